From an optimization exercise on the open Yosys and OpenROAD flow, aimed at small area; shortcuts taken in it are not production practice.
RTL that was checked went through simulation tests only; none was proved equivalent to the original.
The runs stand in the order in which they began. Some may have run side by side, so a run need not build on the results above it, and the first need not be the original design.
The series may have gaps, and a smaller design here may also do less where the tests do not look.
Only the layout flow was run in run 2; the RTL was not checked for function there.
In runs 10, 11, 13 and 14 the design's own scripts or RTL, not TritonCTS, make the clock network.
The clock port is modelled as an ideal driver, which makes a skipped or thinned clock tree look cheaper than it is; a real chip needs a root buffer or a tree.
Power figures rest on the tool's default switching activity, not on a simulated workload.

## flow/design.v

```verilog
module snake(hex3_d,hex2_d,hex1_d,hex0_d,p,sw,button,clk,rst,step);
input step;
output [6:0]hex0_d;
output [6:0]hex1_d;
output [6:0]hex2_d;
output [6:0]hex3_d;
input rst;
reg [2:0]hex_d[11:0];
reg  [6:0]record[30:0];    
reg [3:0]x;
reg [2:0]y;
reg [3:0]regp;
integer length;   
localparam integer initheadx=7;
localparam integer initheady=0;
integer headx;
integer heady;
integer tempheadx;
integer tempheady;
reg [1:0]tempdirection;
reg [1:0]direction;
reg blockdirection;
output [3:0]p;
input clk;
input [3:0]sw;
input [2:0]button;
reg error;
reg delete;
integer i;
integer j;
assign p[3]=!regp[3];
assign p[2]=!regp[2];
assign p[1]=!regp[1];
assign p[0]=!regp[0];
always@(posedge clk)
begin
if(rst==1'b0)
begin
	regp=4'b0000;
	delete=1'b1;
	error=1'b0;
	tempdirection=2'b11;
	direction=2'b11;
	blockdirection=1'b0;
	for (i = 0; i < 12; i = i + 1)
	begin
		hex_d[i]=3'b111;
	end
	for (i = 0; i < 31; i = i + 1)
	begin
		record[i]=7'b1111111;
	end
	headx=initheadx;
	heady=initheady;
	x=headx;
	y=heady;
	length=0;
	record[length]={x,y};
	hex_d[initheadx][initheady]=1'b0;
end
else if(step)
begin
	delete=1'b1;
	if(sw[0])
		regp[0]=1'b1;
	if(sw[1])
		regp[1]=1'b1;
	if(sw[2])
		regp[2]=1'b1;
	if(sw[3])
		regp[3]=1'b1;
	delete=1'b1;
	tempheadx=headx;
	tempheady=heady;
	if(button[2]==1'b1)
	begin
		if(button[1]==1'b0&&button[0]==1'b1)
		begin
			direction=2'b11;
		end
		else if(button[1]==1'b1&&button[0]==1'b0)
		begin
			direction=2'b01;
		end
		else
		begin
			direction=2'b00;
		end
	end
	else
	begin
		direction=2'b10;
	end
	tempdirection=direction;
	if(error==1'b0)
	begin
		if(headx==0&&heady==0&&direction==2'b01&&regp[3]==1'b1)
		begin
			regp[3]=1'b0;
			delete=1'b0;
		end
		if(headx==0&&heady==0&&direction==2'b11&&regp[0]==1'b1)
		begin
			regp[0]=1'b0;
			delete=1'b0;
		end
		if(headx==3&&heady==0&&direction==2'b01&&regp[2]==1'b1)
		begin
			regp[2]=1'b0;
			delete=1'b0;
		end
		if(headx==3&&heady==0&&direction==2'b11&&regp[3]==1'b1)
		begin
			regp[3]=1'b0;
			delete=1'b0;
		end
		if(headx==6&&heady==0&&direction==2'b01&&regp[1]==1'b1)
		begin
			regp[1]=1'b0;
			delete=1'b0;
		end
		if(headx==6&&heady==0&&direction==2'b11&&regp[2]==1'b1)
		begin
			regp[2]=1'b0;
			delete=1'b0;
		end
		if(headx==9&&heady==0&&direction==2'b11&&regp[1]==1'b1)
		begin
			regp[1]=1'b0;
			delete=1'b0;
		end
		if(headx==9&&heady==0&&direction==2'b01&&regp[0]==1'b1)
		begin
			regp[0]=1'b0;
			delete=1'b0;
		end
	end
	if(error==1'b0)
	begin
	if(headx==initheadx&&heady==initheady)
		tempdirection=direction;
	case(direction)
	2'b00:
	begin
		if(heady==0)
		begin
			if(blockdirection==1'b0)
			begin
				heady=heady+1;
			end
			else if(blockdirection==1'b1)
			begin
				heady=heady+2;
			end
			if(headx==2||headx==5||headx==8||headx==11)
			begin
				headx=headx-2;
			end
			blockdirection=1'b0;
		end
		else
		begin
			headx=headx+1;
		end
		blockdirection=1'b0;
	end
	2'b01:
	begin
		if(heady!=0)
		begin
			if(blockdirection==1'b1)
			begin			
				if(heady==2)
					headx=headx+3;
				heady=0;
			end
			else if(blockdirection==1'b0)
			begin			
				headx=headx+1;
				blockdirection=1'b1;
				if(heady==2)
					headx=headx+3;
				heady=0;
			end
		end
		else
		begin
			headx=headx+3;
		end
		blockdirection=1'b1;
	end
	2'b10:
	begin
		if(heady==0)
		begin
			if(blockdirection==1'b0)
			begin
				heady=heady+1;
				headx=headx-1;
			end
			else if(blockdirection==1'b1)
			begin
				heady=heady+2;
				headx=headx-1;
			end
		end
		else
		begin
			headx=headx-1;
		end
		blockdirection=1'b1;
	end
	2'b11:
	begin
		if(heady!=0)
		begin
			if(blockdirection==1'b1)
			begin			
				if(heady==1)
					headx=headx-3;
				heady=0;
			end
			else if(blockdirection==1'b0)
			begin			
				headx=headx+1;
				blockdirection=1'b0;
				if(heady==1)
					headx=headx-3;
				heady=0;
			end
		end
		else
		begin
			headx=headx-3;
		end
		blockdirection=1'b0;
	end
	endcase
	if(tempheadx==10&&headx==11&&direction==2'b00)
	begin
		headx=9;
	end
	else if(tempheadx==7&&headx==8&&direction==2'b00)
	begin
		headx=6;
	end
	else if(tempheadx==4&&headx==5&&direction==2'b00)
	begin
		headx=3;
	end
	else if(tempheadx==1&&headx==2&&direction==2'b00)
	begin
		headx=0;
	end
	else if(tempheadx==0&&headx==-1)
	begin
		headx=1;
	end
	else if(tempheadx==3&&headx==2)
	begin
		headx=4;
	end
	else if(tempheadx==6&&headx==5)
	begin
		headx=7;
	end
	else if(tempheadx==9&&headx==8)
	begin
		headx=10;
	end
	else if(headx==-1)
	begin
		headx=11;
	end
	else if(headx==-2)
	begin
		headx=10;
	end
	else if(headx==-3)
	begin
		headx=9;
	end
	else if(headx==14)
	begin
		headx=2;
	end
	else if(headx==13)
	begin
		headx=1;
	end
	else if(headx==12)
	begin
		headx=0;
	end
	if(error==1'b0)
	begin
		if(delete==1'b1)
		begin
			y={record[0][2],record[0][1],record[0][0]};
			x={record[0][6],record[0][5],record[0][4],record[0][3]};
			hex_d[x][y]=1'b1;	
			for(i=0;i<30;i=i+1)
			begin
				record[i]=record[i+1];
			end
			length=length-1;
		end
	end
	if(hex_d[headx][heady]==1'b0)
		error=1'b1;
	if(error==1'b0)
	begin
		hex_d[headx][heady]=1'b0;
		length=length+1;
		x=headx;
		y=heady;
		record[length]={x,y};
	end
	end
	else if(error==1'b1)
	begin
		hex_d[0][0]=1'b0;
		hex_d[0][1]=1'b0;
		hex_d[0][2]=1'b1;
		hex_d[1][0]=1'b0;
		hex_d[1][1]=1'b0;
		hex_d[1][2]=1'b1;
		hex_d[2][0]=1'b0;
		hex_d[3][0]=1'b1;
		hex_d[3][1]=1'b0;
		hex_d[3][2]=1'b0;
		hex_d[4][0]=1'b0;
		hex_d[4][1]=1'b0;
		hex_d[4][2]=1'b0;
		hex_d[5][0]=1'b0;
		hex_d[6][0]=1'b1;
		hex_d[6][1]=1'b0;
		hex_d[6][2]=1'b0;
		hex_d[7][0]=1'b0;
		hex_d[7][1]=1'b0;
		hex_d[7][2]=1'b0;
		hex_d[8][0]=1'b0;
		hex_d[9][0]=1'b0;
		hex_d[9][1]=1'b1;
		hex_d[9][2]=1'b1;
		hex_d[10][0]=1'b1;
		hex_d[10][1]=1'b1;
		hex_d[10][2]=1'b1;
		hex_d[11][0]=1'b1;
	end
end
end
assign hex0_d[0]=hex_d[2][0];
assign hex0_d[1]=hex_d[1][2];
assign hex0_d[2]=hex_d[0][2];
assign hex0_d[3]=hex_d[0][0];
assign hex0_d[4]=hex_d[0][1];
assign hex0_d[5]=hex_d[1][1];
assign hex0_d[6]=hex_d[1][0];
assign hex1_d[0]=hex_d[5][0];
assign hex1_d[1]=hex_d[4][2];
assign hex1_d[2]=hex_d[3][2];
assign hex1_d[3]=hex_d[3][0];
assign hex1_d[4]=hex_d[3][1];
assign hex1_d[5]=hex_d[4][1];
assign hex1_d[6]=hex_d[4][0];
assign hex2_d[0]=hex_d[8][0];
assign hex2_d[1]=hex_d[7][2];
assign hex2_d[2]=hex_d[6][2];
assign hex2_d[3]=hex_d[6][0];
assign hex2_d[4]=hex_d[6][1];
assign hex2_d[5]=hex_d[7][1];
assign hex2_d[6]=hex_d[7][0];
assign hex3_d[0]=hex_d[11][0];
assign hex3_d[1]=hex_d[10][2];
assign hex3_d[2]=hex_d[9][2];
assign hex3_d[3]=hex_d[9][0];
assign hex3_d[4]=hex_d[9][1];
assign hex3_d[5]=hex_d[10][1];
assign hex3_d[6]=hex_d[10][0];
endmodule 
```

## flow/run.sh

```bash
#!/bin/bash
# synth_recipe.tcl (not shown) runs the flow's synth.tcl, then flattens the netlist and writes it again
# the make line also repeats each setting of config.mk as NAME=value (left out here)
make -C /OpenROAD-flow-scripts/flow DESIGN_CONFIG=/design/flow/config.mk WORK_HOME=/design/flow/orfs CLKGATE_MAP_FILE= SYNTH_SCRIPT=/design/flow/synth_recipe.tcl finish
```

## flow/config.mk

```make
export PLATFORM = sky130hd
export DESIGN_NAME = snake
export DESIGN_NICKNAME = snake
export VERILOG_FILES = /design/flow/design.v
export SDC_FILE = /design/flow/constraint.sdc
export NUM_CORES = 4
export LEC_CHECK = 0
export CAP_MARGIN = 20
export CORE_MARGIN = 2
export CORE_UTILIZATION = 40
export SLEW_MARGIN = 20
```

## flow/constraint.sdc

```tcl
create_clock -name core_clock -period 15.0 [get_ports {clk}]
set_input_delay 3.0000 -clock core_clock [delete_from_list [all_inputs] [get_ports {clk}]]
set_output_delay 3.0000 -clock core_clock [all_outputs]
set_load 0.01 [all_outputs]
```

==> flow_metrics.tcl, run 1 <==
set metrics [dict create \
    drt-initial-drc-count 4382 \
    post_cts_buffers 0 \
    worstSkewPairLatency_ns 0.58 \
    end_kind "register" \
    routed-wl-met3_um 12500 \
    multiInputGateArea_mm2 0.0189 \
    seqCellArea_mm2 0.00657 \
    die_w_um 264 \
    peakVddDrop_v 0.000140 \
    maxCapViolations 0 \
    stdcell_area_mm2 0.0292 \
    worst_pin_slew_ns 1.20 \
    routed_via_density 6.70 \
    post_cts_resized 0 \
    relSlewSlack 0.195 \
    h-tree-depth 2 \
    finalCriticalPeriod_ns 11.32 \
    ys_seq_area_frac 0.243 \
    nets 3676 \
    grt_first_pass_wirelength_um 174000 \
    netlist_area_mm2 0.0270 \
    grt_antenna_before_repair 3 \
    drive_gt1_frac 0.0868 \
    core_region_area_mm2 0.0670 \
    die_h_um 264 \
    cts_hold_buf 0 \
    cts_sinks 328 \
    min_delay_path_depth 2 \
    cts-root-buf "clkbuf_16" \
    finalCritPeriodShare 0.754 \
    synth-edff-count 0 \
    setup_viol 0 \
    rsz0062_at_grt "no" \
    skew_ns 0.0380 \
    wl_per_cell_um 25.4 \
    wl_met2_um 48800 \
    grt_start_max_net_pins 200 \
    grt_pass1_vias 27574 \
    track_usage 0.316 \
    clockBufferDepth 3 \
    clk_pin_slew_ns 0.06 \
    yosys-top-cells-area "dfxtp_1, a21oi_1, nand2_1, clkbuf_1, mux2i_1" \
    vias 30394 \
    yosys.area.top_type "dfxtp_1" \
    syn_nets 3850 \
    syn_avg_cell_area_um2 7.10 \
    cts_tree "built" \
    die_area_mm2 0.0697 \
    dr.pass1.iters 9 \
    synth-main-ff-cell "dfxtp_1" \
    required_ns 15.44 \
    fillers 6966 \
    port_buffers 41 \
    p_per_area_mw_per_mm2 172 \
    r2r_cells 21 \
    criticalPathCategory "primary input to register" \
    hold_viol_final 0 \
    cp.arrival_ns 11.76 \
    initial_core_util 0.403 \
    critPathLaunchType "primary input" \
    io_pins 42 \
    synth_warnings 3 \
    ys_ff_latch 328 \
    grt_overflow 0 \
    syn_inst 3810 \
    gp_congestion 1.05 \
    status "complete, no violations" \
    detail-route-antenna-nets 0 \
    fp-row-count 95 \
    fin_hold_ws_ns 0.443 \
    cts-buffers-inserted 39 \
    place_hpwl_um 76900 \
    p_leak_nw 11.3 \
    dpl-instance-area_mm2 0.0280 \
    synth_top_area_share 0.243 \
    power_mw 5.02 \
    hold_path.class "register to register" \
    drc 0 \
    fmax_mhz 88.4 \
    area_growth_pct 8.10 \
    met1Wirelength_um 46100 \
    yosysUniqueCellTypes 103 \
    drv_slew 0 \
    tns_ns 0 \
    postSynth.asyncResetShare 0 \
    cp_max_fo 29 \
    routed.top_layer "met5" \
    finalWirelength_um 115000 \
]
-- where the power goes --
group | internal [mW] | total [mW] | switching (mW)
clock | 0.543 | 0.958 | 0.416
combinational | 0.869 | 2.85 | 1.98
sequential | 1.05 | 1.21 | 0.167
-- cell usage after synthesis (12+ instances only) --
cell / n
a211oi_1: 26
a21o_1: 25
a21oi_1: 431
a221o_1: 12
a22oi_1: 29
a31o_2: 13
a31oi_1: 56
a32oi_1: 15
and2_1: 58
and3_1: 44
and4_1: 20
buf_1: 27
buf_2: 52
clkbuf_1: 262
dfxtp_1: 328
ha_1: 30
inv_1: 70
mux2_2: 42
mux2i_1: 96
nand2_1: 521
nand2b_1: 33
nand3_1: 138
nand4_1: 87
nor2_1: 249
nor2b_1: 17
nor3_1: 120
nor4_1: 74
o2111ai_1: 20
o211ai_1: 97
o21a_1: 19
o21ai_0: 164
o21ai_1: 32
o22ai_1: 22
o31a_1: 14
o31ai_1: 57
or2_2: 15
or3_1: 49
or4_1: 29
xnor2_1: 79
xor2_1: 39
-- logic make-up after synthesis --
group                      Yosys count  synth area share
AOI/OAI and AO/OA                 1205             0.289
xor gates and xnor gates           118            0.0382
adders and majority gates           30            0.0139
buffers and inverters              430            0.0649
DFF                                328             0.243
muxes                              144            0.0557
and+or+nand+nor                   1555             0.295
-- area by class of cell --
cell class                      count  area share
Antenna cell                        1   0.0000856
Tap cell                          873      0.0374
Timing Repair Buffer              140      0.0397
Clock buffer                       56      0.0386
Clock inverter                     11     0.00372
Inverter                           75     0.00989
Sequential cell                   328       0.225
Multi-Input combinational cell   3052       0.646
-- path summary, 6_finish.rpt --
check           startpoint             to  slack, ns
min reg2reg  record[30][2]  record[30][2]       0.44
min          record[30][2]  record[30][2]       0.44
max reg2reg       headx[1]  record[19][2]       4.55
max              button[1]  record[19][2]       3.68
-- through the flow --
stage	util	worst slack, ns	std cells
6_report	0.436	3.68	4536
5_1_grt	0.436	3.39	4535
4_1_cts	0.436	3.97	4535
3_5_place_dp	0.417	3.41	4468
3_3_place_gp	0.417	3.61	4468
2_1_floorplan	-	6.63	3810
-- registers in the layout, indices dropped and copies added (netlist names) --
| signal | cells |
|---|---|
| record | 217 |
| hex_d | 36 |
| headx | 32 |
| heady | 32 |
| length | 5 |
| regp | 4 |
| blockdirection | 1 |
| error | 1 |
-- cells in the final DEF, fill, tap and decap left out, drive strengths merged, types with 87 or more instances in the layout --
master	n
nand2	521
a21oi	432
dfxtp	328
nor2	250
o21ai	196
nand3	144
nor3	126
buf	100
nand4	99
o211ai	98
mux2i	96
nor4	87
-- layer usage --
layer	vias to the layer above	global-route usage
met2	1860	0.473
met3	509	0.0790
met5	-	0
li1	13792	-
met1	14229	0.412
met4	4	0.183
-- worst max-delay path: stages --
cell	delay [ns]
clkdlybuf4s50_1	0.45
inv_1	0.04
ha_1	0.26
nor2b_1	0.21
inv_1	0.10
ha_2	0.40
inv_1	0.65
buf_4	0.38
o221ai_1	0.15
a31oi_1	0.30
a32oi_1	0.19
or4b_1	0.66
or4_4	0.58
nor4b_1	0.72
a21o_1	0.14
buf_4	0.32
mux2_4	0.33
o32a_1	0.29
o211a_1	0.15
o211ai_4	0.81
buf_4	0.44
nand4_1	0.65
a31oi_1	0.38
o21ai_1	0.10
==> inputs of run 2 (changes only) <==
==> flow/design.v (replaced) <==
module snake(hex3_d,hex2_d,hex1_d,hex0_d,p,sw,button,clk,rst,step);
input clk, rst, step;
input [3:0] sw;
input [2:0] button;
output [6:0] hex0_d, hex1_d, hex2_d, hex3_d;
output [3:0] p;
reg [1:0] hd, td;       
reg [2:0] hs, ts;       
reg blk, err, len0;
reg [3:0] regp;
reg [83:0] cd;          
function [4:0] mv;
input [2:0] s; input b; input [1:0] d;
begin
  case ({s, b, d})
  6'b000000: mv = 5'b00011;
  6'b000001: mv = 5'b01000;
  6'b000010: mv = 5'b00100;
  6'b000011: mv = 5'b11000;
  6'b000100: mv = 5'b00101;
  6'b000101: mv = 5'b01000;
  6'b000110: mv = 5'b00110;
  6'b000111: mv = 5'b11000;
  6'b001000: mv = 5'b00100;
  6'b001001: mv = 5'b01001;
  6'b001010: mv = 5'b00011;
  6'b001011: mv = 5'b11001;
  6'b001100: mv = 5'b00110;
  6'b001101: mv = 5'b01001;
  6'b001110: mv = 5'b00101;
  6'b001111: mv = 5'b11001;
  6'b010000: mv = 5'b00011;
  6'b010001: mv = 5'b01010;
  6'b010010: mv = 5'b00100;
  6'b010011: mv = 5'b11010;
  6'b010100: mv = 5'b00101;
  6'b010101: mv = 5'b01010;
  6'b010110: mv = 5'b00110;
  6'b010111: mv = 5'b11010;
  6'b011000: mv = 5'b00100;
  6'b011001: mv = 5'b00001;
  6'b011010: mv = 5'b00100;
  6'b011011: mv = 5'b11001;
  6'b011100: mv = 5'b00100;
  6'b011101: mv = 5'b00000;
  6'b011110: mv = 5'b00100;
  6'b011111: mv = 5'b11000;
  6'b100000: mv = 5'b00011;
  6'b100001: mv = 5'b00010;
  6'b100010: mv = 5'b00011;
  6'b100011: mv = 5'b11010;
  6'b100100: mv = 5'b00011;
  6'b100101: mv = 5'b00001;
  6'b100110: mv = 5'b00011;
  6'b100111: mv = 5'b11001;
  6'b101000: mv = 5'b00110;
  6'b101001: mv = 5'b01001;
  6'b101010: mv = 5'b00110;
  6'b101011: mv = 5'b00001;
  6'b101100: mv = 5'b00110;
  6'b101101: mv = 5'b01000;
  6'b101110: mv = 5'b00110;
  6'b101111: mv = 5'b00000;
  6'b110000: mv = 5'b00101;
  6'b110001: mv = 5'b01010;
  6'b110010: mv = 5'b00101;
  6'b110011: mv = 5'b00010;
  6'b110100: mv = 5'b00101;
  6'b110101: mv = 5'b01001;
  6'b110110: mv = 5'b00101;
  6'b110111: mv = 5'b00001;
  default: mv = 5'b00000;
  endcase
end
endfunction
function [2:0] enc;
input [2:0] s; input b; input [1:0] d;
begin
  case ({s, b, d})
  6'b000000: enc = 3'd1;
  6'b000001: enc = 3'd5;
  6'b000010: enc = 3'd3;
  6'b000011: enc = 3'd6;
  6'b000100: enc = 3'd2;
  6'b000101: enc = 3'd5;
  6'b000110: enc = 3'd4;
  6'b000111: enc = 3'd6;
  6'b001000: enc = 3'd3;
  6'b001001: enc = 3'd5;
  6'b001010: enc = 3'd1;
  6'b001011: enc = 3'd6;
  6'b001100: enc = 3'd4;
  6'b001101: enc = 3'd5;
  6'b001110: enc = 3'd2;
  6'b001111: enc = 3'd6;
  6'b010000: enc = 3'd1;
  6'b010001: enc = 3'd5;
  6'b010010: enc = 3'd3;
  6'b010011: enc = 3'd6;
  6'b010100: enc = 3'd2;
  6'b010101: enc = 3'd5;
  6'b010110: enc = 3'd4;
  6'b010111: enc = 3'd6;
  6'b011000: enc = 3'd3;
  6'b011001: enc = 3'd2;
  6'b011010: enc = 3'd3;
  6'b011011: enc = 3'd5;
  6'b011100: enc = 3'd3;
  6'b011101: enc = 3'd1;
  6'b011110: enc = 3'd3;
  6'b011111: enc = 3'd4;
  6'b100000: enc = 3'd1;
  6'b100001: enc = 3'd3;
  6'b100010: enc = 3'd1;
  6'b100011: enc = 3'd5;
  6'b100100: enc = 3'd1;
  6'b100101: enc = 3'd2;
  6'b100110: enc = 3'd1;
  6'b100111: enc = 3'd4;
  6'b101000: enc = 3'd3;
  6'b101001: enc = 3'd5;
  6'b101010: enc = 3'd3;
  6'b101011: enc = 3'd2;
  6'b101100: enc = 3'd3;
  6'b101101: enc = 3'd4;
  6'b101110: enc = 3'd3;
  6'b101111: enc = 3'd1;
  6'b110000: enc = 3'd1;
  6'b110001: enc = 3'd5;
  6'b110010: enc = 3'd1;
  6'b110011: enc = 3'd3;
  6'b110100: enc = 3'd1;
  6'b110101: enc = 3'd4;
  6'b110110: enc = 3'd1;
  6'b110111: enc = 3'd2;
  default: enc = 3'd1;
  endcase
end
endfunction
function [4:0] tmv;
input [2:0] s; input [2:0] c;
begin
  case ({s, c})
  6'b000001: tmv = 5'b00011;
  6'b000010: tmv = 5'b00101;
  6'b000011: tmv = 5'b00100;
  6'b000100: tmv = 5'b00110;
  6'b000101: tmv = 5'b01000;
  6'b000110: tmv = 5'b11000;
  6'b001001: tmv = 5'b00011;
  6'b001010: tmv = 5'b00101;
  6'b001011: tmv = 5'b00100;
  6'b001100: tmv = 5'b00110;
  6'b001101: tmv = 5'b01001;
  6'b001110: tmv = 5'b11001;
  6'b010001: tmv = 5'b00011;
  6'b010010: tmv = 5'b00101;
  6'b010011: tmv = 5'b00100;
  6'b010100: tmv = 5'b00110;
  6'b010101: tmv = 5'b01010;
  6'b010110: tmv = 5'b11010;
  6'b011001: tmv = 5'b00000;
  6'b011010: tmv = 5'b00001;
  6'b011011: tmv = 5'b00100;
  6'b011100: tmv = 5'b11000;
  6'b011101: tmv = 5'b11001;
  6'b100001: tmv = 5'b00011;
  6'b100010: tmv = 5'b00001;
  6'b100011: tmv = 5'b00010;
  6'b100100: tmv = 5'b11001;
  6'b100101: tmv = 5'b11010;
  6'b101001: tmv = 5'b00000;
  6'b101010: tmv = 5'b00001;
  6'b101011: tmv = 5'b00110;
  6'b101100: tmv = 5'b01000;
  6'b101101: tmv = 5'b01001;
  6'b110001: tmv = 5'b00101;
  6'b110010: tmv = 5'b00001;
  6'b110011: tmv = 5'b00010;
  6'b110100: tmv = 5'b01001;
  6'b110101: tmv = 5'b01010;
  default: tmv = 5'b00000;
  endcase
end
endfunction
function [4:0] cellno;
input [1:0] dg; input [2:0] s;
begin
  case (s)
  3'd0: cellno = dg*7 + 0;
  3'd1: cellno = dg*7 + 1;
  3'd2: cellno = dg*7 + 2;
  3'd3: cellno = dg*7 + 3;
  3'd4: cellno = dg*7 + 4;
  3'd5: cellno = dg*7 + 5;
  3'd6: cellno = dg*7 + 6;
  default: cellno = dg*7 + 6;
  endcase
end
endfunction
wire [1:0] dir = button[2] ? (button[1:0] == 2'b01 ? 2'b11 :
                              button[1:0] == 2'b10 ? 2'b01 : 2'b00) : 2'b10;
wire [3:0] rp = regp | sw;
wire [1:0] pidx = dir[1] ? -hd : 2'd3 - hd;
wire eat = !err && hs == 3'd0 && dir[0] && rp[pidx];
wire del = !eat;
wire [4:0] hm = mv(hs, blk, dir);
wire [1:0] nd = hd + hm[4:3];
wire [2:0] ns = hm[2:0];
wire [4:0] hc = cellno(hd, hs);
wire [4:0] tc = cellno(td, ts);
wire [4:0] nc = cellno(nd, ns);
wire [2:0] tcode = cd[tc*3 +: 3];
wire [4:0] tm = tmv(ts, tcode);
wire [1:0] ntd = td + tm[4:3];
wire nocc = |cd[nc*3 +: 3];
wire coll = nocc && !(del && nc == tc);
wire [2:0] cn = enc(hs, blk, dir);
localparam [27:0] LIT = 28'b0000001111111011111100011111;
integer i;
always @(posedge clk) begin
  if (!rst) begin
    hd <= 2'd2; hs <= 3'd1; td <= 2'd2; ts <= 3'd1;
    blk <= 1'b0; err <= 1'b0; len0 <= 1'b1; regp <= 4'd0;
    cd <= 84'd0;
  end else if (step) begin
    regp <= eat ? rp & ~(4'd1 << pidx) : rp;
    if (!err) begin
      hd <= nd; hs <= ns; blk <= dir[1] ^ dir[0];
      err <= coll;
      if (eat) len0 <= 1'b0;
      if (del && len0) begin
        td <= nd; ts <= ns;
      end else if (del) begin
        td <= ntd; ts <= tm[2:0];
        cd[tc*3 +: 3] <= 3'd0;
      end
      if (!(del && len0)) cd[hc*3 +: 3] <= cn;
    end else begin
      for (i = 0; i < 28; i = i + 1)
        cd[i*3 +: 3] <= LIT[i] ? 3'd1 : 3'd0;
    end
  end
end
wire [27:0] on;
genvar g;
generate for (g = 0; g < 28; g = g + 1) begin : c
  assign on[g] = |cd[g*3 +: 3] || (!err && hc == g);
end endgenerate
assign hex0_d = {!on[1], !on[4], !on[3], !on[0], !on[5], !on[6], !on[2]};
assign hex1_d = {!on[8], !on[11], !on[10], !on[7], !on[12], !on[13], !on[9]};
assign hex2_d = {!on[15], !on[18], !on[17], !on[14], !on[19], !on[20], !on[16]};
assign hex3_d = {!on[22], !on[25], !on[24], !on[21], !on[26], !on[27], !on[23]};
assign p = ~regp;
endmodule
==> run 2 against run 1 <==
Still clean on timing, DRC and antenna. Die area down 66%. First-iteration DRC count down 73%. Fmax up 30%.
==> flow_metrics.tcl, run 2 <==
set metrics [dict create \
    status "complete, no violations" \
    cts-root-buf "clkbuf_16" \
    yosysUniqueCellTypes 86 \
    startpoint "button[0]" \
    clk_pin_slew_ns 0.07 \
    port_buffers 41 \
    die_w_um 155 \
    final_common_cell "nand2_1" \
    path_depth 25 \
    track_usage 0.283 \
    clockBufferDepth 2 \
    synth_warnings 1 \
    worst-path-buf-inv 5 \
    die_area_mm2 0.0239 \
    drt-initial-drc-count 1177 \
    syn_inst 1159 \
    core_region_area_mm2 0.0224 \
    r2r-start "ts[2]" \
    criticalPathCategory "primary input to register" \
    cp-endpoint "err" \
    maxCapViolations 0 \
    cp_max_fo 8 \
    r2r_cells 19 \
    finalWirelength_um 34000 \
    gp_congestion 1.01 \
    syn_avg_cell_area_um2 7.84 \
    tns_ns 0 \
    finalCritPeriodShare 0.581 \
    end_kind "register" \
    nets 1198 \
    place_hpwl_um 25000 \
    grt_antenna_before_repair 1 \
    min_delay_path_depth 2 \
    ys_ff_latch 101 \
    crit_path_frequent_cell "ha_1" \
    hold_viol_final 0 \
    yosysMostFrequentCell "nand2_1" \
    wl_per_cell_um 23.6 \
    relSlewSlack 0.256 \
    largest_reg_flops 84 \
    finalCriticalPeriod_ns 8.72 \
    h-tree-depth 3 \
    worst_pin_slew_ns 1.11 \
    synth_common_cells "nand2_1, dfxtp_1, nor2_1, o21ai_0, a21oi_1" \
    post-route-util 0.443 \
    fmax_mhz 115 \
    routed_via_density 6.47 \
    synth_top_area_share 0.223 \
    netlist_area_mm2 0.00908 \
    vias 9315 \
    ff2ff_setup_slack_ns 8.60 \
    crit_family "compound AO/OA/AOI/OAI gates" \
    grt_first_pass_wirelength_um 52500 \
    grt_pass1_vias 8751 \
    worstSkewPairLatency_ns 0.37 \
    die_h_um 155 \
    worst_path_max_delay_cell "xnor2_1" \
    p_leak_nw 3.64 \
    io_pins 42 \
    synth-main-ff-cell "dfxtp_1" \
    setup_viol 0 \
    detail-route-antenna-nets 0 \
    area_growth_pct 9.33 \
    cp.arrival_ns 8.97 \
    postSynth.asyncResetShare 0 \
    fp-row-count 55 \
    rsz0062_at_grt "no" \
    r2r_end "td[1]" \
    cts-buffers-inserted 9 \
    drc 0 \
    yosys.area.top_type "dfxtp_1" \
    post_cts_resized 0 \
    dr.pass1.iters 6 \
    slowest_delay_ns 0.61 \
    post_cts_buffers 0 \
    skew_ns 0.0155 \
    drive_gt1_frac 0.0815 \
    cts_tree "built" \
    critPathLaunchType "primary input" \
    cts_hold_buf 0 \
    hold_path.class "register to register" \
    p_per_area_mw_per_mm2 172 \
    syn_nets 1208 \
    initial_core_util 0.405 \
    peakVddDrop_v 0.0000804 \
    ys_seq_area_frac 0.223 \
    drv_slew 0 \
    yosys-top-cells-area "dfxtp_1, ha_1, mux4_2, nand2_1, nor2_1" \
    grt_overflow 0 \
    cts_sinks 101 \
    synth-edff-count 0 \
    most-common-layout-cells "nand2_1, dfxtp_1, nor2_1" \
    required_ns 15.25 \
    grt_start_max_net_pins 63 \
]
==> run 2: kinds of logic (layout without fill, tap and decap cells) <==
kind of cell,after synthesis,after routing,synth area share
multiplexers,62,62,0.0988
other,0,1,0
flip-flops,101,101,0.223
XOR/XNOR,38,38,0.0395
adder cells (fa/ha/maj),39,39,0.0537
AO/OA/AOI/OAI,377,377,0.300
buffers and inverters,127,122,0.0572
AND/OR/NAND/NOR,415,415,0.229
==> run 2: worst min path at each step <==
stage	from	slack (ns)	end
after floorplan	cd[7]	0.44	cd[7]
after global placement	cd[7]	0.46	cd[7]
after detailed placement	cd[7]	0.47	cd[7]
after CTS	cd[19]	0.48	cd[19]
after global routing	cd[18]	0.50	cd[18]
final	cd[19]	0.48	cd[19]
==> run 2: worst min-delay path, stage by stage, from the launching register on <==
cell	delay (ns)
dfxtp_1	0.33
inv_1	0.05
o32ai_1	0.05
==> run 2: power breakdown <==
group          switching, mW  internal, mW  total (mW)
Combinational          0.760         0.405        1.17
Clock                  0.123         0.116       0.239
Sequential            0.0258         0.281       0.307
==> run 2: through the flow <==
step           power, mW  cells  cell area (µm²)  hold WS [ns]  setup slack [ns]
2_1_floorplan       1.11   1159             9080         0.439              7.17
3_3_place_gp        1.44   1423             9640         0.463              6.11
3_5_place_dp        1.44   1423             9640         0.467              6.00
4_1_cts             1.68   1439             9930         0.480              6.39
5_1_grt             1.80   1439             9930         0.504              5.75
6_report            1.71   1440             9930         0.481              6.28
==> run 2: routing by layer <==
layer	vias to the layer above	share of wire	track usage
li1	4314	-	-
met1	4412	0.43	0.385
met2	481	0.43	0.434
met3	106	0.089	0.0566
met4	2	0.049	0.130
met5	-	0.00035	0
==> run 2: layout make-up <==
type                    count  area [µm²]
clock buffers              10         229
multi-input cells         931        6550
flip-flops and latches    101        2020
diodes                      1        2.50
repair buffers             59         541
fillers                  2272       12500
inverters                  47         176
clock inverters             6        55.1
well taps                 285         357
==> inputs of run 3 (changes only) <==
--- a/flow/design.v
+++ b/flow/design.v
@@ -8,5 +8,4 @@
 reg [2:0] hs, ts;       
-reg blk, err, len0;
+reg blk, errd, len0;   
 reg [3:0] regp;
-reg [83:0] cd;          
 function [4:0] mv;
@@ -185,17 +184,2 @@
 endfunction
-function [4:0] cellno;
-input [1:0] dg; input [2:0] s;
-begin
-  case (s)
-  3'd0: cellno = dg*7 + 0;
-  3'd1: cellno = dg*7 + 1;
-  3'd2: cellno = dg*7 + 2;
-  3'd3: cellno = dg*7 + 3;
-  3'd4: cellno = dg*7 + 4;
-  3'd5: cellno = dg*7 + 5;
-  3'd6: cellno = dg*7 + 6;
-  default: cellno = dg*7 + 6;
-  endcase
-end
-endfunction
 wire [1:0] dir = button[2] ? (button[1:0] == 2'b01 ? 2'b11 :
@@ -203,2 +187,5 @@
 wire [3:0] rp = regp | sw;
+wire [27:0] hdec;
+wire [27:0] hit;
+wire err = errd || |hit;
 wire [1:0] pidx = dir[1] ? -hd : 2'd3 - hd;
@@ -209,13 +196,32 @@
 wire [2:0] ns = hm[2:0];
-wire [4:0] hc = cellno(hd, hs);
-wire [4:0] tc = cellno(td, ts);
-wire [4:0] nc = cellno(nd, ns);
-wire [2:0] tcode = cd[tc*3 +: 3];
+localparam [27:0] LIT = 28'b0000001111111011111100011111;
+wire [3:0] hdo, tdo;
+wire [6:0] hso, tso;
+genvar g;
+generate for (g = 0; g < 4; g = g + 1) begin : dg
+  assign hdo[g] = hd == g;
+  assign tdo[g] = td == g;
+end endgenerate
+assign hso[0] = hs == 3'd0;
+assign tso[0] = ts == 3'd0;
+assign hso[1] = hs == 3'd1;
+assign tso[1] = ts == 3'd1;
+assign hso[2] = hs == 3'd2;
+assign tso[2] = ts == 3'd2;
+assign hso[3] = hs == 3'd3;
+assign tso[3] = ts == 3'd3;
+assign hso[4] = hs == 3'd4;
+assign tso[4] = ts == 3'd4;
+assign hso[5] = hs == 3'd5;
+assign tso[5] = ts == 3'd5;
+assign hso[6] = hs == 3'd6;
+assign tso[6] = ts == 3'd6;
+wire go = rst && step && !err;
+wire hw = go && !(del && len0);       
+wire tw = go && del && !len0;         
+wire es = rst && step && err;         
+wire [2:0] tcode;
 wire [4:0] tm = tmv(ts, tcode);
 wire [1:0] ntd = td + tm[4:3];
-wire nocc = |cd[nc*3 +: 3];
-wire coll = nocc && !(del && nc == tc);
 wire [2:0] cn = enc(hs, blk, dir);
-localparam [27:0] LIT = 28'b0000001111111011111100011111;
-integer i;
 always @(posedge clk) begin
@@ -223,9 +229,8 @@
     hd <= 2'd2; hs <= 3'd1; td <= 2'd2; ts <= 3'd1;
-    blk <= 1'b0; err <= 1'b0; len0 <= 1'b1; regp <= 4'd0;
-    cd <= 84'd0;
+    blk <= 1'b0; errd <= 1'b0; len0 <= 1'b1; regp <= 4'd0;
   end else if (step) begin
     regp <= eat ? rp & ~(4'd1 << pidx) : rp;
-    if (!err) begin
+    if (err) errd <= 1'b1;
+    else begin
       hd <= nd; hs <= ns; blk <= dir[1] ^ dir[0];
-      err <= coll;
       if (eat) len0 <= 1'b0;
@@ -235,8 +240,3 @@
         td <= ntd; ts <= tm[2:0];
-        cd[tc*3 +: 3] <= 3'd0;
       end
-      if (!(del && len0)) cd[hc*3 +: 3] <= cn;
-    end else begin
-      for (i = 0; i < 28; i = i + 1)
-        cd[i*3 +: 3] <= LIT[i] ? 3'd1 : 3'd0;
     end
@@ -244,6 +244,22 @@
 end
+wire [3:0] hwd = hdo & {4{hw}};
+wire [3:0] twd = tdo & {4{tw}};
+wire [3:0] hdv = hdo & {4{!errd}};
 wire [27:0] on;
-genvar g;
+wire [83:0] tq;
 generate for (g = 0; g < 28; g = g + 1) begin : c
-  assign on[g] = |cd[g*3 +: 3] || (!err && hc == g);
+  localparam integer D = g / 7, K = g % 7;
+  snake_cell #(.LIT(LIT[g])) u (.clk(clk), .rst(rst), .es(es), .cn(cn),
+    .hd(hdo[D]), .hwd(hwd[D]), .hdv(hdv[D]), .hs(hso[K]),
+    .td(tdo[D]), .twd(twd[D]), .ts(tso[K]),
+    .tq(tq[g*3 +: 3]), .hit(hit[g]), .on(on[g]));
+  assign hdec[g] = hdo[D] & hso[K];
+end endgenerate
+generate for (g = 0; g < 3; g = g + 1) begin : tc
+  wire [27:0] sel;
+  genvar k;
+  for (k = 0; k < 28; k = k + 1) begin : b
+    assign sel[k] = tq[k*3 + g];
+  end
+  assign tcode[g] = |sel;
 end endgenerate
@@ -255 +271,17 @@
 endmodule
+module snake_cell #(parameter LIT = 1'b0) (
+  input clk, input rst, input es, input [2:0] cn,
+  input hd, input hwd, input hdv, input hs,
+  input td, input twd, input ts,
+  output [2:0] tq, output hit, output on);
+reg [2:0] q;
+wire occ = |q;
+wire wr = hwd & hs | es & LIT;
+wire clr = twd & ts | es & !LIT | !rst;
+wire keep = !(wr | clr);
+always @(posedge clk)
+  q <= ({3{wr}} & cn) | ({3{keep}} & q);
+assign tq = q & {3{td & ts}};
+assign hit = occ & hd & hs;
+assign on = occ | hdv & hs;
+endmodule
==> run 3 against run 2 <==
Non-clock buffer count is 5 lower. Critical path depth is 16 lower. Design area is 24% lower. Combinational power is 31% lower. Sequential power is 29% higher. Cell count is 30% lower. Worst setup slack better by 2.3 ns. Core utilization is 1.3 points higher. Clock-buffer cell count is 1 lower. Global-route usage is 2.2 points higher. Critical endpoint is now c[11].u.q[1]. Highest routed layer is now met4.
==> flow_metrics.tcl, run 3 <==
set metrics [dict create \
    synth-edff-count 0 \
    cp_max_fo 22 \
    min-delay-start "c[23].u.q[0]" \
    maxCapViolations 0 \
    drv_slew 0 \
    dp.cells 990 \
    grt_overflow 0 \
    initial_core_util 0.407 \
    die_w_um 134 \
    cts_hold_buf 0 \
    p_per_area_mw_per_mm2 195 \
    worstSkewPairLatency_ns 0.37 \
    met2_usage 0.463 \
    clockBufferDepth 2 \
    post_cts_resized 0 \
    detail-route-antenna-nets 0 \
    required_ns 15.26 \
    h-tree-depth 3 \
    globalRouteMet3Util 0.0601 \
    area_growth_pct 11.8 \
    dr.pass1.iters 5 \
    finalCritPeriodShare 0.429 \
    fp-row-count 47 \
    worst_path_max_delay_cell "clkdlybuf4s50_1" \
    hold_viol_final 0 \
    final_common_cell "dfxtp_1" \
    setup_viol 0 \
    grt_antenna_before_repair 0 \
    crit_path_cell_trace "clkdlybuf4s50_1, inv_1, nor2_1, o311a_4, nor4b_4, buf_4, nand3_1, and3_1, mux2_2" \
    syn_nets 807 \
    power_mw 1.47 \
    die_area_mm2 0.0179 \
    gp_congestion 0.984 \
    core_region_area_mm2 0.0165 \
    p_sw_mw 0.710 \
    fmax_mhz 155 \
    cts_tree "built" \
    drive_gt1_frac 0.0916 \
    drc 0 \
    ff2ff_setup_slack_ns 10.19 \
    r2r-start "hs[2]" \
    clk_pin_slew_ns 0.08 \
    use_met1 0.419 \
    postSynth.asyncResetShare 0 \
    yosysMostFrequentCell "dfxtp_1" \
    yosysUniqueCellTypes 87 \
    port_buffers 41 \
    track_usage 0.305 \
    finalWirelength_um 27500 \
    end_kind "register" \
    min_delay_path_depth 1 \
    antenna_cells 0 \
    cp.arrival_ns 6.69 \
    skew_ns 0.00872 \
    relSlewSlack 0.279 \
    critPathLaunchType "primary input" \
    place_hpwl_um 19600 \
    worst_pin_slew_ns 1.08 \
    ys_seq_area_frac 0.301 \
    tns_ns 0 \
    synth_warnings 3 \
    p_sw_frac 0.484 \
    cts_sinks 101 \
    grt_busiest_layer "met2" \
    synth_top_area_share 0.301 \
    io_pins 42 \
    status "complete, no violations" \
    drt-initial-drc-count 857 \
    wl_per_cell_um 27.3 \
    grt_pass1_vias 6642 \
    p_comb_frac 0.552 \
    cts-root-buf "clkbuf_16" \
    most-common-layout-cells "dfxtp_1, a32o_1, nor2_1" \
    fin_hold_ws_ns 0.504 \
    finalCriticalPeriod_ns 6.43 \
    post_cts_buffers 0 \
    p_seq_frac 0.271 \
    instances_no_fill 1006 \
    p_clk_frac 0.177 \
    die_h_um 134 \
    synth_common_cells "dfxtp_1, a32o_1, nor2_1, nor3_1, nand2_1" \
    rsz0062_at_grt "no" \
    grt_start_max_net_pins 38 \
    cts-buffers-inserted 9 \
    yosys-top-cells-area "dfxtp_1, a32o_1, a22o_1, mux2i_1, ha_1" \
    peakVddDrop_v 0.000115 \
    criticalPathCategory "primary input to register" \
    grt_first_pass_wirelength_um 41000 \
    ys_ff_latch 101 \
    nets 808 \
    largest_reg_flops 84 \
    yosys.area.top_type "dfxtp_1" \
    p_leak_nw 2.81 \
    r2r_cells 9 \
    routed_via_density 6.92 \
    syn_avg_cell_area_um2 8.62 \
    hold_path.class "register to register" \
    vias 6959 \
    netlist_area_mm2 0.00673 \
    slowest_delay_ns 1.07 \
    startpoint "rst" \
    syn_inst 780 \
    p_int_mw 0.757 \
    synth-main-ff-cell "dfxtp_1" \
]
[run 3: cell types whose count changed after synthesis, moves of 16 or more]
cell,previous run,this run
o21a_1,18,2
clkbuf_1,50,25
o21ai_0,63,27
nand2_1,109,35
a21oi_1,54,28
xnor2_1,30,1
nor2b_1,36,18
inv_1,45,18
a32o_1,5,48
nor2_1,87,43
a22o_1,17,33
mux4_2,21,2
ha_1,39,17
o2bb2ai_1,16,0
[run 3: routing by layer]
metal	share of wire	vias to the layer above	routed length [µm]
met2	0.44	396	12100
met1	0.43	3439	11800
li1	-	3049	-
met4	0.043	0	1170
met3	0.087	75	2390
met5	0	-	0
[run 3: power groups by stage]
stage	clock network [mW]	logic (mW)	registers, mW
floorplan	0	0.517	0.359
global placement	0	0.781	0.396
detailed placement	0	0.786	0.399
CTS	0.259	0.789	0.393
global route	0.268	0.855	0.403
finish	0.259	0.810	0.397
[run 3: area by class of cell]
type                            instances  area, µm²
Multi-Input combinational cell        594       4320
Clock inverter                          7       90.1
Fill cell                            1637       9000
Tap cell                              220        275
Timing Repair Buffer                   54        508
Sequential cell                       101       2020
Clock buffer                            9        225
Inverter                               21       78.8
[run 3: cell families (layout without fill, tap and decap cells)]
logic type                 Yosys count  count (layout)  synth area share
AOI/OAI and AO/OA                  274             274             0.312
xor gates and xnor gates             4               4           0.00633
adders and majority gates           17              17            0.0316
buffers and inverters               85              91            0.0575
DFF                                101             101             0.301
muxes                               43              43            0.0718
and+or+nand+nor                    256             256             0.220
[run 3: path summary, 6_finish.rpt]
kind             endpoint
min          c[23].u.q[0]
min reg2reg  c[23].u.q[0]
max reg2reg  c[20].u.q[1]
max          c[11].u.q[1]
[run 3: critical path, delay by kind of cell]
family                 cells  cell delay [ns]
AO/OA/AOI/OAI              1             0.36
buffers and inverters      3             1.88
multiplexers               1             0.25
AND/OR/NAND/NOR            4             1.17
[run 3: through the flow]
stage,util,cell area (µm²),setup slack (ns)
after floorplan,-,6730,9.54
after global placement,0.436,7210,8.33
after detailed placement,0.436,7210,8.20
after CTS,0.455,7520,8.60
after global routing,0.455,7520,8.31
final,0.455,7520,8.57
==> inputs of run 4 (changes only) <==
==> flow/design.v (replaced) <==
module snake(hex3_d,hex2_d,hex1_d,hex0_d,p,sw,button,clk,rst,step);
input clk, rst, step;
input [3:0] sw;
input [2:0] button;
output [6:0] hex0_d, hex1_d, hex2_d, hex3_d;
output [3:0] p;
reg [1:0] hd, td;    
reg [2:0] hs, ts;    
reg blk, errd, len0;
reg [3:0] regp;
function [4:0] mv;
  input [2:0] s; input [1:0] dir; input b;
  reg t, a, c;
  begin
    t = s[2]; a = s[1]; c = s[0];
    if (!t) begin
      if (dir[0]) mv = {dir[1], !dir[1], s};           
      else mv = {2'b00, 1'b1, b, c ^ dir[1]};          
    end else begin
      if (!dir[0]) mv = {2'b00, 1'b1, a, !c};          
      else mv = {dir[1] & !a, !dir[1] & a, 1'b0, c & !b, !(c ^ b)};   
    end
  end
endfunction
wire [1:0] dir = button[2] ? (button[1:0] == 2'b01 ? 2'b11 :
                              button[1:0] == 2'b10 ? 2'b01 : 2'b00) : 2'b10;
wire [3:0] rp = regp | sw;
wire [2:0] cn = hs[2] ? {dir[1] | !dir[0], dir[0], blk}
                      : {dir[1], !dir[0], !(blk & !(dir == 2'b01))};
wire [4:0] hm = mv(hs, dir, blk);
wire [1:0] nd = hd + {hm[4], hm[4] | hm[3]};
wire [2:0] ns = hm[2:0];
wire [3:0] hdo = 4'b0001 << hd;
wire [3:0] tdo = 4'b0001 << td;
wire [7:0] hso = 8'b00000001 << hs;
wire [7:0] tso = 8'b00000001 << ts;
wire [27:0] hit, on;
wire [83:0] tq;
wire [2:0] tcode;
wire err = errd || |hit;
wire [3:0] pt = dir[1] ? {hdo[1], hdo[2], hdo[3], hdo[0]}
                       : {hdo[0], hdo[1], hdo[2], hdo[3]};
wire [3:0] eatv = pt & rp & {4{!err && hs == 3'b000 && dir[0]}};
wire eat = |eatv;
wire del = !eat;
wire [2:0] traw = tcode ^ (ts[2] ? 3'b000 : 3'b011);
wire [4:0] tm = mv(ts, traw[2:1], traw[0]);
wire [1:0] ntd = td + {tm[4], tm[4] | tm[3]};
wire go = rst && step && !err;
wire hw = go && !(del && len0);    
wire tw = go && del && !len0;      
wire es = rst && step && err;      
always @(posedge clk) begin
  if (!rst) begin
    hd <= 2'd2; hs <= 3'b001; td <= 2'd2; ts <= 3'b001;
    blk <= 1'b0; errd <= 1'b0; len0 <= 1'b1; regp <= 4'd0;
  end else if (step) begin
    regp <= rp & ~eatv;
    if (err) errd <= 1'b1;
    else begin
      hd <= nd; hs <= ns; blk <= dir[1] ^ dir[0];
      if (eat) len0 <= 1'b0;
      if (del && len0) begin
        td <= nd; ts <= ns;
      end else if (del) begin
        td <= ntd; ts <= tm[2:0];
      end
    end
  end
end
localparam [31:0] LIT = 32'b00000001_11110110_11110110_00110111;
wire [3:0] hwd = hdo & {4{hw}};
wire [3:0] twd = tdo & {4{tw}};
wire [3:0] hdv = hdo & {4{!errd}};
genvar g;
generate for (g = 0; g < 32; g = g + 1) begin : c
  localparam integer D = g / 8, S = g % 8;
  if (S != 3) begin : u
    localparam integer K = D * 7 + (S > 3 ? S - 1 : S);
    snake_cell #(.LIT(LIT[g])) sc (.clk(clk), .rst(rst), .es(es), .cn(cn),
      .hd(hdo[D]), .hwd(hwd[D]), .hdv(hdv[D]), .hs(hso[S]),
      .td(tdo[D]), .twd(twd[D]), .ts(tso[S]),
      .tq(tq[K*3 +: 3]), .hit(hit[K]), .on(on[K]));
  end
end endgenerate
generate for (g = 0; g < 3; g = g + 1) begin : tc
  wire [27:0] sel;
  genvar k;
  for (k = 0; k < 28; k = k + 1) begin : b
    assign sel[k] = tq[k*3 + g];
  end
  assign tcode[g] = |sel;
end endgenerate
assign hex0_d = ~{on[1], on[4], on[3], on[0], on[5], on[6], on[2]};
assign hex1_d = ~{on[8], on[11], on[10], on[7], on[12], on[13], on[9]};
assign hex2_d = ~{on[15], on[18], on[17], on[14], on[19], on[20], on[16]};
assign hex3_d = ~{on[22], on[25], on[24], on[21], on[26], on[27], on[23]};
assign p = ~regp;
endmodule
module snake_cell #(parameter LIT = 1'b0) (
  input clk, input rst, input es, input [2:0] cn,
  input hd, input hwd, input hdv, input hs,
  input td, input twd, input ts,
  output [2:0] tq, output hit, output on);
reg [2:0] q;
wire occ = |q;
wire wr = hwd & hs | es & LIT;
wire clr = twd & ts | es & !LIT | !rst;
wire keep = !(wr | clr);
always @(posedge clk)
  q <= ({3{wr}} & cn) | ({3{keep}} & q);
assign tq = q & {3{td & ts}};
assign hit = occ & hd & hs;
assign on = occ | hdv & hs;
endmodule
==> run 4 against run 3 <==
Still clean on timing, DRC and antenna. Hold slack got worse by 0.010 ns. Worst setup slack got worse by 0.0061 ns. Power rose by 11%. Non-clock buffer count rose by 4. Sequential share of layout area is 3.0 points higher. First-iteration DRC count increased by 6.5%. Synthesized cell count fell by 13%. Sequential cell count unchanged. Clock skew up 0.0021 ns. Clock-buffer cell count unchanged. Cell count decreased by 11%. Global-route usage is 0.39 points lower. Highest routed layer unchanged.
==> flow_metrics.tcl, run 4 <==
set metrics [dict create \
    worst-path-buf-inv 1 \
    post_cts_buffers 0 \
    post-route-util 0.472 \
    port_buffers 41 \
    critPathLaunchType "register" \
    syn_inst 680 \
    skew_ns 0.0108 \
    worst_pin_slew_ns 1.18 \
    final_common_cell "dfxtp_1" \
    maxCapViolations 0 \
    postSynth.asyncResetShare 0 \
    synth_top_area_share 0.347 \
    most-common-layout-cells "dfxtp_1, nand2_1, nor2_1" \
    yosys.area.top_type "dfxtp_1" \
    routed_via_density 6.98 \
    ys_ff_latch 101 \
    crit_path_cell_trace "nand2b_1, nor2_1, a2111oi_0, clkdlybuf4s50_1" \
    drt-initial-drc-count 913 \
    synth-main-ff-cell "dfxtp_1" \
    clk_pin_slew_ns 0.07 \
    p_per_area_mw_per_mm2 241 \
    p_sw_frac 0.467 \
    drv_slew 0 \
    nets 725 \
    synth_common_cells "dfxtp_1, nand2_1, nor2_1, nor3_1, clkbuf_1" \
    clockBufferDepth 2 \
    grt_overflow 0 \
    status "complete, no violations" \
    yosys-top-cells-area "dfxtp_1, a221o_1, nand2_1, nor2_1, a221oi_1" \
    finalWirelength_um 23900 \
    io_pins 42 \
    detail-route-antenna-nets 0 \
    initial_core_util 0.406 \
    drc 0 \
    die_area_mm2 0.0156 \
    finalCriticalPeriod_ns 6.44 \
    largest_reg_flops 84 \
    area_growth_pct 16.2 \
    worstSkewPairLatency_ns 0.37 \
    power_mw 1.63 \
    worst_path_max_delay_cell "dfxtp_1" \
    antenna_cells 0 \
    grt_pass1_vias 5944 \
    cts-root-buf "clkbuf_16" \
    grt_start_max_net_pins 32 \
    core_region_area_mm2 0.0144 \
    p_clk_frac 0.170 \
    cts_hold_buf 0 \
    place_hpwl_um 17100 \
    gp_congestion 0.989 \
    drive_gt1_frac 0.0874 \
    crit_family "flip-flops" \
    end_kind "output pin" \
    track_usage 0.301 \
    vias 6236 \
    fmax_mhz 155 \
    grt_antenna_before_repair 0 \
    hold_viol_final 0 \
    relSlewSlack 0.205 \
    ys_seq_area_frac 0.347 \
    criticalPathCategory "register to output pin" \
    netlist_area_mm2 0.00583 \
    grt_first_pass_wirelength_um 36500 \
    h-tree-depth 3 \
    setup_viol 0 \
    synth_warnings 3 \
    rsz0062_at_grt "no" \
    fp-row-count 44 \
    yosysUniqueCellTypes 69 \
    p_leak_nw 2.53 \
    dr.pass1.iters 7 \
    p_sw_mw 0.763 \
    cts-buffers-inserted 9 \
    cts_sinks 101 \
    p_comb_frac 0.543 \
    p_seq_frac 0.287 \
    required_ns 12.00 \
    cp_max_fo 19 \
    wl_per_cell_um 26.8 \
    post_cts_resized 0 \
    yosysMostFrequentCell "dfxtp_1" \
    slowest_delay_ns 0.95 \
    synth-edff-count 0 \
    cp.arrival_ns 3.44 \
    p_int_mw 0.872 \
    finalCritPeriodShare 0.429 \
    hold_path.class "register to register" \
    peakVddDrop_v 0.000143 \
    die_w_um 125 \
    syn_nets 701 \
    tns_ns 0 \
    cts_tree "built" \
    die_h_um 125 \
    syn_avg_cell_area_um2 8.58 \
]
[run 4: changes by cell type in the layout (fill, tap and decap cells not counted), moves of 11 or more]
cell	delta
a221o_1	+28
a221oi_1	+18
a22o_1	-14
a31oi_1	-16
a32o_1	-41
and3_1	-16
mux2i_1	-12
nand2_1	+22
nand3_1	-14
nand4_1	-12
nor2b_1	-11
o2bb2ai_1	+17
[run 4: worst paths after layout]
check / startpoint / to / slack [ns] / depth (start not counted)
setup / recovery: hd[1] / hex1_d[3] / 8.56 / 4
hold / removal: c[5].u.sc.q[0] / c[5].u.sc.q[0] / 0.49 / 1
setup reg to reg: ts[0] / ts[0] / 10.62 / 11
hold reg to reg: c[5].u.sc.q[0] / c[5].u.sc.q[0] / 0.49 / 1
[run 4: metrics by stage]
stage	hold WS, ns	worst slack [ns]	instance area, µm²	cells
after detailed placement	0.475	8.05	6430	877
after floorplan	0.442	9.33	5830	680
after global routing	0.513	8.38	6780	893
after global placement	0.473	8.32	6430	877
after CTS	0.492	8.46	6770	893
final	0.494	8.56	6780	893
[run 4: logic make-up (layout without fill, tap and decap cells)]
kind of cell,count (synthesis),count (layout),share of synthesized area
compound gates,266,266,0.353
simple gates,211,211,0.185
flops,101,101,0.347
buf+inv,64,93,0.0433
mux,19,19,0.0365
fa+ha+maj,11,11,0.0236
xor+xnor,8,8,0.0120
[run 4: worst reg2reg max path, delay by kind of cell (launching register included)]
kind            cells  cell delay [ns]
compound gates      6             1.76
simple gates        1             0.78
buf+inv             2             0.64
mux                 1             0.44
flops               1             0.31
fa+ha+maj           1             0.28
[run 4: cell type report]
type	instances	area, µm²
clock buffers	9	225
multi-input cells	515	3570
repair buffers	58	538
inverters	19	71.3
clock inverters	7	121
well taps	184	230
fillers	1395	7590
flip-flops and latches	101	2020
[run 4: power by group through the flow]
stage	sequential (mW)	combinational, mW	clock [mW]
after global routing	0.475	0.941	0.286
after CTS	0.463	0.861	0.276
after floorplan	0.408	0.550	0
final	0.469	0.888	0.278
after detailed placement	0.468	0.855	0
after global placement	0.466	0.852	0
[run 4: per-layer routing]
metal	GRT usage	share of wire
met5	0	0
met4	0.118	0.039
met1	0.414	0.42
met2	0.464	0.44
met3	0.0623	0.10
==> inputs of run 5 (changes only) <==
==> flow/flow/run.sh (new file) <==
#!/bin/bash
# Own layout flow: the standard layout, with two changes:
#  - synthesis maps the logic with an area-oriented ABC script (flow/area.abc)
#    instead of ORFS's speed script; everything else in synthesis (the
#    script synth_recipe.tcl sources, the flattening and renaming) is unchanged,
#    so the registers are the standard synthesis's;
#  - the port buffers are the smallest buffer cell.
# Each step's full output goes to a log file in the work folder.
set -euo pipefail
W=$(pwd)
export OWN_ABC_SCRIPT=$W/flow/area.abc

# ORFS's synth.tcl with only its ABC call changed
sed 's|log_cmd abc {\*}\$abc_args|log_cmd abc -script $::env(OWN_ABC_SCRIPT) {*}$lib_args {*}$lib_dont_use_args|' \
  "$FLOW_HOME/scripts/synth.tcl" > "$W/own_synth_core.tcl"
grep -q OWN_ABC_SCRIPT "$W/own_synth_core.tcl"
# The standard flow's synthesis script, sourcing that copy
sed "s|source \$::env(SCRIPTS_DIR)/synth.tcl|source $W/own_synth_core.tcl|" synth_recipe.tcl > "$W/own_synth.tcl"
grep -q own_synth_core "$W/own_synth.tcl"
# standard.sh with that synthesis script
sed "s|SYNTH_SCRIPT=[^ ]*|SYNTH_SCRIPT=$W/own_synth.tcl|" standard.sh > "$W/own_standard.sh"
grep -q own_synth.tcl "$W/own_standard.sh"

bash "$W/own_standard.sh" synth > "$W/synth.log" 2>&1
bash "$W/own_standard.sh" finish "BUFFER_PORTS_ARGS=-buffer_cell sky130_fd_sc_hd__buf_1" > "$W/layout.log" 2>&1
test -s "$W/out/final.def"
==> flow/flow/area.abc (new file) <==
strash
&get -n
&st
&syn2
&dch -f
&nf -a -R 2000 -F 10 -A 10
&put
topo
==> flow/standard.sh (new file) <==
#!/bin/bash
# synth_recipe.tcl (not shown) runs the flow's synth.tcl, then flattens the netlist and writes it again
# the make line also repeats each setting of config.mk as NAME=value (left out here)
make -C /OpenROAD-flow-scripts/flow DESIGN_CONFIG=/design/flow/config.mk WORK_HOME=/design/flow/orfs CLKGATE_MAP_FILE= SYNTH_SCRIPT=/design/flow/synth_recipe.tcl "${@:-finish}"
removed: flow/run.sh
==> run 5 against run 4 <==
Still clean. Combinational power fell by 34%. Non-clock buffer count fell by 2. Hold slack got worse by 0.017 ns. Sequential share of layout area rose by 4.7 points. Core utilization rose by 1.2 points. Cell count fell by 4.0%. Die area fell by 14%. Critical path depth rose by 13. Via count fell by 13%. Critical path type is now primary input to register.
==> flow_metrics.tcl, run 5 <==
set metrics [dict create \
    p_leak_nw 2.01 \
    track_usage 0.268 \
    core_region_area_mm2 0.0121 \
    io_pins 42 \
    finalWirelength_um 17300 \
    yosysUniqueCellTypes 36 \
    tns_ns 0 \
    p_sw_mw 0.605 \
    crit_path_cell_trace "buf_1, clkinv_1, ha_1, nand2b_1, clkinv_1, nand2_1, o21ai_0, a21oi_1, nor4_1, nor2_1, nand2_1, nand2_1, nand3_1, nor2_1, a221oi_1, nand2_1, o21ai_0" \
    ys_ff_latch 101 \
    fillers 1228 \
    ys_seq_area_frac 0.404 \
    worst_pin_slew_ns 1.11 \
    slowest_delay_ns 0.86 \
    finalCriticalPeriod_ns 6.29 \
    antenna_cells 0 \
    skew_ns 0.0109 \
    clockBufferDepth 2 \
    p_clk_frac 0.191 \
    status "complete, no violations" \
    required_ns 15.18 \
    cp.arrival_ns 6.47 \
    post_cts_buffers 0 \
    syn_avg_cell_area_um2 8.12 \
    instances_no_fill 857 \
    end_kind "register" \
    peakVddDrop_v 0.000103 \
    largest_reg_flops 84 \
    p_comb_frac 0.452 \
    grt_start_max_net_pins 29 \
    worst-path-buf-inv 3 \
    p_sw_frac 0.468 \
    crit_path_frequent_cell "nand2_1" \
    setup_viol 0 \
    die_h_um 116 \
    initial_core_util 0.413 \
    die_area_mm2 0.0134 \
    netlist_area_mm2 0.00501 \
    dpl-instance-area_mm2 0.00556 \
    dp.cells 841 \
    clk_pin_slew_ns 0.07 \
    routed_via_density 6.33 \
    worstSkewPairLatency_ns 0.36 \
    synth-main-ff-cell "dfxtp_1" \
    place_hpwl_um 11800 \
    hold_viol_final 0 \
    grt_pass1_vias 5221 \
    drv_slew 0 \
    syn_nets 638 \
    h-tree-depth 3 \
    cts_tree "built" \
    maxCapViolations 0 \
    r2r_cells 12 \
    hold_path.class "register to register" \
    synth_top_area_share 0.404 \
    fmax_mhz 159 \
    post_cts_resized 0 \
    rsz0062_at_grt "no" \
    fin_hold_ws_ns 0.477 \
    dp_slack_ns 8.46 \
    p_int_mw 0.687 \
    yosysMostFrequentCell "nand2_1" \
    cts_hold_buf 0 \
    postSynth.asyncResetShare 0 \
    syn_inst 617 \
    grt_overflow 0 \
    cp_max_fo 14 \
    final.setup.worst_slack_ns 8.71 \
    grt_antenna_before_repair 0 \
    drive_gt1_frac 0.0610 \
    yosys.area.top_type "dfxtp_1" \
    synth-edff-count 0 \
    cts_sinks 101 \
    stdcell_area_mm2 0.00586 \
    critPathLaunchType "primary input" \
    worst_path_max_delay_cell "nor2_1" \
    gp_congestion 0.882 \
    die_w_um 116 \
    area_growth_pct 17.1 \
    grt_first_pass_wirelength_um 27600 \
    drc 0 \
    synth_warnings 3 \
    relSlewSlack 0.261 \
    cts-buffers-inserted 9 \
    finalCritPeriodShare 0.420 \
    detail-route-antenna-nets 0 \
    final_common_cell "nand2_1" \
    yosys-top-cells-area "dfxtp_1, o21ai_0, nand2_1, a221oi_1, a21oi_1" \
    wl_per_cell_um 20.2 \
    crit_family "simple AND/OR/NAND/NOR gates" \
    fp-row-count 40 \
    synth_common_cells "nand2_1, dfxtp_1, o21ai_0, a21oi_1, a221oi_1" \
    path_depth 17 \
    p_per_area_mw_per_mm2 220 \
    min_delay_path_depth 2 \
    port_buffers 41 \
    criticalPathCategory "primary input to register" \
    p_seq_frac 0.357 \
    nets 705 \
    vias 5429 \
    cts-root-buf "clkbuf_16" \
    drt-initial-drc-count 647 \
    most-common-layout-cells "nand2_1, dfxtp_1, o21ai_0" \
    dr.pass1.iters 8 \
]
-- run 5: cell types whose count changed after synthesis, moves of 23 or more --
cell      change
a21oi_1      +23
a221o_1      -27
clkbuf_1     -31
nand2_1      +68
nor2_1       -24
nor3_1       -23
o21ai_0      +75
-- run 5: kinds of logic (layout without fill, tap and decap cells) --
logic type / count (synthesis) / in the layout / synth area share
AO/OA/AOI/OAI: 276 / 276 / 0.358
XOR/XNOR: 6 / 6 / 0.0105
adder cells (fa/ha/maj): 11 / 11 / 0.0275
buffers and inverters: 14 / 86 / 0.0105
flip-flops: 101 / 101 / 0.404
multiplexers: 7 / 7 / 0.0140
AND/OR/NAND/NOR: 202 / 202 / 0.176
-- run 5: through the flow --
step	util	power [mW]
CTS	0.484	1.29
floorplan	-	0.796
global placement	0.459	1.03
global route	0.484	1.38
detailed placement	0.459	1.04
finish	0.484	1.29
-- run 5: worst paths after layout --
check / startpoint / endpoint / slack (ns)
worst min-delay path: c[17].u.sc.q[1] / c[17].u.sc.q[1] / 0.48
worst max-delay path: button[1] / c[25].u.sc.q[1] / 8.71
worst min register to register: c[17].u.sc.q[1] / c[17].u.sc.q[1] / 0.48
worst max register to register: hs[2] / c[6].u.sc.q[1] / 9.90
-- run 5: worst min-delay path, delay by kind of cell, from the launching register on --
| family | cells | cell delay, ns |
|---|---|---|
| simple gates | 1 | 0.05 |
| flops | 1 | 0.34 |
| compound gates | 1 | 0.06 |
-- run 5: per-layer routing --
| metal | GRT usage | share of wire | vias to the layer above |
|---|---|---|---|
| li1 | - | - | 2547 |
| met1 | 0.343 | 0.42 | 2586 |
| met2 | 0.429 | 0.46 | 249 |
| met3 | 0.0737 | 0.085 | 47 |
| met4 | 0.105 | 0.036 | 0 |
| met5 | 0 | 0 | - |
-- run 5: power by group through the flow --
stage	Sequential [mW]	Clock [mW]	Combinational (mW)
2_1_floorplan	0.427	0	0.369
3_3_place_gp	0.461	0	0.568
3_5_place_dp	0.463	0	0.576
4_1_cts	0.458	0.248	0.579
5_1_grt	0.474	0.259	0.645
6_report	0.461	0.246	0.585
-- run 5: cell type report --
class | count | area, µm² | area share
Sequential cell | 101 | 2020 | 0.345
Clock buffer | 11 | 243 | 0.0414
Tap cell | 168 | 210 | 0.0358
Multi-Input combinational cell | 502 | 3000 | 0.512
Timing Repair Buffer | 56 | 267 | 0.0454
Inverter | 14 | 52.6 | 0.00896
Clock inverter | 5 | 66.3 | 0.0113
==> inputs of run 6 (changes only) <==
--- a/flow/flow/run.sh
+++ b/flow/flow/run.sh
@@ -6,3 +6,4 @@
 #    so the registers are the standard synthesis's;
-#  - the port buffers are the smallest buffer cell.
+#  - the port buffers are the smallest buffer cell;
+#  - clock tree synthesis uses clkbuf_8 buffers and no dummy loads.
 # Each step's full output goes to a log file in the work folder.
@@ -24,3 +25,5 @@
 bash "$W/own_standard.sh" synth > "$W/synth.log" 2>&1
-bash "$W/own_standard.sh" finish "BUFFER_PORTS_ARGS=-buffer_cell sky130_fd_sc_hd__buf_1" > "$W/layout.log" 2>&1
+bash "$W/own_standard.sh" finish "BUFFER_PORTS_ARGS=-buffer_cell sky130_fd_sc_hd__buf_1" \
+  "CTS_ARGS=-sink_clustering_enable -repair_clock_nets -dont_use_dummy_load -buf_list sky130_fd_sc_hd__clkbuf_8" \
+  > "$W/layout.log" 2>&1
 test -s "$W/out/final.def"
--- a/flow/config.mk
+++ b/flow/config.mk
@@ -9,3 +9,3 @@
 export CORE_MARGIN = 2
-export CORE_UTILIZATION = 40
+export CORE_UTILIZATION = 60
 export SLEW_MARGIN = 20
==> run 6 against run 5 <==
Still clean on timing, DRC and antenna. Die area shrank 32%. Critical path depth is the same. Largest power group unchanged. Design area shrank 4.6%. Clock-buffer cell count shrank 2.
==> flow_metrics.tcl, run 6 <==
set metrics [dict create \
    detail-route-antenna-nets 0 \
    yosys.area.top_type "dfxtp_1" \
    relSlewSlack 0.307 \
    synth-main-ff-cell "dfxtp_1" \
    drive_gt1_frac 0.0513 \
    yosysMostFrequentCell "nand2_1" \
    place_hpwl_um 10900 \
    fin_hold_ws_ns 0.477 \
    dr.pass1.iters 8 \
    yosysUniqueCellTypes 36 \
    grt_pass1_vias 5138 \
    min-delay-start "c[30].u.sc.q[2]" \
    synth_mux_area_frac 0.0140 \
    track_usage 0.371 \
    synth_top_area_share 0.404 \
    skew_ns 0.0330 \
    routed_via_density 6.95 \
    largest_reg_flops 84 \
    use_met1 0.494 \
    p_seq_frac 0.387 \
    status "complete, no violations" \
    synthAdderAreaFrac 0.0275 \
    h-tree-depth 3 \
    worstSkewPairLatency_ns 0.38 \
    crit_path_cell_trace "buf_1, clkinv_1, ha_1, nand2b_1, clkinv_1, nand2_1, o21ai_0, a21oi_1, nor4_1, nor2_1, nand2_1, nand2_1, nand3_1, nor2_1, a221oi_1, nand2_1, o21ai_0" \
    fmax_mhz 162 \
    yosys-top-cells-area "dfxtp_1, o21ai_0, nand2_1, a221oi_1, a21oi_1" \
    vias 5468 \
    stdcell_area_mm2 0.00559 \
    clockBufferDepth 2 \
    instances_no_fill 787 \
    synth_common_cells "nand2_1, dfxtp_1, o21ai_0, a21oi_1, a221oi_1" \
    gp_congestion 0.950 \
    fp-row-count 33 \
    grt_first_pass_wirelength_um 25900 \
    p_sw_mw 0.573 \
    grt_busiest_layer "met2" \
    netlist_area_mm2 0.00501 \
    synth-edff-count 0 \
    finalWirelength_um 16200 \
    rsz0062_at_grt "no" \
    dp.cells 778 \
    globalRouteMet3Util 0.0830 \
    nets 705 \
    die_w_um 95.4 \
    most-common-layout-cells "nand2_1, dfxtp_1, o21ai_0" \
    worst_pin_slew_ns 1.04 \
    synth_top_family_by_area "compound AO/OA/AOI/OAI gates" \
    peakVddDrop_v 0.000125 \
    ys_seq_area_frac 0.404 \
    cts-root-buf "clkbuf_8" \
    criticalPathCategory "primary input to register" \
    hold_viol_final 0 \
    postSynth.asyncResetShare 0 \
    drc 0 \
    antenna_cells 0 \
    cts_tree "built" \
    cts_sinks 101 \
    post_cts_resized 0 \
    p_clk_frac 0.118 \
    syn_nets 638 \
    synth_simple_gate_area_frac 0.176 \
    core_region_area_mm2 0.00813 \
    syn_inst 617 \
    met2_usage 0.579 \
    r2r-start "hs[2]" \
    p_leak_nw 1.93 \
    fillers 717 \
    p_per_area_mw_per_mm2 211 \
    dpl-instance-area_mm2 0.00547 \
    finalCritPeriodShare 0.411 \
    syn_avg_cell_area_um2 8.12 \
    drv_slew 0 \
    tns_ns 0 \
    initial_core_util 0.616 \
    hold_path.class "register to register" \
    p_sw_frac 0.486 \
    die_area_mm2 0.00909 \
    synth_warnings 3 \
    cp_max_fo 14 \
    end_kind "register" \
    slowest_delay_ns 0.82 \
    drt-initial-drc-count 568 \
    p_int_mw 0.606 \
    post_cts_buffers 0 \
    maxCapViolations 0 \
    cts_hold_buf 0 \
    setup_viol 0 \
    area_growth_pct 11.7 \
    p_comb_frac 0.495 \
    cts-buffers-inserted 9 \
    port_buffers 41 \
    clk_pin_slew_ns 0.07 \
    wl_per_cell_um 20.5 \
    grt_start_max_net_pins 29 \
    grt_antenna_before_repair 0 \
    finalCriticalPeriod_ns 6.17 \
    critPathLaunchType "primary input" \
    crit_path_frequent_cell "nand2_1" \
    grt_overflow 0 \
    required_ns 15.20 \
    startpoint "button[1]" \
    synth_compound_area_frac 0.358 \
    worst_path_max_delay_cell "nor2_1" \
    die_h_um 95.4 \
    cp.arrival_ns 6.37 \
    ys_ff_latch 101 \
    final_common_cell "nand2_1" \
    synth-xor-area-share 0.0105 \
    io_pins 42 \
]
-- run 6: cell counts after synthesis --
Identical to the previous run, type by type.
-- run 6: final timing paths --
kind	end	slack (ns)	depth (start not counted)
hold reg to reg	c[30].u.sc.q[2]	0.48	2
hold / removal	c[30].u.sc.q[2]	0.48	2
setup / recovery	c[10].u.sc.q[0]	8.83	17
setup reg to reg	c[0].u.sc.q[1]	9.96	14
-- run 6: layout make-up --
| class | instances | area [µm²] | share of cell area |
|---|---|---|---|
| Clock buffer | 9 | 124 | 0.0221 |
| Inverter | 14 | 52.6 | 0.00939 |
| Multi-Input combinational cell | 502 | 3000 | 0.536 |
| Sequential cell | 101 | 2020 | 0.361 |
| Tap cell | 105 | 131 | 0.0235 |
| Timing Repair Buffer | 56 | 267 | 0.0476 |
-- run 6: power groups by stage --
stage	combinational (mW)	clock, mW	sequential (mW)
3_5_place_dp	0.568	0	0.458
4_1_cts	0.572	0.139	0.452
2_1_floorplan	0.369	0	0.427
6_report	0.583	0.139	0.456
5_1_grt	0.639	0.149	0.468
3_3_place_gp	0.557	0	0.455
-- run 6: through the flow --
stage	worst slack, ns	util	total power [mW]
2_1_floorplan	9.11	-	0.796
3_3_place_gp	8.74	0.672	1.01
3_5_place_dp	8.51	0.672	1.03
4_1_cts	8.90	0.687	1.16
5_1_grt	8.42	0.688	1.26
6_report	8.83	0.688	1.18
-- run 6: cells by family after synthesis --
kind of cell / count (synthesis)
compound gates: 276
simple gates: 202
flops: 101
buf+inv: 14
fa+ha+maj: 11
mux: 7
xor+xnor: 6
-- run 6: worst max-delay path, delay by kind of cell --
family | cells | cell delay (ns)
AOI/OAI and AO/OA | 4 | 0.67
adders and majority gates | 1 | 0.12
buffers and inverters | 3 | 0.36
and+or+nand+nor | 9 | 2.21
-- run 6: metal layers --
layer,share of wire,up-vias
li1,-,2545
met1,0.41,2588
met2,0.46,295
met3,0.097,40
met4,0.031,0
met5,0,-
==> inputs of run 7 (changes only) <==
==> flow/design.v (replaced) <==
module snake(hex3_d,hex2_d,hex1_d,hex0_d,p,sw,button,clk,rst,step);
input clk, rst, step;
input [3:0] sw;
input [2:0] button;
output [6:0] hex0_d, hex1_d, hex2_d, hex3_d;
output [3:0] p;
reg [1:0] hd, td;    
reg [2:0] hs, ts;    
reg blk, tblk, errd, len0;
reg [3:0] regp;
function [4:0] mv;
  input [2:0] s; input [1:0] dir; input b;
  reg t, a, c;
  begin
    t = s[2]; a = s[1]; c = s[0];
    if (!t) begin
      if (dir[0]) mv = {dir[1], !dir[1], s};           
      else mv = {2'b00, 1'b1, b, c ^ dir[1]};          
    end else begin
      if (!dir[0]) mv = {2'b00, 1'b1, a, !c};          
      else mv = {dir[1] & !a, !dir[1] & a, 1'b0, c & !b, !(c ^ b)};   
    end
  end
endfunction
function [1:0] dstep;
  input [1:0] d; input [1:0] st;
  begin
    dstep = {d[1] ^ (st[0] & d[0] | st[1] & !d[0]), d[0] ^ (st[0] | st[1])};
  end
endfunction
wire [1:0] dir = button[2] ? (button[1:0] == 2'b01 ? 2'b11 :
                              button[1:0] == 2'b10 ? 2'b01 : 2'b00) : 2'b10;
wire [3:0] rp = regp | sw;
wire [4:0] hm = mv(hs, dir, blk);
wire [1:0] nd = dstep(hd, hm[4:3]);
wire [2:0] ns = hm[2:0];
wire [3:0] hdo = {hd == 2'd3, hd == 2'd2, hd == 2'd1, hd == 2'd0};
wire [3:0] tdo = {td == 2'd3, td == 2'd2, td == 2'd1, td == 2'd0};
wire [6:0] hso = {hs == 3'd7, hs == 3'd6, hs == 3'd5, hs == 3'd4, hs == 3'd2, hs == 3'd1, hs == 3'd0};
wire [6:0] tso = {ts == 3'd7, ts == 3'd6, ts == 3'd5, ts == 3'd4, ts == 3'd2, ts == 3'd1, ts == 3'd0};
wire [27:0] hit, on;
wire [55:0] tq;
wire [1:0] tdir;
wire [3:0] hitd;
wire err = errd || |hitd;
wire [3:0] pt = dir[1] ? {hdo[1], hdo[2], hdo[3], hdo[0]}
                       : {hdo[0], hdo[1], hdo[2], hdo[3]};
wire [3:0] eatv = pt & rp & {4{!err && hs == 3'b000 && dir[0]}};
wire eat = |eatv;
wire del = !eat;
wire [4:0] tm = mv(ts, tdir, tblk);
wire [1:0] ntd = dstep(td, tm[4:3]);
wire go = rst && step && !err;
wire hw = go && !(del && len0);    
wire tw = go && del && !len0;      
always @(posedge clk) begin
  if (!rst) begin
    hd <= 2'd2; hs <= 3'b001; td <= 2'd2; ts <= 3'b001;
    blk <= 1'b0; tblk <= 1'b0; errd <= 1'b0; len0 <= 1'b1; regp <= 4'd0;
  end else if (step) begin
    regp <= rp & ~eatv;
    if (err) errd <= 1'b1;
    else begin
      hd <= nd; hs <= ns; blk <= dir[1] ^ dir[0];
      if (eat) len0 <= 1'b0;
      if (del && len0) begin
        td <= nd; ts <= ns; tblk <= dir[1] ^ dir[0];
      end else if (del) begin
        td <= ntd; ts <= tm[2:0]; tblk <= tdir[1] ^ tdir[0];
      end
    end
  end
end
localparam [31:0] LIT = 32'b00000001_11110110_11110110_00110111;
wire [3:0] hwd = hdo & {4{hw}};
wire [3:0] twd = tdo & {4{tw}} | {4{!rst}};    
wire [6:0] tsr = tso | {7{!rst}};
wire [3:0] hdv = hdo & {4{!errd}};
genvar g;
generate for (g = 0; g < 32; g = g + 1) begin : c
  localparam integer D = g / 8, S = g % 8;
  if (S != 3) begin : u
    localparam integer J = S > 3 ? S - 1 : S;
    localparam integer K = D * 7 + J;
    snake_cell #(.LIT(LIT[g])) sc (.clk(clk), .errd(errd), .dir(dir),
      .hwd(hwd[D]), .hdv(hdv[D]), .hs(hso[J]),
      .twd(twd[D]), .ts(tso[J]), .tsr(tsr[J]),
      .tq(tq[K*2 +: 2]), .hit(hit[K]), .on(on[K]));
  end
end endgenerate
wire [7:0] tqd;
generate for (g = 0; g < 4; g = g + 1) begin : rd
  assign tqd[g*2 +: 2] = tq[g*14 +: 2] | tq[g*14+2 +: 2] | tq[g*14+4 +: 2] | tq[g*14+6 +: 2]
                       | tq[g*14+8 +: 2] | tq[g*14+10 +: 2] | tq[g*14+12 +: 2];
  assign hitd[g] = |hit[g*7 +: 7] & hdo[g];
end endgenerate
assign tdir = tqd[1:0] & {2{tdo[0]}} | tqd[3:2] & {2{tdo[1]}}
            | tqd[5:4] & {2{tdo[2]}} | tqd[7:6] & {2{tdo[3]}};
assign hex0_d = ~{on[1], on[4], on[3], on[0], on[5], on[6], on[2]};
assign hex1_d = ~{on[8], on[11], on[10], on[7], on[12], on[13], on[9]};
assign hex2_d = ~{on[15], on[18], on[17], on[14], on[19], on[20], on[16]};
assign hex3_d = ~{on[22], on[25], on[24], on[21], on[26], on[27], on[23]};
assign p = ~regp;
endmodule
module snake_cell #(parameter LIT = 1'b0) (
  input clk, input errd, input [1:0] dir,
  input hwd, input hdv, input hs,
  input twd, input ts, input tsr,
  output [1:0] tq, output hit, output on);
reg occ;
reg [1:0] dr;
wire wr = hwd & hs;
always @(posedge clk) begin
  occ <= wr | occ & !(twd & tsr);
  if (wr) dr <= dir;
end
assign tq = dr & {2{ts}};
assign hit = occ & hs;
assign on = errd ? LIT : occ | hdv & hs;
endmodule
==> flow/flow/area.abc (replaced) <==
strash
&get -n
&st
&dch -f
&nf -a -R 1000
&put
strash
&get -n
&st
&dch -f
&nf -a -R 1000
&put
topo
==> run 7 against run 6 <==
Sequential cell count increased by 1. Critical path depth is 6 lower. Still clean on timing, DRC and antenna. Die area decreased by 5.3%. Clock power about the same. Wire length is 16% lower. Clock skew shrank 0.0039 ns. Combinational power decreased by 84%. Non-clock buffer count is 6 lower. Hold slack got worse by 0.015 ns. Sequential share of layout area grew 14 points.
==> flow_metrics.tcl, run 7 <==
set metrics [dict create \
    netlist_area_mm2 0.00473 \
    synth_compound_area_frac 0.253 \
    seqCellArea_mm2 0.00260 \
    yosys.area.top_type "edfxtp_1" \
    yosysUniqueCellTypes 39 \
    cts_tree "built" \
    crit_path_cell_trace "buf_1, clkinv_1, ha_1, nor2b_2, buf_4, nand3_1, a211oi_1, nor4_1, nand2_1, nand3_1, nor3_1" \
    synth_top_area_share 0.355 \
    cp_max_fo 40 \
    peakVddDrop_v 0.0000487 \
    r2r_end "c[22].u.sc.dr[1]" \
    end_kind "register" \
    ys_seq_area_frac 0.550 \
    synth_simple_gate_area_frac 0.155 \
    cts-root-buf "clkbuf_8" \
    grt_antenna_before_repair 0 \
    worstSkewPairLatency_ns 0.37 \
    synth-xor-area-share 0.0111 \
    min-delay-start "tblk" \
    min_delay_path_depth 2 \
    worst_pin_slew_ns 1.08 \
    synth_warnings 3 \
    crit_path_frequent_cell "nand3_1" \
    die_h_um 92.8 \
    die_area_mm2 0.00861 \
    vias 4264 \
    routed_via_density 6.77 \
    drv_slew 0 \
    drive_gt1_frac 0.0379 \
    place_hpwl_um 9040 \
    drt-initial-drc-count 448 \
    yosysMostFrequentCell "o21ai_0" \
    yosys-top-cells-area "edfxtp_1, dfxtp_1, o21ai_0, a211oi_1, nor3_1" \
    dr.pass1.iters 6 \
    fillers 656 \
    syn_avg_cell_area_um2 10.1 \
    status "complete, no violations" \
    area_growth_pct 10.2 \
    syn_inst 469 \
    tns_ns 0 \
    synth_common_cells "o21ai_0, edfxtp_1, dfxtp_1, nor2_1" \
    most-common-layout-cells "o21ai_0, edfxtp_1, dfxtp_1" \
    grt_pass1_vias 4063 \
    final.setup.worst_slack_ns 8.66 \
    ff2ff_setup_slack_ns 9.86 \
    post_cts_resized 0 \
    largest_reg_flops 56 \
    fp-row-count 32 \
    relSlewSlack 0.277 \
    critPathLaunchType "primary input" \
    grt_overflow 0 \
    initial_core_util 0.616 \
    finalCritPeriodShare 0.423 \
    nets 547 \
    port_buffers 41 \
    antenna_cells 0 \
    worst_path_max_delay_cell "nand3_1" \
    dp_slack_ns 8.35 \
    synth_top_family_by_area "compound AO/OA/AOI/OAI gates" \
    synth_mux_area_frac 0.00212 \
    setup_viol 0 \
    gp_congestion 0.920 \
    synth-edff-count 56 \
    wl_per_cell_um 21.6 \
    maxCapViolations 0 \
    io_pins 42 \
    multiInputGateArea_mm2 0.00209 \
    drc 0 \
    fmax_mhz 158 \
    post_cts_buffers 0 \
    hold_path.class "register to register" \
    grt_start_max_net_pins 41 \
    post-route-util 0.678 \
    p_leak_nw 1.60 \
    r2r_cells 12 \
    skew_ns 0.0291 \
    power_mw 0.542 \
    final_common_cell "o21ai_0" \
    hold_end "tblk" \
    syn_nets 486 \
    cp.arrival_ns 6.36 \
    synthAdderAreaFrac 0.0185 \
    fin_hold_ws_ns 0.462 \
    postSynth.asyncResetShare 0 \
    grt_first_pass_wirelength_um 21700 \
    p_per_area_mw_per_mm2 104 \
    synth-main-ff-cell "edfxtp_1" \
    h-tree-depth 3 \
    criticalPathCategory "primary input to register" \
    r2r-start "hs[0]" \
    required_ns 15.02 \
    finalWirelength_um 13600 \
    rsz0062_at_grt "no" \
    clockBufferDepth 2 \
    die_w_um 92.8 \
    cts_sinks 102 \
    track_usage 0.329 \
    detail-route-antenna-nets 0 \
    hold_viol_final 0 \
    finalCriticalPeriod_ns 6.34 \
    core_region_area_mm2 0.00769 \
    ys_ff_latch 102 \
    cts_hold_buf 0 \
    clk_pin_slew_ns 0.09 \
    slowest_delay_ns 0.80 \
    cts-buffers-inserted 9 \
]
==> run 7: cell count changes in the layout (fill, tap and decap cells not counted), moves of 22 or more <==
cell      before  now
edfxtp_1       0   56
a21oi_1       50   19
nand2_1      125   30
a221oi_1      31    5
nor3_1         8   30
dfxtp_1      101   46
==> run 7: worst max path at each step <==
stage                    from          endpoint  slack [ns]  cells after the start
finish              button[1]  c[22].u.sc.dr[1]        8.66                     11
detailed placement  button[1]  c[22].u.sc.dr[0]        8.35                     11
global placement    button[1]  c[22].u.sc.dr[0]        8.63                     11
floorplan           button[1]   c[0].u.sc.dr[0]        8.48                      9
global route        button[1]  c[22].u.sc.dr[1]        8.34                     11
CTS                 button[1]  c[22].u.sc.dr[1]        8.74                     11
==> run 7: power breakdown <==
group          internal (mW)  switching, mW  total, mW  leakage, nW
Sequential             0.299         0.0105      0.310        0.879
Clock                 0.0541         0.0837      0.138       0.0647
Combinational         0.0293         0.0647     0.0939        0.652
==> run 7: per-stage QoR <==
step	instance area, µm²	std cells
finish	5210	630
global route	5210	630
global placement	5080	621
detailed placement	5080	621
CTS	5210	630
floorplan	4730	469
==> run 7: kinds of logic after synthesis <==
| group | after synthesis |
|---|---|
| and+or+nand+nor | 151 |
| buffers and inverters | 13 |
| muxes | 1 |
| DFF | 102 |
| AOI/OAI and AO/OA | 189 |
| adders and majority gates | 7 |
| xor gates and xnor gates | 6 |
==> run 7: layout make-up <==
cell class,instances,area share
sequential,102,0.499
multi-input combinational,354,0.401
timing repair buffer,50,0.0425
tap,102,0.0245
clock buffer,9,0.0238
inverter,13,0.00936
==> run 7: worst max-delay path: cells and delay by family <==
family / cells / cell delay [ns]
compound gates: 1 / 0.37
fa+ha+maj: 1 / 0.28
buf+inv: 3 / 0.48
simple gates: 6 / 2.22
==> run 7: routing by layer <==
metal	global-route usage	part of all wire
met4	0.126	0.030
met2	0.501	0.45
met1	0.476	0.42
met5	0	0
met3	0.0496	0.099
==> inputs of run 8 (changes only) <==
--- a/flow/flow/run.sh
+++ b/flow/flow/run.sh
@@ -1,10 +1,2 @@
 #!/bin/bash
-# Own layout flow: the standard layout, with two changes:
-#  - synthesis maps the logic with an area-oriented ABC script (flow/area.abc)
-#    instead of ORFS's speed script; everything else in synthesis (the
-#    script synth_recipe.tcl sources, the flattening and renaming) is unchanged,
-#    so the registers are the standard synthesis's;
-#  - the port buffers are the smallest buffer cell;
-#  - clock tree synthesis uses clkbuf_8 buffers and no dummy loads.
-# Each step's full output goes to a log file in the work folder.
 set -euo pipefail
--- a/flow/config.mk
+++ b/flow/config.mk
@@ -9,3 +9,4 @@
 export CORE_MARGIN = 2
-export CORE_UTILIZATION = 60
+export CORE_UTILIZATION = 75
+export GPL_TIMING_DRIVEN = 0
 export SLEW_MARGIN = 20
==> run 8 against run 7 <==
Combinational power increased by 2%. Core utilization up 18 points. Via count is 5.5% higher. First-iteration DRC count increased by 64%. Design area shrank 1.0%. Die area decreased by 19%. Hold slack improved by 0.0060 ns. Sequential power about the same. Register-to-register slack lost 0.54 ns. Clock power is essentially flat. Non-clock buffer count shrank 8. Critical endpoint is now c[30].u.sc.occ. Largest cell class unchanged.
==> flow_metrics.tcl, run 8 <==
set metrics [dict create \
    p_leak_nw 1.57 \
    routed_via_density 7.56 \
    grt_first_pass_wirelength_um 21700 \
    track_usage 0.400 \
    initial_core_util 0.785 \
    grt_overflow 0 \
    relSlewSlack 0.293 \
    cts_tree "built" \
    globalRouteMet3Util 0.0696 \
    post_cts_buffers 0 \
    synth_warnings 3 \
    port_buffers 41 \
    synth_top_area_share 0.355 \
    r2r-start "hs[2]" \
    skew_ns 0.0272 \
    cts_sinks 102 \
    die_area_mm2 0.00696 \
    tns_ns 0 \
    synth_compound_area_frac 0.253 \
    rsz0062_at_grt "no" \
    syn_avg_cell_area_um2 10.1 \
    wl_per_cell_um 23.3 \
    dp_slack_ns 8.28 \
    area_growth_pct 9.04 \
    final_common_cell "o21ai_0" \
    synth_simple_gate_area_frac 0.155 \
    dpl-instance-area_mm2 0.00502 \
    die_w_um 83.4 \
    synth_top_family_by_area "compound AO/OA/AOI/OAI gates" \
    r2r_end "c[30].u.sc.occ" \
    grt_busiest_layer "met2" \
    synth_common_cells "o21ai_0, edfxtp_1, dfxtp_1, nor2_1" \
    status "complete, no violations" \
    min_delay_path_depth 2 \
    fin_hold_ws_ns 0.468 \
    maxCapViolations 0 \
    synth-main-ff-cell "edfxtp_1" \
    setup_viol 0 \
    worst_pin_slew_ns 1.06 \
    drc 0 \
    postSynth.asyncResetShare 0 \
    nets 539 \
    p_per_area_mw_per_mm2 105 \
    cts-root-buf "clkbuf_8" \
    syn_inst 469 \
    critPathLaunchType "primary input" \
    gp_congestion 0.952 \
    most-common-layout-cells "o21ai_0, edfxtp_1, dfxtp_1" \
    clockBufferDepth 2 \
    end_kind "register" \
    largest_reg_flops 56 \
    h-tree-depth 3 \
    vias 4497 \
    startpoint "button[1]" \
    syn_nets 486 \
    drt-initial-drc-count 735 \
    finalCriticalPeriod_ns 6.78 \
    yosys.area.top_type "edfxtp_1" \
    drive_gt1_frac 0.0346 \
    fmax_mhz 148 \
    grt_start_max_net_pins 39 \
    finalCritPeriodShare 0.452 \
    r2r_cells 13 \
    final.setup.worst_slack_ns 8.22 \
    peakVddDrop_v 0.0000708 \
    io_pins 42 \
    yosysUniqueCellTypes 39 \
    cts-buffers-inserted 9 \
    synth-xor-area-share 0.0111 \
    fp-row-count 28 \
    synth_mux_area_frac 0.00212 \
    yosys-top-cells-area "edfxtp_1, dfxtp_1, o21ai_0, a211oi_1, nor3_1" \
    met2_usage 0.631 \
    yosysMostFrequentCell "o21ai_0" \
    drv_slew 0 \
    post_cts_resized 0 \
    hold_path.class "register to register" \
    ys_seq_area_frac 0.550 \
    clk_pin_slew_ns 0.09 \
    stdcell_area_mm2 0.00516 \
    required_ns 15.22 \
    grt_pass1_vias 4201 \
    cts_hold_buf 0 \
    die_h_um 83.4 \
    ys_ff_latch 102 \
    ff2ff_setup_slack_ns 9.32 \
    synth-edff-count 56 \
    synthAdderAreaFrac 0.0185 \
    antenna_cells 0 \
    criticalPathCategory "primary input to register" \
    cp-endpoint "c[30].u.sc.occ" \
    grt_antenna_before_repair 0 \
    dr.pass1.iters 6 \
    cp.arrival_ns 7.00 \
    hold_viol_final 0 \
    use_met1 0.540 \
    power_mw 0.542 \
    detail-route-antenna-nets 0 \
    worstSkewPairLatency_ns 0.37 \
    netlist_area_mm2 0.00473 \
    finalWirelength_um 13800 \
    cp_max_fo 38 \
    place_hpwl_um 9090 \
    core_region_area_mm2 0.00603 \
]
-- run 8: cell counts after synthesis --
Identical to the previous run, type by type.
-- run 8: stage by stage --
step	utilization	cells
finish	0.856	595
global route	0.856	595
floorplan	-	469
detailed placement	0.833	586
global placement	0.826	585
CTS	0.854	595
-- run 8: per-layer routing --
metal / up-vias / routed length, µm
met4: 0 / 566
li1: 1927 / -
met1: 2057 / 5080
met5: - / 0
met2: 439 / 6230
met3: 74 / 1970
-- run 8: worst min-delay path by stage --
stage / startpoint / endpoint / slack, ns
2_1_floorplan: blk / blk / 0.43
3_3_place_gp: tblk / tblk / 0.45
3_5_place_dp: tblk / tblk / 0.46
4_1_cts: tblk / tblk / 0.47
5_1_grt: tblk / tblk / 0.48
6_report: tblk / tblk / 0.47
-- run 8: layout make-up --
| class | count | area (µm²) |
|---|---|---|
| timing repair buffer | 42 | 175 |
| clock buffer | 9 | 124 |
| sequential | 102 | 2600 |
| fill | 359 | 866 |
| tap | 75 | 93.8 |
| inverter | 13 | 48.8 |
| multi-input combinational | 354 | 2120 |
-- run 8: kinds of logic (layout without fill, tap and decap cells) --
| family | Yosys count | after routing |
|---|---|---|
| AOI/OAI and AO/OA | 189 | 189 |
| xor gates and xnor gates | 6 | 6 |
| adders and majority gates | 7 | 7 |
| buffers and inverters | 13 | 64 |
| DFF | 102 | 102 |
| muxes | 1 | 1 |
| and+or+nand+nor | 151 | 151 |
-- run 8: worst max-delay path: stages --
cell	delay, ns
buf_1	0.07
clkinv_1	0.07
ha_1	0.19
nand2b_2	0.55
o22ai_1	0.29
a211oi_1	0.09
nor4_1	0.88
nand2_1	0.50
nand3_1	0.84
or2_0	0.36
o21ai_0	0.13
-- run 8: power by group --
group / internal, mW / switching [mW]
combinational: 0.0288 / 0.0669
sequential: 0.299 / 0.0109
clock: 0.0540 / 0.0822
total: 0.382 / 0.160
==> inputs of run 9 (changes only) <==
--- a/flow/design.v
+++ b/flow/design.v
@@ -114,3 +114,3 @@
   occ <= wr | occ & !(twd & tsr);
-  if (wr) dr <= dir;
+  if (!occ) dr <= dir;
 end
==> flow/flow/area.abc (replaced) <==
strash
&get -n
&st
&deepsyn -T 30
&dch -f
&nf -a -R 1000
&put
topo
==> run 9 against run 8 <==
Still clean on timing, DRC and antenna. Core utilization is 1.3 points lower. Combinational power fell by 8.9%. Sequential share of layout area is 1.7 points higher. Sequential power up 5%. Sequential cell count unchanged. Critical path depth increased by 3. Clock skew shrank 0.0060 ns. Critical endpoint is now c[5].u.sc.occ.
==> flow_metrics.tcl, run 9 <==
set metrics [dict create \
    fp-row-count 28 \
    grt_overflow 0 \
    setup_viol 0 \
    p_leak_nw 1.62 \
    final_common_cell "o21ai_0" \
    finalCriticalPeriod_ns 5.97 \
    drive_gt1_frac 0.0317 \
    detail-route-antenna-nets 0 \
    syn_nets 472 \
    largest_reg_flops 56 \
    cts_hold_buf 0 \
    netlist_area_mm2 0.00459 \
    core_region_area_mm2 0.00592 \
    power_mw 0.550 \
    postSynth.asyncResetShare 0 \
    yosysMostFrequentCell "o21ai_0" \
    yosysUniqueCellTypes 40 \
    synth_warnings 3 \
    clockBufferDepth 2 \
    crit_path_cell_trace "buf_1, clkinv_1, ha_1, nand2b_2, clkinv_1, xnor2_1, nor2b_1, o311ai_0, and3_1, nand2_1, nor2_1, a21oi_1, o21ai_0, o21ai_0" \
    rsz0062_at_grt "no" \
    dpl-instance-area_mm2 0.00487 \
    most-common-layout-cells "o21ai_0, edfxtp_1, clkinv_1" \
    peakVddDrop_v 0.0000780 \
    grt_pass1_vias 3937 \
    place_hpwl_um 9460 \
    die_area_mm2 0.00676 \
    syn_inst 455 \
    p_per_area_mw_per_mm2 110 \
    cts_tree "built" \
    worst_path_max_delay_cell "nand2b_2" \
    routed_via_density 7.49 \
    synth_top_area_share 0.367 \
    io_pins 42 \
    hold_path.class "register to register" \
    antenna_cells 0 \
    cts-root-buf "clkbuf_8" \
    worst-path-buf-inv 3 \
    vias 4342 \
    area_growth_pct 8.86 \
    synth_common_cells "o21ai_0, edfxtp_1, clkinv_1, dfxtp_1, nand2_1" \
    fmax_mhz 167 \
    cts_sinks 102 \
    track_usage 0.437 \
    status "complete, no violations" \
    worst_pin_slew_ns 1.11 \
    stdcell_area_mm2 0.00499 \
    cp_max_fo 30 \
    hold_viol_final 0 \
    drt-initial-drc-count 663 \
    wl_per_cell_um 24.3 \
    finalWirelength_um 14100 \
    final.setup.worst_slack_ns 9.03 \
    criticalPathCategory "primary input to register" \
    ys_seq_area_frac 0.567 \
    slowest_delay_ns 0.55 \
    synth-edff-count 56 \
    synth-main-ff-cell "edfxtp_1" \
    ys_ff_latch 102 \
    dp_slack_ns 8.50 \
    skew_ns 0.0212 \
    dp.cells 571 \
    die_h_um 82.2 \
    syn_avg_cell_area_um2 10.1 \
    post-route-util 0.844 \
    finalCritPeriodShare 0.398 \
    initial_core_util 0.775 \
    relSlewSlack 0.252 \
    worstSkewPairLatency_ns 0.36 \
    critPathLaunchType "primary input" \
    clk_pin_slew_ns 0.08 \
    required_ns 15.23 \
    post_cts_buffers 0 \
    instances_no_fill 580 \
    die_w_um 82.2 \
    end_kind "register" \
    yosys-top-cells-area "edfxtp_1, dfxtp_1, o21ai_0, clkinv_1, a22oi_1" \
    grt_antenna_before_repair 0 \
    grt_start_max_net_pins 40 \
    yosys.area.top_type "edfxtp_1" \
    gp_congestion 0.988 \
    dr.pass1.iters 10 \
    h-tree-depth 3 \
    crit_family "simple AND/OR/NAND/NOR gates" \
    cp.arrival_ns 6.20 \
    post_cts_resized 0 \
    port_buffers 41 \
    nets 524 \
    cts-buffers-inserted 9 \
    maxCapViolations 0 \
    tns_ns 0 \
    drv_slew 0 \
    grt_first_pass_wirelength_um 21400 \
    fin_hold_ws_ns 0.497 \
    drc 0 \
]
-- run 9: cell types whose count changed in the layout (fill, tap and decap cells not counted), sizes merged, moves of 6 or more --
cell / before / now
clkinv: 13 / 47
nor3: 30 / 9
nand2: 30 / 40
and2: 10 / 1
nor2: 37 / 30
nor2b: 12 / 5
a31oi: 11 / 5
nand4: 3 / 9
o21ai: 76 / 70
-- run 9: layout make-up --
cell class / count / area (µm²)
Multi-Input combinational cell: 306 / 1840
Clock buffer: 9 / 124
Tap cell: 75 / 93.8
Inverter: 47 / 176
Sequential cell: 102 / 2600
Timing Repair Buffer: 41 / 154
Fill cell: 338 / 926
-- run 9: kinds of logic after synthesis --
family	after synthesis	share of synthesized area
buffers and inverters	47	0.0385
multiplexers	2	0.00436
XOR/XNOR	5	0.00954
flip-flops	102	0.567
adder cells (fa/ha/maj)	7	0.0191
AO/OA/AOI/OAI	179	0.248
AND/OR/NAND/NOR	113	0.114
-- run 9: final timing paths --
path         cells past startpoint            end  slack (ns)  startpoint
min                              2            blk        0.50         blk
min reg2reg                      2            blk        0.50         blk
max reg2reg                     15  c[5].u.sc.occ       10.06       hs[2]
max                             14  c[5].u.sc.occ        9.03   button[1]
-- run 9: report_power, final --
part	leakage (nW)	internal [mW]	total (mW)	switching, mW
sequential	0.978	0.310	0.325	0.0147
clock	0.0647	0.0541	0.138	0.0840
combinational	0.579	0.0260	0.0871	0.0611
total	1.62	0.390	0.550	0.160
-- run 9: layer usage --
metal | vias to the layer above | share of wire | GRT usage
met3 | 122 | 0.15 | 0.118
met1 | 1966 | 0.34 | 0.567
met4 | 0 | 0.066 | 0.213
met2 | 431 | 0.45 | 0.678
met5 | - | 0 | 0
li1 | 1823 | - | -
-- run 9: worst min-delay path: cells and delay by family (launching register included) --
family	cells	cell delay (ns)
AND/OR/NAND/NOR	2	0.12
flip-flops	1	0.34
==> inputs of run 10 (changes only) <==
--- a/flow/flow/run.sh
+++ b/flow/flow/run.sh
@@ -1,2 +1,11 @@
 #!/bin/bash
+# Own layout flow: the standard layout (standard.sh), with these changes:
+#  - synthesis maps the logic with an area-oriented ABC script (flow/area.abc)
+#    instead of ORFS's speed script; everything else in synthesis (the
+#    script synth_recipe.tcl sources, the flattening and renaming) is unchanged,
+#    so the registers are the standard synthesis's;
+#  - the port buffers are the smallest buffer cell;
+#  - the clock tree is built by flow/clock_tree.tcl (a root buffer and six
+#    clkbuf_8 buffers, each driving a sixth of the registers) instead of by
+#    TritonCTS;
 set -euo pipefail
@@ -4,2 +13,5 @@
 export OWN_ABC_SCRIPT=$W/flow/area.abc
+export OWN_CTS_ROOT=sky130_fd_sc_hd__clkbuf_2
+export OWN_CTS_CELL=sky130_fd_sc_hd__clkbuf_8
+export OWN_CTS_NBUF=6
 
@@ -18,4 +30,3 @@
 bash "$W/own_standard.sh" finish "BUFFER_PORTS_ARGS=-buffer_cell sky130_fd_sc_hd__buf_1" \
-  "CTS_ARGS=-sink_clustering_enable -repair_clock_nets -dont_use_dummy_load -buf_list sky130_fd_sc_hd__clkbuf_8" \
-  > "$W/layout.log" 2>&1
+  "PRE_CTS_TCL=$W/flow/clock_tree.tcl" > "$W/layout.log" 2>&1
 test -s "$W/out/final.def"
==> flow/flow/clock_tree.tcl (new file) <==
# Sourced by ORFS's cts.tcl before clock tree synthesis (PRE_CTS_TCL): builds
# a small two-level clock tree instead of TritonCTS's H-tree. The registers
# are split by placement into OWN_CTS_NBUF balanced groups (alternating
# median cuts in x and y). The clock port drives one root buffer
# (OWN_CTS_ROOT), placed at the centre of the registers, which drives one
# OWN_CTS_CELL buffer per group, placed at the group's centre; each of these
# drives its group's clock pins. clock_tree_synthesis then only marks the
# clock propagated.
set own_nbuf $::env(OWN_CTS_NBUF)
set own_cell $::env(OWN_CTS_CELL)
set own_block [ord::get_db_block]
set own_clk [$own_block findNet clk]
set own_master [[ord::get_db] findMaster $own_cell]

set own_sinks {}
foreach it [$own_clk getITerms] {
  set bb [[$it getInst] getBBox]
  lappend own_sinks [list $it [expr {([$bb xMin] + [$bb xMax]) / 2}] \
                             [expr {([$bb yMin] + [$bb yMax]) / 2}]]
}

proc own_split { sinks n axis } {
  if { $n <= 1 } { return [list $sinks] }
  set idx [expr { $axis == 0 ? 1 : 2 }]
  set sorted [lsort -integer -index $idx $sinks]
  set m [expr { $n / 2 }]
  set half [expr { ([llength $sorted] * $m + $n / 2) / $n }]
  set a [lrange $sorted 0 [expr { $half - 1 }]]
  set b [lrange $sorted $half end]
  return [concat [own_split $a $m [expr { 1 - $axis }]] \
                 [own_split $b [expr { $n - $m }] [expr { 1 - $axis }]]]
}

set own_rx 0
set own_ry 0
foreach s $own_sinks {
  set own_rx [expr { $own_rx + [lindex $s 1] }]
  set own_ry [expr { $own_ry + [lindex $s 2] }]
}
set own_root [odb::dbInst_create $own_block [[ord::get_db] findMaster $::env(OWN_CTS_ROOT)] "clkbuf_own_root"]
set own_rnet [odb::dbNet_create $own_block "clk_own_root"]
$own_rnet setSigType CLOCK
[$own_root findITerm A] connect $own_clk
[$own_root findITerm X] connect $own_rnet
$own_root setLocation [expr { $own_rx / [llength $own_sinks] }] [expr { $own_ry / [llength $own_sinks] }]
$own_root setPlacementStatus PLACED

set own_k 0
foreach group [own_split $own_sinks $own_nbuf 0] {
  set sx 0
  set sy 0
  foreach s $group {
    set sx [expr { $sx + [lindex $s 1] }]
    set sy [expr { $sy + [lindex $s 2] }]
  }
  set cx [expr { $sx / [llength $group] }]
  set cy [expr { $sy / [llength $group] }]
  set inst [odb::dbInst_create $own_block $own_master "clkbuf_own_$own_k"]
  set net [odb::dbNet_create $own_block "clk_own_$own_k"]
  $net setSigType CLOCK
  [$inst findITerm A] connect $own_rnet
  [$inst findITerm X] connect $net
  foreach s $group {
    set it [lindex $s 0]
    $it disconnect
    $it connect $net
  }
  $inst setLocation $cx $cy
  $inst setPlacementStatus PLACED
  puts "own clock tree: buffer $own_k drives [llength $group] registers"
  incr own_k
}

rename clock_tree_synthesis own_unused_clock_tree_synthesis
proc clock_tree_synthesis { args } {
  set_propagated_clock [all_clocks]
}
==> run 10 against run 9 <==
Design area is 0.73% lower. Fmax is 5.1% higher. Wire length is 5.9% lower. Sequential share of layout area is 0.38 points higher. Sequential power hardly changed. First-iteration DRC count is 22% higher. Highest routed layer unchanged. Clock skew is 0.0069 ns lower. Sequential cell count stayed put.
==> flow_metrics.tcl, run 10 <==
set metrics [dict create \
    synth_common_cells "o21ai_0, edfxtp_1, clkinv_1, dfxtp_1, nand2_1" \
    power_mw 0.529 \
    stdcell_area_mm2 0.00496 \
    p_sw_frac 0.294 \
    synth-xor-area-share 0.00954 \
    required_ns 15.43 \
    skew_ns 0.0143 \
    drive_gt1_frac 0.0278 \
    drv_slew 0 \
    worstSkewPairLatency_ns 0.54 \
    grt_overflow 0 \
    syn_avg_cell_area_um2 10.1 \
    most-common-layout-cells "o21ai_0, edfxtp_1, clkinv_1" \
    die_h_um 82.2 \
    finalWirelength_um 13300 \
    core_region_area_mm2 0.00592 \
    ff2ff_setup_slack_ns 10.27 \
    relSlewSlack 0.278 \
    port_buffers 41 \
    wl_per_cell_um 23.0 \
    routed_via_density 7.19 \
    nets 522 \
    synthAdderAreaFrac 0.0191 \
    place_hpwl_um 9460 \
    maxCapViolations 0 \
    synth_mux_area_frac 0.00436 \
    postSynth.asyncResetShare 0 \
    ys_seq_area_frac 0.567 \
    post_cts_buffers 0 \
    rsz0062_at_grt "no" \
    fp-row-count 28 \
    netlist_area_mm2 0.00459 \
    p_int_mw 0.373 \
    setup_viol 0 \
    r2r_cells 15 \
    clk_pin_slew_ns 0.12 \
    synth-edff-count 56 \
    cp.arrival_ns 6.11 \
    yosys-top-cells-area "edfxtp_1, dfxtp_1, o21ai_0, clkinv_1, a22oi_1" \
    syn_nets 472 \
    finalCritPeriodShare 0.379 \
    critPathLaunchType "primary input" \
    cp_max_fo 30 \
    criticalPathCategory "primary input to register" \
    die_w_um 82.2 \
    gp_congestion 0.988 \
    drt-initial-drc-count 807 \
    worst_pin_slew_ns 1.07 \
    hold_end "blk" \
    vias 4153 \
    min-delay-start "blk" \
    ys_ff_latch 102 \
    synth_top_area_share 0.367 \
    finalCriticalPeriod_ns 5.69 \
    grt_pass1_vias 3774 \
    fmax_mhz 176 \
    initial_core_util 0.775 \
    area_growth_pct 8.07 \
    io_pins 42 \
    end_kind "register" \
    dr.pass1.iters 7 \
    r2r_end "c[31].u.sc.occ" \
    dpl-instance-area_mm2 0.00487 \
    track_usage 0.395 \
    tns_ns 0 \
    p_leak_nw 1.60 \
    syn_inst 455 \
    synth_compound_area_frac 0.248 \
    r2r-start "hs[0]" \
    synth_top_family_by_area "compound AO/OA/AOI/OAI gates" \
    final_common_cell "o21ai_0" \
    p_comb_frac 0.158 \
    min_delay_path_depth 2 \
    grt_start_max_net_pins 40 \
    final.setup.worst_slack_ns 9.31 \
    hold_path.class "register to register" \
    die_area_mm2 0.00676 \
    antenna_cells 0 \
    dp_slack_ns 8.50 \
    yosysUniqueCellTypes 40 \
    yosys.area.top_type "edfxtp_1" \
    p_sw_mw 0.155 \
    p_clk_frac 0.228 \
    peakVddDrop_v 0.0000956 \
    p_per_area_mw_per_mm2 107 \
    p_seq_frac 0.614 \
    detail-route-antenna-nets 0 \
    hold_viol_final 0 \
    largest_reg_flops 56 \
    synth-main-ff-cell "edfxtp_1" \
    drc 0 \
    status "complete, no violations" \
    synth_warnings 3 \
    grt_first_pass_wirelength_um 20000 \
    post_cts_resized 0 \
    cts_hold_buf 0 \
    yosysMostFrequentCell "o21ai_0" \
    grt_antenna_before_repair 0 \
    synth_simple_gate_area_frac 0.114 \
]
==> run 10: cell counts after synthesis <==
No cell type changed its count.
==> run 10: critical path, cell delays in order <==
cell and delay, ns:
buf_1 0.07, clkinv_1 0.04, ha_1 0.20, nand2b_2 0.54, clkinv_1 0.23, xnor2_1 0.23, nor2b_1 0.09, o311ai_0 0.10
and3_1 0.33, nand2_1 0.13, nor2_1 0.43, a31oi_1 0.36, o21ai_0 0.24, o21ai_0 0.12
==> run 10: power by group through the flow <==
stage / clock [mW] / combinational (mW) / sequential, mW
after floorplan: 0 / 0.0516 / 0.325
after global placement: 0 / 0.0734 / 0.328
after detailed placement: 0 / 0.0796 / 0.330
after CTS: 0.117 / 0.0806 / 0.324
after global routing: 0.128 / 0.0889 / 0.326
final: 0.121 / 0.0837 / 0.324
==> run 10: worst max path at each step <==
| stage | start | end | cells past startpoint |
|---|---|---|---|
| 2_1_floorplan | button[1] | c[24].u.sc.occ | 12 |
| 3_3_place_gp | button[1] | c[25].u.sc.occ | 13 |
| 3_5_place_dp | button[1] | c[31].u.sc.occ | 14 |
| 4_1_cts | button[1] | c[31].u.sc.occ | 14 |
| 5_1_grt | button[1] | c[24].u.sc.occ | 14 |
| 6_report | button[1] | c[31].u.sc.occ | 14 |
==> run 10: logic make-up (layout without fill, tap and decap cells) <==
| family | Yosys count | count (layout) |
|---|---|---|
| mux | 2 | 2 |
| compound gates | 179 | 179 |
| flops | 102 | 102 |
| fa+ha+maj | 7 | 7 |
| buf+inv | 47 | 95 |
| simple gates | 113 | 113 |
| xor+xnor | 5 | 5 |
==> run 10: routing by layer <==
metal	vias to the layer above	track usage	part of all wire	wire length, µm
li1	1820	-	-	-
met3	56	0.0565	0.12	1590
met1	1948	0.540	0.37	4880
met2	329	0.646	0.48	6310
met4	0	0.137	0.038	510
met5	-	0	0	0
==> run 10: area by class of cell <==
class	instances	area, µm²
flip-flops and latches	102	2600
multi-input cells	306	1840
fillers	343	962
inverters	47	176
well taps	75	93.8
plain buffers	7	87.6
repair buffers	41	154
==> run 10: stage by stage <==
step           hold WS (ns)  instances  utilization
3_3_place_gp          0.459        571        0.817
5_1_grt               0.534        578        0.837
3_5_place_dp          0.487        571        0.822
4_1_cts               0.508        578        0.837
6_report              0.504        578        0.837
2_1_floorplan         0.440        455            -
==> inputs of run 11 (changes only) <==
--- a/flow/flow/run.sh
+++ b/flow/flow/run.sh
@@ -7,4 +7,4 @@
 #  - the port buffers are the smallest buffer cell;
-#  - the clock tree is built by flow/clock_tree.tcl (a root buffer and six
-#    clkbuf_8 buffers, each driving a sixth of the registers) instead of by
+#  - the clock tree is built by flow/clock_tree.tcl (a root buffer and seven
+#    clkbuf_8 buffers, each driving a seventh of the registers) instead of by
 #    TritonCTS;
@@ -15,3 +15,3 @@
 export OWN_CTS_CELL=sky130_fd_sc_hd__clkbuf_8
-export OWN_CTS_NBUF=6
+export OWN_CTS_NBUF=7
 
==> run 11 against run 10 <==
Register-to-register slack better by 0.06 ns. Critical path depth unchanged. Sequential cell count unchanged. Global-route usage up 1.1 points. Fmax up 0.64%. Still clean. Wire length up 2.3%. Sequential share of layout area down 0.15 points. Cell count up 0.17%. First-iteration DRC count down 19%. Die area unchanged. Critical endpoint unchanged. Power up 2.0%.
==> flow_metrics.tcl, run 11 <==
set metrics [dict create \
    status "complete, no violations" \
    die_w_um 82.2 \
    track_usage 0.405 \
    core_region_area_mm2 0.00592 \
    yosys-top-cells-area "edfxtp_1, dfxtp_1, o21ai_0, clkinv_1, a22oi_1" \
    syn_inst 455 \
    clk_pin_slew_ns 0.11 \
    fin_hold_ws_ns 0.501 \
    initial_core_util 0.775 \
    stdcell_area_mm2 0.00497 \
    fp-row-count 28 \
    synth_common_cells "o21ai_0, edfxtp_1, clkinv_1, dfxtp_1, nand2_1" \
    relSlewSlack 0.275 \
    cts_hold_buf 0 \
    die_h_um 82.2 \
    gp_congestion 0.988 \
    hold_viol_final 0 \
    ys_ff_latch 102 \
    dp_slack_ns 8.50 \
    postSynth.asyncResetShare 0 \
    drive_gt1_frac 0.0298 \
    finalWirelength_um 13600 \
    min_delay_path_depth 2 \
    drv_slew 0 \
    r2r_end "c[31].u.sc.occ" \
    post-route-util 0.840 \
    min-delay-start "blk" \
    yosysMostFrequentCell "o21ai_0" \
    cp_max_fo 30 \
    syn_avg_cell_area_um2 10.1 \
    post_cts_buffers 0 \
    p_leak_nw 1.61 \
    detail-route-antenna-nets 0 \
    synth_warnings 3 \
    most-common-layout-cells "o21ai_0, edfxtp_1, clkinv_1" \
    grt_start_max_net_pins 40 \
    instances_no_fill 579 \
    wl_per_cell_um 23.5 \
    cp.arrival_ns 6.14 \
    final.setup.worst_slack_ns 9.35 \
    io_pins 42 \
    power_mw 0.539 \
    required_ns 15.49 \
    netlist_area_mm2 0.00459 \
    area_growth_pct 8.37 \
    worst_pin_slew_ns 1.08 \
    peakVddDrop_v 0.0000989 \
    ff2ff_setup_slack_ns 10.33 \
    end_kind "register" \
    yosys.area.top_type "edfxtp_1" \
    largest_reg_flops 56 \
    grt_first_pass_wirelength_um 20400 \
    dr.pass1.iters 7 \
    r2r-start "hs[2]" \
    maxCapViolations 0 \
    vias 4218 \
    skew_ns 0.0140 \
    hold_path.class "register to register" \
    crit_path_cell_trace "buf_1, clkinv_1, ha_1, nand2b_2, clkinv_1, xnor2_1, nor2b_1, o311ai_0, and3_1, nand2_1, nor2_1, a31oi_1, o21ai_0, o21ai_0" \
    finalCritPeriodShare 0.377 \
    worst_path_max_delay_cell "nand2b_2" \
    place_hpwl_um 9460 \
    hold_end "blk" \
    ys_seq_area_frac 0.567 \
    finalCriticalPeriod_ns 5.65 \
    p_per_area_mw_per_mm2 108 \
    rsz0062_at_grt "no" \
    port_buffers 41 \
    criticalPathCategory "primary input to register" \
    r2r_cells 15 \
    post_cts_resized 0 \
    dp.cells 571 \
    worstSkewPairLatency_ns 0.60 \
    syn_nets 472 \
    setup_viol 0 \
    routed_via_density 7.28 \
    die_area_mm2 0.00676 \
    grt_pass1_vias 3839 \
    tns_ns 0 \
    dpl-instance-area_mm2 0.00487 \
    final_common_cell "o21ai_0" \
    synth_top_area_share 0.367 \
    yosysUniqueCellTypes 40 \
    nets 523 \
    antenna_cells 0 \
    drt-initial-drc-count 654 \
    synth-edff-count 56 \
    critPathLaunchType "primary input" \
    drc 0 \
    fmax_mhz 177 \
    grt_antenna_before_repair 0 \
    slowest_delay_ns 0.55 \
    grt_overflow 0 \
    synth-main-ff-cell "edfxtp_1" \
]
[run 11: metal layers]
layer / part of all wire / GRT usage / wire, µm / up-vias
met5: 0 / 0 / 0 / -
met4: 0.051 / 0.148 / 687 / 0
met3: 0.13 / 0.0609 / 1770 / 80
met2: 0.46 / 0.669 / 6250 / 401
met1: 0.36 / 0.545 / 4890 / 1921
li1: - / - / - / 1816
[run 11: area by class of cell]
class | count | area (µm²)
flip-flops and latches | 102 | 2600
multi-input cells | 306 | 1840
fillers | 348 | 948
inverters | 47 | 176
repair buffers | 41 | 154
plain buffers | 8 | 101
well taps | 75 | 93.8
[run 11: worst max path at each step]
stage | from | end | slack, ns | cells past startpoint
after floorplan | button[1] | c[24].u.sc.occ | 9.02 | 12
after global placement | button[1] | c[25].u.sc.occ | 7.79 | 13
after detailed placement | button[1] | c[31].u.sc.occ | 8.50 | 14
after CTS | button[1] | c[31].u.sc.occ | 9.07 | 14
after global routing | button[1] | c[24].u.sc.occ | 9.11 | 14
final | button[1] | c[31].u.sc.occ | 9.35 | 14
[run 11: worst max-delay path, delay by kind of cell]
family                     cells  cell delay (ns)
AOI/OAI and AO/OA              4             0.82
xor gates and xnor gates       1             0.23
adders and majority gates      1             0.20
buffers and inverters          3             0.34
and+or+nand+nor                5             1.52
[run 11: cell families (layout without fill, tap and decap cells)]
family	Yosys count	after routing	share of synthesized area
XOR/XNOR	5	5	0.00954
flip-flops	102	102	0.567
multiplexers	2	2	0.00436
AO/OA/AOI/OAI	179	179	0.248
buffers and inverters	47	96	0.0385
AND/OR/NAND/NOR	113	113	0.114
adder cells (fa/ha/maj)	7	7	0.0191
[run 11: power breakdown]
part           leakage (nW)  switching, mW  internal (mW)  total (mW)
logic                 0.579         0.0592         0.0260      0.0852
registers             0.978         0.0141          0.310       0.324
clock network        0.0545         0.0867         0.0429       0.130
total                  1.61          0.160          0.379       0.539
==> inputs of run 12 (changes only) <==
==> flow/run.sh (new file) <==
#!/bin/bash
# synth_recipe.tcl (not shown) runs the flow's synth.tcl, then flattens the netlist and writes it again
# the make line also repeats each setting of config.mk as NAME=value (left out here)
make -C /OpenROAD-flow-scripts/flow DESIGN_CONFIG=/design/flow/config.mk WORK_HOME=/design/flow/orfs CLKGATE_MAP_FILE= SYNTH_SCRIPT=/design/flow/synth_recipe.tcl finish
--- a/flow/config.mk
+++ b/flow/config.mk
@@ -9,3 +9,4 @@
 export CORE_MARGIN = 2
-export CORE_UTILIZATION = 75
+export CORE_UTILIZATION = 70
+export CTS_BUF_LIST = sky130_fd_sc_hd__clkbuf_8
 export GPL_TIMING_DRIVEN = 0
removed: flow/flow/run.sh
removed: flow/flow/area.abc
removed: flow/flow/clock_tree.tcl
removed: flow/standard.sh
==> run 12 against run 11 <==
Area after synthesis is 21% higher. Critical path type unchanged. Clock skew hardly changed. Critical path depth is 3 lower. Clock power is 29% higher. Power is 17% higher. Highest routed layer unchanged. Sequential cell count stayed put. Still clean on timing, DRC and antenna. Critical endpoint is now c[26].u.sc.occ. Via count is 16% higher.
==> flow_metrics.tcl, run 12 <==
set metrics [dict create \
    status "complete, no violations" \
    cts_hold_buf 0 \
    syn_avg_cell_area_um2 10.2 \
    setup_viol 0 \
    post_cts_buffers 0 \
    die_w_um 93.2 \
    cp.arrival_ns 6.51 \
    synth_top_area_share 0.302 \
    synth_simple_gate_area_frac 0.145 \
    p_leak_nw 2.30 \
    wl_per_cell_um 22.3 \
    tns_ns 0 \
    synth-edff-count 56 \
    track_usage 0.376 \
    ys_ff_latch 102 \
    postSynth.asyncResetShare 0 \
    largest_reg_flops 56 \
    finalWirelength_um 15700 \
    final_common_cell "edfxtp_1" \
    critPathLaunchType "primary input" \
    drt-initial-drc-count 534 \
    grt_pass1_vias 4594 \
    netlist_area_mm2 0.00557 \
    fin_hold_ws_ns 0.526 \
    die_area_mm2 0.00869 \
    worstSkewPairLatency_ns 0.37 \
    synth-main-ff-cell "edfxtp_1" \
    end_kind "register" \
    syn_inst 547 \
    rsz0062_at_grt "no" \
    grt_start_max_net_pins 36 \
    yosys-top-cells-area "edfxtp_1, dfxtp_1, mux2i_1, inv_1, o211ai_2" \
    maxCapViolations 0 \
    core_region_area_mm2 0.00773 \
    fp-row-count 32 \
    drv_slew 0 \
    yosysMostFrequentCell "edfxtp_1" \
    post-route-util 0.813 \
    cp_max_fo 35 \
    yosysUniqueCellTypes 74 \
    place_hpwl_um 11500 \
    antenna_cells 0 \
    synth_top_family_by_area "compound AO/OA/AOI/OAI gates" \
    port_buffers 40 \
    cts_sinks 102 \
    p_per_area_mw_per_mm2 101 \
    cts-buffers-inserted 9 \
    finalCriticalPeriod_ns 6.25 \
    drc 0 \
    vias 4877 \
    post_cts_resized 0 \
    nets 615 \
    cts_tree "built" \
    io_pins 42 \
    dr.pass1.iters 6 \
    area_growth_pct 12.8 \
    fillers 482 \
    hold_path.class "register to register" \
    criticalPathCategory "primary input to register" \
    routed_via_density 6.92 \
    peakVddDrop_v 0.0000586 \
    drive_gt1_frac 0.129 \
    yosys.area.top_type "edfxtp_1" \
    final.setup.worst_slack_ns 8.75 \
    synthAdderAreaFrac 0.0157 \
    skew_ns 0.0141 \
    syn_nets 564 \
    initial_core_util 0.721 \
    most-common-layout-cells "edfxtp_1, inv_1, dfxtp_1" \
    h-tree-depth 3 \
    synth_warnings 3 \
    synth_common_cells "edfxtp_1, inv_1, dfxtp_1, nand2_1, mux2i_1" \
    die_h_um 93.2 \
    grt_antenna_before_repair 0 \
    synth_compound_area_frac 0.222 \
    relSlewSlack 0.280 \
    dp_slack_ns 8.44 \
    hold_viol_final 0 \
    clockBufferDepth 2 \
    grt_overflow 0 \
    grt_first_pass_wirelength_um 24600 \
    detail-route-antenna-nets 0 \
    required_ns 15.26 \
    gp_congestion 0.999 \
    synth-xor-area-share 0.00472 \
    fmax_mhz 160 \
    clk_pin_slew_ns 0.11 \
    worst_pin_slew_ns 1.08 \
    finalCritPeriodShare 0.417 \
    ys_seq_area_frac 0.467 \
    cts-root-buf "clkbuf_8" \
    synth_mux_area_frac 0.0757 \
]
run 12: changes by cell type after synthesis, sizes merged, moves of 8 or more:
cell / change
inv: +49
clkinv: -47
o21ai: -30
mux2i: +24
o211ai: +22
a22oi: -21
clkbuf: +21
buf: +19
nand2b: +13
nand3: +10
nor2: -10
a311oi: +9
nand4: -8
run 12: cells by family (layout without fill, tap and decap cells):
group / count (synthesis) / in the layout
buffers and inverters: 89 / 145
XOR/XNOR: 3 / 3
multiplexers: 36 / 36
flip-flops: 102 / 102
adder cells (fa/ha/maj): 7 / 7
AO/OA/AOI/OAI: 165 / 165
AND/OR/NAND/NOR: 145 / 145
run 12: critical path: stages:
cell             delay, ns
clkdlybuf4s50_1       0.45
inv_1                 0.04
ha_1                  0.27
nand2b_1              0.25
inv_1                 0.83
nand2_1               0.28
nor2_1                0.26
a21oi_1               0.17
or4_1                 0.55
clkbuf_1              0.20
o32ai_1               0.21
run 12: per-layer routing:
layer,track usage,wire length (µm),vias up
met2,0.607,7300,376
met3,0.0612,1760,55
met5,0,0,-
li1,-,-,2162
met1,0.511,6080,2284
met4,0.150,564,0
run 12: worst paths after layout:
kind | slack, ns | cells past startpoint | endpoint | start
max | 8.75 | 11 | c[26].u.sc.occ | button[1]
min | 0.53 | 2 | blk | blk
max reg2reg | 11.67 | 15 | td[1] | ts[0]
min reg2reg | 0.53 | 2 | blk | blk
run 12: layout make-up:
type | count | area [µm²] | area share
tap | 102 | 128 | 0.0203
clock buffer | 9 | 124 | 0.0197
inverter | 49 | 184 | 0.0293
sequential | 102 | 2600 | 0.414
buffer | 40 | 206 | 0.0329
clock inverter | 7 | 61.3 | 0.00976
multi-input combinational | 356 | 2580 | 0.410
timing repair buffer | 40 | 400 | 0.0637
run 12: power by group:
part / switching (mW) / leakage (nW) / internal, mW / total [mW]
Combinational: 0.0916 / 1.23 / 0.0555 / 0.147
Sequential: 0.00682 / 0.978 / 0.311 / 0.317
Clock: 0.104 / 0.0955 / 0.0641 / 0.168
Total: 0.202 / 2.30 / 0.430 / 0.632
run 12: through the flow:
step           area [µm²]  power (mW)  cells
2_1_floorplan        5570       0.420    547
3_3_place_gp         6100       0.460    689
3_5_place_dp         6100       0.465    689
4_1_cts              6280       0.626    705
5_1_grt              6280       0.655    705
6_report             6280       0.632    705
==> inputs of run 13 (changes only) <==
--- a/flow/design.v
+++ b/flow/design.v
@@ -114,3 +114,3 @@
   occ <= wr | occ & !(twd & tsr);
-  if (!occ) dr <= dir;
+  dr <= dir & {2{wr}} | dr & {2{!(twd & tsr)}};
 end
==> flow/flow/run.sh (new file) <==
#!/bin/bash
# Own layout flow: the standard layout (standard.sh), with these changes:
#  - synthesis maps the logic with an area-oriented ABC script (flow/area.abc)
#    instead of ORFS's speed script; everything else in synthesis (the
#    script synth_recipe.tcl sources, the flattening and renaming) is unchanged,
#    so the registers are the standard synthesis's;
#  - the port buffers are the smallest buffer cell;
#  - the clock tree is built by flow/clock_tree.tcl (a root buffer and seven
#    clkbuf_8 buffers, each driving a seventh of the registers) instead of by
#    TritonCTS;
set -euo pipefail
W=$(pwd)
export OWN_ABC_SCRIPT=$W/flow/area.abc
export OWN_CTS_ROOT=sky130_fd_sc_hd__clkbuf_2
export OWN_CTS_CELL=sky130_fd_sc_hd__clkbuf_8
export OWN_CTS_NBUF=7

# ORFS's synth.tcl with only its ABC call changed
sed 's|log_cmd abc {\*}\$abc_args|log_cmd abc -script $::env(OWN_ABC_SCRIPT) {*}$lib_args {*}$lib_dont_use_args|' \
  "$FLOW_HOME/scripts/synth.tcl" > "$W/own_synth_core.tcl"
grep -q OWN_ABC_SCRIPT "$W/own_synth_core.tcl"
# The standard flow's synthesis script, sourcing that copy
sed "s|source \$::env(SCRIPTS_DIR)/synth.tcl|source $W/own_synth_core.tcl|" synth_recipe.tcl > "$W/own_synth.tcl"
grep -q own_synth_core "$W/own_synth.tcl"
# standard.sh with that synthesis script
sed "s|SYNTH_SCRIPT=[^ ]*|SYNTH_SCRIPT=$W/own_synth.tcl|" standard.sh > "$W/own_standard.sh"
grep -q own_synth.tcl "$W/own_standard.sh"

bash "$W/own_standard.sh" synth > "$W/synth.log" 2>&1
bash "$W/own_standard.sh" finish "BUFFER_PORTS_ARGS=-buffer_cell sky130_fd_sc_hd__buf_1" \
  "PRE_CTS_TCL=$W/flow/clock_tree.tcl" > "$W/layout.log" 2>&1
test -s "$W/out/final.def"
==> flow/flow/area.abc (new file) <==
strash
&get -n
&st
&deepsyn -T 30
&dch -f
&nf -a -R 1000
&put
topo
==> flow/flow/clock_tree.tcl: back to that of run 10 <==
==> flow/standard.sh (new file) <==
#!/bin/bash
# synth_recipe.tcl (not shown) runs the flow's synth.tcl, then flattens the netlist and writes it again
# the make line also repeats each setting of config.mk as NAME=value (left out here)
make -C /OpenROAD-flow-scripts/flow DESIGN_CONFIG=/design/flow/config.mk WORK_HOME=/design/flow/orfs CLKGATE_MAP_FILE= SYNTH_SCRIPT=/design/flow/synth_recipe.tcl "${@:-finish}"
--- a/flow/config.mk
+++ b/flow/config.mk
@@ -9,4 +9,3 @@
 export CORE_MARGIN = 2
-export CORE_UTILIZATION = 70
-export CTS_BUF_LIST = sky130_fd_sc_hd__clkbuf_8
+export CORE_UTILIZATION = 75
 export GPL_TIMING_DRIVEN = 0
removed: flow/run.sh
==> run 13 against run 12 <==
Wire length fell by 12%. Highest routed layer unchanged. Still clean on timing, DRC and antenna. Sequential power is 8.2% lower. Register-to-register slack worse by 2.1 ns. Largest power group unchanged.
==> flow_metrics.tcl, run 13 <==
set metrics [dict create \
    initial_core_util 0.772 \
    antenna_cells 0 \
    r2r-start "hs[0]" \
    drc 0 \
    grt_antenna_before_repair 0 \
    ys_seq_area_frac 0.447 \
    fp-row-count 28 \
    syn_inst 555 \
    largest_reg_flops 56 \
    post_cts_resized 0 \
    worstSkewPairLatency_ns 0.59 \
    grt_start_max_net_pins 31 \
    yosys.area.top_type "dfxtp_1" \
    postSynth.asyncResetShare 0 \
    yosys-top-cells-area "dfxtp_1, nand2_1, o21ai_0, a22o_1, a22oi_1" \
    hold_path.class "register to register" \
    p_leak_nw 1.70 \
    core_region_area_mm2 0.00592 \
    tns_ns 0 \
    die_h_um 82.0 \
    instances_no_fill 679 \
    vias 4762 \
    r2r_cells 17 \
    fmax_mhz 159 \
    ys_ff_latch 102 \
    synth_top_area_share 0.447 \
    maxCapViolations 0 \
    end_kind "register" \
    nets 623 \
    relSlewSlack 0.257 \
    cts_hold_buf 0 \
    syn_avg_cell_area_um2 8.23 \
    port_buffers 41 \
    critPathLaunchType "primary input" \
    dr.pass1.iters 5 \
    worst_pin_slew_ns 1.11 \
    post_cts_buffers 0 \
    post-route-util 0.836 \
    finalCriticalPeriod_ns 6.29 \
    setup_viol 0 \
    wl_per_cell_um 20.3 \
    grt_pass1_vias 4204 \
    status "complete, no violations" \
    power_mw 0.525 \
    clk_pin_slew_ns 0.09 \
    cp.arrival_ns 6.79 \
    hold_viol_final 0 \
    final_common_cell "nand2_1" \
    skew_ns 0.00867 \
    die_w_um 82.0 \
    r2r_end "c[23].u.sc.dr[1]" \
    finalCritPeriodShare 0.419 \
    gp_congestion 0.958 \
    synth_common_cells "nand2_1, dfxtp_1, o21ai_0, a22o_1, a22oi_1" \
    drive_gt1_frac 0.0248 \
    p_per_area_mw_per_mm2 106 \
    detail-route-antenna-nets 0 \
    peakVddDrop_v 0.0000994 \
    yosysMostFrequentCell "nand2_1" \
    hold_end "c[4].u.sc.dr[1]" \
    routed_via_density 7.01 \
    area_growth_pct 8.41 \
    cp_max_fo 13 \
    grt_first_pass_wirelength_um 21000 \
    drv_slew 0 \
    most-common-layout-cells "nand2_1, dfxtp_1, o21ai_0" \
    fin_hold_ws_ns 0.465 \
    track_usage 0.408 \
    dp.cells 671 \
    min-delay-start "c[4].u.sc.dr[1]" \
    die_area_mm2 0.00673 \
    io_pins 42 \
    netlist_area_mm2 0.00457 \
    drt-initial-drc-count 635 \
    grt_overflow 0 \
    synth-main-ff-cell "dfxtp_1" \
    yosysUniqueCellTypes 37 \
    synth-edff-count 0 \
    required_ns 15.50 \
    min_delay_path_depth 2 \
    rsz0062_at_grt "no" \
    synth_warnings 3 \
    ff2ff_setup_slack_ns 9.56 \
    finalWirelength_um 13800 \
    place_hpwl_um 9780 \
    criticalPathCategory "primary input to register" \
    syn_nets 572 \
]
run 13: cell types whose count changed after synthesis, moves of 24 or more:
cell	previous run	this run
edfxtp_1	56	0
nand2_1	31	119
dfxtp_1	46	102
mux2i_1	26	1
a22oi_1	2	27
o21ai_1	24	0
a22o_1	3	33
o21ai_0	16	73
inv_1	47	0
run 13: worst max-delay path, stage by stage:
cell	delay (ns)
buf_1	0.07
clkinv_1	0.06
ha_1	0.25
nand2b_1	0.21
clkinv_1	0.30
and3_1	0.22
and2_0	0.14
a21boi_0	0.24
o21ai_0	0.13
nand3_1	0.10
clkinv_1	0.18
nand2_1	0.23
nand2_1	0.13
nor3_1	0.86
nand2_1	0.38
o21ai_0	0.28
run 13: worst max-delay path by stage:
| stage | start | end | cells past startpoint |
|---|---|---|---|
| after floorplan | button[1] | c[21].u.sc.dr[0] | 15 |
| after CTS | button[1] | c[23].u.sc.dr[1] | 16 |
| after detailed placement | button[1] | c[23].u.sc.dr[1] | 16 |
| after global routing | button[1] | c[22].u.sc.dr[0] | 16 |
| after global placement | button[1] | c[22].u.sc.dr[0] | 16 |
| final | button[1] | c[23].u.sc.dr[1] | 16 |
run 13: per-layer routing:
layer,global-route usage,wire (µm),vias to the layer above,part of all wire
li1,-,-,2156,-
met3,0.0868,1560,81,0.11
met1,0.531,5230,2178,0.38
met4,0.170,777,0,0.056
met5,0,0,-,0
met2,0.658,6180,347,0.45
run 13: cells by family after synthesis:
logic type / synth area share
XOR/XNOR: 0.00767
adder cells (fa/ha/maj): 0.0192
multiplexers: 0.00219
AND/OR/NAND/NOR: 0.205
buffers and inverters: 0.0173
flip-flops: 0.447
AO/OA/AOI/OAI: 0.301
run 13: where the power goes:
| part | internal (mW) | switching [mW] | total (mW) | leakage (nW) |
|---|---|---|---|---|
| registers | 0.276 | 0.0145 | 0.291 | 0.824 |
| logic | 0.0301 | 0.0749 | 0.105 | 0.817 |
| clock network | 0.0429 | 0.0864 | 0.129 | 0.0545 |
run 13: area by class of cell:
| cell class | count | area [µm²] |
|---|---|---|
| fill | 401 | 968 |
| tap | 75 | 93.8 |
| buffer | 8 | 101 |
| sequential | 102 | 2040 |
| timing repair buffer | 41 | 154 |
| multi-input combinational | 432 | 2480 |
| inverter | 21 | 78.8 |
run 13: through the flow:
stage	setup slack [ns]	cell area [µm²]
detailed placement	8.22	4830
global placement	8.33	4820
CTS	8.78	4930
finish	8.71	4950
global route	8.38	4950
floorplan	9.38	4570
==> inputs of run 14 (changes only) <==
--- a/flow/flow/run.sh
+++ b/flow/flow/run.sh
@@ -8,3 +8,3 @@
 #  - the clock tree is built by flow/clock_tree.tcl (a root buffer and seven
-#    clkbuf_8 buffers, each driving a seventh of the registers) instead of by
+#    buf_6 buffers, each driving a seventh of the registers) instead of by
 #    TritonCTS;
@@ -14,3 +14,3 @@
 export OWN_CTS_ROOT=sky130_fd_sc_hd__clkbuf_2
-export OWN_CTS_CELL=sky130_fd_sc_hd__clkbuf_8
+export OWN_CTS_CELL=sky130_fd_sc_hd__buf_6
 export OWN_CTS_NBUF=7
--- a/flow/flow/clock_tree.tcl
+++ b/flow/flow/clock_tree.tcl
@@ -19,2 +19,8 @@
                              [expr {([$bb yMin] + [$bb yMax]) / 2}]]
+}
+
+proc own_out { inst } {
+  foreach it [$inst getITerms] {
+    if { [$it getIoType] == "OUTPUT" } { return $it }
+  }
 }
@@ -43,3 +49,3 @@
 [$own_root findITerm A] connect $own_clk
-[$own_root findITerm X] connect $own_rnet
+[own_out $own_root] connect $own_rnet
 $own_root setLocation [expr { $own_rx / [llength $own_sinks] }] [expr { $own_ry / [llength $own_sinks] }]
@@ -61,3 +67,3 @@
   [$inst findITerm A] connect $own_rnet
-  [$inst findITerm X] connect $net
+  [own_out $inst] connect $net
   foreach s $group {
==> run 14 against run 13 <==
Via count stayed put. Sequential power hardly changed. Core utilization is 0.30 points lower. Power is 1.4% lower. Clock power is 5% lower. First-iteration DRC count is 12% lower. Cell count stayed put. Area after synthesis stayed put. Combinational power hardly changed. Clock skew is 0.0012 ns higher. Synthesized cell count stayed put. Wire length is 0.11% higher. Critical path type unchanged. Largest power group unchanged.
==> flow_metrics.tcl, run 14 <==
set metrics [dict create \
    track_usage 0.404 \
    synth_top_area_share 0.447 \
    routed_via_density 7.01 \
    dp_slack_ns 8.22 \
    end_kind "register" \
    setup_viol 0 \
    netlist_area_mm2 0.00457 \
    syn_avg_cell_area_um2 8.23 \
    power_mw 0.518 \
    place_hpwl_um 9780 \
    seqCellArea_mm2 0.00204 \
    core_region_area_mm2 0.00592 \
    die_h_um 82.0 \
    drt-initial-drc-count 557 \
    worst_pin_slew_ns 1.13 \
    skew_ns 0.00992 \
    p_per_area_mw_per_mm2 105 \
    postSynth.asyncResetShare 0 \
    rsz0062_at_grt "no" \
    drc 0 \
    grt_pass1_vias 4205 \
    status "complete, no violations" \
    cp_max_fo 13 \
    yosys.area.top_type "dfxtp_1" \
    clk_pin_slew_ns 0.10 \
    post_cts_buffers 0 \
    syn_nets 572 \
    wl_per_cell_um 20.3 \
    grt_first_pass_wirelength_um 20800 \
    finalWirelength_um 13800 \
    die_w_um 82.0 \
    worstSkewPairLatency_ns 0.54 \
    synth_common_cells "nand2_1, dfxtp_1, o21ai_0, a22o_1, a22oi_1" \
    synth_warnings 3 \
    synth-edff-count 0 \
    fmax_mhz 157 \
    detail-route-antenna-nets 0 \
    fin_hold_ws_ns 0.465 \
    io_pins 42 \
    area_growth_pct 8.03 \
    grt_antenna_before_repair 0 \
    syn_inst 555 \
    relSlewSlack 0.238 \
    yosys-top-cells-area "dfxtp_1, nand2_1, o21ai_0, a22o_1, a22oi_1" \
    vias 4762 \
    most-common-layout-cells "nand2_1, dfxtp_1, o21ai_0" \
    routed-wl-met3_um 1440 \
    wl_met2_um 6260 \
    final_common_cell "nand2_1" \
    p_leak_nw 1.69 \
    peakVddDrop_v 0.0000953 \
    post-route-util 0.833 \
    met1Wirelength_um 5370 \
    fillers 404 \
    required_ns 15.44 \
    finalCriticalPeriod_ns 6.38 \
    grt_overflow 0 \
    yosysUniqueCellTypes 37 \
    hold_path.class "register to register" \
    cts_hold_buf 0 \
    gp_congestion 0.958 \
    tns_ns 0 \
    routed.top_layer "met4" \
    fp-row-count 28 \
    cp.arrival_ns 6.82 \
    critPathLaunchType "primary input" \
    ys_seq_area_frac 0.447 \
    hold_viol_final 0 \
    final.setup.worst_slack_ns 8.62 \
    port_buffers 41 \
    drv_slew 0 \
    largest_reg_flops 56 \
    ys_ff_latch 102 \
    die_area_mm2 0.00673 \
    drive_gt1_frac 0.0248 \
    dr.pass1.iters 6 \
    multiInputGateArea_mm2 0.00248 \
    grt_start_max_net_pins 31 \
    antenna_cells 0 \
    finalCritPeriodShare 0.425 \
    nets 623 \
    initial_core_util 0.772 \
    criticalPathCategory "primary input to register" \
    synth-main-ff-cell "dfxtp_1" \
    post_cts_resized 0 \
    maxCapViolations 0 \
    yosysMostFrequentCell "nand2_1" \
]
[run 14: changes by cell type in the layout (fill, tap and decap cells not counted)]
cell	before	now
buf_6	0	7
clkbuf_8	7	0
[run 14: area by class of cell]
type	instances	share of cell area
inverters	21	0.0160
plain buffers	8	0.0170
flip-flops and latches	102	0.414
repair buffers	41	0.0312
multi-input cells	432	0.503
well taps	75	0.0190
[run 14: report_power, final]
part           internal, mW  switching [mW]
clock network        0.0373          0.0849
registers             0.276          0.0146
logic                0.0301          0.0746
[run 14: metal layers]
metal,up-vias,GRT usage
met2,329,0.652
met5,-,0
li1,2151,-
met3,63,0.0824
met1,2219,0.523
met4,0,0.180
[run 14: logic make-up (layout without fill, tap and decap cells)]
logic type / Yosys count / count (layout) / synth area share
adders and majority gates: 7 / 7 / 0.0192
and+or+nand+nor: 212 / 212 / 0.205
DFF: 102 / 102 / 0.447
buffers and inverters: 21 / 70 / 0.0173
muxes: 1 / 1 / 0.00219
AOI/OAI and AO/OA: 208 / 208 / 0.301
xor gates and xnor gates: 4 / 4 / 0.00767
[run 14: through the flow]
step / cells / area (µm²)
2_1_floorplan: 555 / 4570
3_3_place_gp: 671 / 4820
3_5_place_dp: 671 / 4830
4_1_cts: 679 / 4910
5_1_grt: 679 / 4930
6_report: 679 / 4930
[run 14: worst max-delay path: stages]
cell and delay, ns:
buf_1 0.07, clkinv_1 0.06, ha_1 0.25, nand2b_1 0.21, clkinv_1 0.29, and3_1 0.22
and2_0 0.14, a21boi_0 0.24, o21ai_0 0.13, nand3_1 0.10, clkinv_1 0.18, nand2_1 0.23
nand2_1 0.13, nor3_1 0.88, nand2_1 0.38, o21ai_0 0.30
[run 14: path summary, 6_finish.rpt]
kind	start	end	slack (ns)	depth (start not counted)
min	c[4].u.sc.dr[1]	c[4].u.sc.dr[1]	0.47	2
max	button[1]	c[23].u.sc.dr[1]	8.62	16
max reg2reg	hs[1]	c[23].u.sc.dr[1]	9.53	18
min reg2reg	c[4].u.sc.dr[1]	c[4].u.sc.dr[1]	0.47	2

## afterwards: timing with drivers on the ports
Ports are ideal in the flow. The routed layouts listed here were re-timed in OpenROAD. Step 1: set_driving_cell puts a clkbuf_16 on clk and a buf_2 on each other input, an assumption about the parent block. Step 2, shift: input delay + t, output delay - t, t = (earliest + latest rising clock arrival at the registers) / 2. This alone moves slack from input paths to output paths. Slacks: no drivers / after step 1 / after step 2; pairs: no drivers / after step 1.
run | t, ns | setup WS [ns] | latest minus earliest clock arrival (ns) | slew at the worst register clock pin (ns)
run 1 | 0.628 | 3.685 / 3.722 / 3.094 | 0.038 / 0.038 | 0.09 / 0.09
run 2 | 0.405 | 6.280 / 6.298 / 5.892 | 0.016 / 0.015 | 0.08 / 0.08
run 3 | 0.415 | 8.567 / 8.590 / 8.175 | 0.009 / 0.008 | 0.08 / 0.08
run 4 | 0.408 | 8.561 / 8.519 / 8.174 | 0.011 / 0.011 | 0.08 / 0.08
run 5 | 0.396 | 8.706 / 8.728 / 8.333 | 0.011 / 0.011 | 0.08 / 0.08
run 6 | 0.393 | 8.830 / 8.842 / 8.449 | 0.033 / 0.033 | 0.10 / 0.10
run 7 | 0.388 | 8.662 / 8.672 / 8.284 | 0.029 / 0.029 | 0.10 / 0.10
run 8 | 0.389 | 8.221 / 8.228 / 7.840 | 0.028 / 0.027 | 0.10 / 0.10
run 9 | 0.381 | 9.027 / 9.041 / 8.660 | 0.022 / 0.021 | 0.10 / 0.10
run 10 | 0.570 | 9.314 / 9.328 / 8.759 | 0.015 / 0.015 | 0.12 / 0.12
run 11 | 0.626 | 9.350 / 9.362 / 8.738 | 0.014 / 0.014 | 0.11 / 0.11
run 12 | 0.400 | 8.748 / 8.759 / 8.359 | 0.014 / 0.014 | 0.11 / 0.11
run 13 | 0.617 | 8.713 / 8.719 / 8.102 | 0.008 / 0.009 | 0.10 / 0.10
run 14 | 0.561 | 8.620 / 8.624 / 8.063 | 0.010 / 0.010 | 0.11 / 0.11
After both steps every run listed still meets setup and hold. For run 11, which loses most, drivers alone change the setup slack by +0.012 ns; drivers and shift together by -0.612 ns.
